Source: an optimization exercise on an open RTL-to-GDS flow (aim: small area). Production flows keep margins and buffers that such runs may drop.
Only simulation tests tie the RTL to the original design; equivalence was not proved.
The runs stand in the order in which they began. Some may have run side by side, so a run need not build on the results above it, and the first need not be the original design.
Not every run is shown, and edits may drop behaviour that the tests do not exercise.
The clock port is modelled as an ideal driver; clocking choices that lean on that would not hold on a real chip.
Power figures rest on the tool's default switching activity, not on a simulated workload.

==> flow/design.v <==
module SPI (
			input wire   MOSI ,
			input clk , 
			input rst , 
			input wire SCK ,
			input wire CS ,
			output  MISO  ,
			output reg DATR , 
			input datr_clr ,  
			input wire [7:0] tx_load_data , 
			input tx_load_ctrl ,
			output wire [7:0] rx_read_data
			);
reg r1_mosi , r2_mosi ;
reg r1_sck , r2_sck , r3_sck ; 
reg r1_cs , r2_cs , r3_cs ; 
reg r_miso ; 
reg [7:0] rx_REG     ;
reg [7:0] tx_REG     ;		
reg [2:0] tx_COUNTER ;
reg [7:0] rx_DATA    ;
reg [7:0] tx_DATA    ; 
reg sck_posedge ; 
always@( posedge clk ) begin 
	if ( rst == 1'b1 ) begin 
		r1_mosi <= 1'b0 ; r2_mosi <= 1'b0 ; 
		r1_sck <= 1'b0 ; r2_sck <= 1'b0 ; r3_sck <= 1'b0 ; 
		r1_cs <= 1'b0 ; r2_cs <= 1'b0 ; r3_cs <= 1'b0 ; 
		r_miso <= 1'b0 ; DATR <= 1'b0 ; sck_posedge <= 1'b0 ; 
		rx_REG <= 8'd0 ; tx_REG <= 8'd0 ; tx_COUNTER <= 3'd0 ; rx_DATA <= 8'd0 ; 
	end 
	else begin 
	r1_mosi <= MOSI ; 
	r2_mosi <= r1_mosi ;
	r1_sck <= SCK ; 
	r2_sck <= r1_sck ;
	r3_sck <= r2_sck ; 
	r1_cs <= CS ; 
	r2_cs <= r1_cs ; 
	r3_cs <= r2_cs ;
	if ( (r3_cs == 1'b1) && (r2_cs == 1'b0) ) begin 
		tx_COUNTER <= 3'b110 ; 
		tx_REG <= 8'B11111111 ; 
		r_miso <=  1'b1 ; 
		DATR <= 1'B0 ; 
		sck_posedge <= 1'b0 ; 
	end 
	else if( (r3_sck == 1'b0) && (r2_sck == 1'b1) && ( r3_cs == 1'b0 )) begin 
		if ( tx_COUNTER == 3'B111  ) begin 
			rx_DATA[7:0] <= { rx_REG[6:0] , r2_mosi }; 
			DATR <= 1'b1 ; 
		end 
		else begin 
			rx_REG[7:0] <= { rx_REG[6:0] , r2_mosi } ;
		end
	sck_posedge <= 1'b1 ; 
	end 
	else if( (r3_sck == 1'b1) && (r2_sck == 1'b0) && (r3_cs == 1'b0 ) ) begin 
	if( sck_posedge == 1'b1 ) begin 
		tx_COUNTER <= tx_COUNTER - 1'b1 ;
		r_miso <= tx_REG[ tx_COUNTER ] ; 
		sck_posedge <= 1'b0 ; 
	end 
	end 
	if ( datr_clr == 1'b1 ) begin 
		DATR <= 1'b0 ; 
	end 
	if ( tx_load_ctrl == 1'b1  ) begin 
		tx_REG <= tx_load_data ;
	end 
	end 
end 
assign MISO = r_miso  ; 
assign rx_read_data = rx_DATA ; 
endmodule 
module main (	
				 input wire mclk ,
				 input wire rst ,
				 input wire MOSI ,
				 input wire SCK  ,
				 input wire CS   ,
				 output wire MISO ,
				 output wire [7:0] SEG , 
				 output wire [7:0] DEG 
 ) ;
 localparam STATE_IDLE   = 3'B00 ; 
 localparam STATE_READ   = 3'B01 ; 
 localparam STATE_WAIT   = 3'B10 ; 
 localparam STATE_FINISH = 3'B11 ;
 localparam TMUX_OVF = 18'd25000 ; 
 localparam INTERVAL_OVF = 7'd10 ;
localparam SEG_A  = 0 ; 
localparam SEG_B  = 1 ; 
localparam SEG_C  = 2 ; 
localparam SEG_D  = 3 ;
localparam SEG_E  = 4 ; 
localparam SEG_F  = 5 ; 
localparam SEG_G  = 6 ; 
localparam SEG_DP = 7 ;
localparam S117_CNTR_ADDR  = 4'b0001 ;
localparam S117_DIGEN_ADDR = 4'b0010 ;
localparam S117_BADJ_ADDR  = 4'b0011 ;
localparam S117_SEG0_ADDR  = 4'b0100 ;
localparam S117_SEG1_ADDR  = 4'b0101 ;
localparam S117_SEG2_ADDR  = 4'b0110 ;
localparam S117_SEG3_ADDR  = 4'b0111 ;
localparam S117_BLNK0_ADDR = 4'B1000 ; 
localparam S117_BLNK1_ADDR = 4'B1001 ;
localparam S117_DP_ADDR    = 4'B1010 ; 
localparam S117_CNTR_PWRDN = 7 ;
localparam S117_CNTR_TEST  = 6 ; 
localparam S117_CNTR_CLKMD = 5 ;
localparam S117_CNTR_POL   = 4 ; 
localparam S117_CNTR_NC3   = 3 ; 
localparam S117_CNTR_NC2   = 2 ; 
localparam S117_CNTR_NC1   = 1 ; 
localparam S117_CNTR_NC0   = 0 ; 
localparam S117_BADJ_PWDMD7 = 7 ; 
localparam S117_BADJ_PWDMD6 = 6 ; 
localparam S117_BADJ_PWDMD5 = 5 ; 
localparam S117_BADJ_PWDMD4 = 4 ; 
localparam S117_BADJ_PWDMD3 = 3 ; 
localparam S117_BADJ_PWDMD2 = 2 ; 
localparam S117_BADJ_PWDMD1 = 1 ; 
localparam S117_BADJ_PWDMD0 = 0 ; 
localparam S117_SEG0_DIG2_3 = 7 ;
localparam S117_SEG0_DIG2_2 = 6 ;
localparam S117_SEG0_DIG2_1 = 5 ;
localparam S117_SEG0_DIG2_0 = 4 ;
localparam S117_SEG0_DIG1_3 = 3 ;
localparam S117_SEG0_DIG1_2 = 2 ;
localparam S117_SEG0_DIG1_1 = 1 ;
localparam S117_SEG0_DIG1_0 = 0 ;
localparam S117_SEG1_DIG4_3 = 7 ;
localparam S117_SEG1_DIG4_2 = 6 ;
localparam S117_SEG1_DIG4_1 = 5 ;
localparam S117_SEG1_DIG4_0 = 4 ;
localparam S117_SEG1_DIG3_3 = 3 ;
localparam S117_SEG1_DIG3_2 = 2 ;
localparam S117_SEG1_DIG3_1 = 1 ;
localparam S117_SEG1_DIG3_0 = 0 ;
localparam S117_SEG2_DIG6_3 = 7 ;
localparam S117_SEG2_DIG6_2 = 6 ;
localparam S117_SEG2_DIG6_1 = 5 ;
localparam S117_SEG2_DIG6_0 = 4 ;
localparam S117_SEG2_DIG5_3 = 3 ;
localparam S117_SEG2_DIG5_2 = 2 ;
localparam S117_SEG2_DIG5_1 = 1 ;
localparam S117_SEG2_DIG5_0 = 0 ;
localparam S117_SEG3_DIG8_3 = 7 ;
localparam S117_SEG3_DIG8_2 = 6 ;
localparam S117_SEG3_DIG8_1 = 5 ;
localparam S117_SEG3_DIG8_0 = 4 ;
localparam S117_SEG3_DIG7_3 = 3 ;
localparam S117_SEG3_DIG7_2 = 2 ;
localparam S117_SEG3_DIG7_1 = 1 ;
localparam S117_SEG3_DIG7_0 = 0 ;
localparam S117_DIGEN_DIG8EN = 7 ;
localparam S117_DIGEN_DIG7EN = 6 ;
localparam S117_DIGEN_DIG6EN = 5 ;
localparam S117_DIGEN_DIG5EN = 4 ;
localparam S117_DIGEN_DIG4EN = 3 ;
localparam S117_DIGEN_DIG3EN = 2 ;
localparam S117_DIGEN_DIG2EN = 1 ;
localparam S117_DIGEN_DIG1EN = 0 ;
localparam S117_BLNK0_BP7 = 7 ; 
localparam S117_BLNK0_BP6 = 6 ;
localparam S117_BLNK0_BP5 = 5 ;
localparam S117_BLNK0_BP4 = 4 ;
localparam S117_BLNK0_BP3 = 3 ;
localparam S117_BLNK0_BP2 = 2 ;
localparam S117_BLNK0_BP1 = 1 ;
localparam S117_BLNK0_BP0 = 0 ;
localparam S117_BLNK1_BP7 = 7 ; 
localparam S117_BLNK1_BP6 = 6 ;
localparam S117_BLNK1_BP5 = 5 ;
localparam S117_BLNK1_BP4 = 4 ;
localparam S117_BLNK1_BP3 = 3 ;
localparam S117_BLNK1_BP2 = 2 ;
localparam S117_BLNK1_BP1 = 1 ;
localparam S117_BLNK1_BP0 = 0 ;
localparam S117_DP_DP7 = 7 ; 
localparam S117_DP_DP6 = 6 ;
localparam S117_DP_DP5 = 5 ;
localparam S117_DP_DP4 = 4 ;
localparam S117_DP_DP3 = 3 ;
localparam S117_DP_DP2 = 2 ;
localparam S117_DP_DP1 = 1 ;
localparam S117_DP_DP0 = 0 ;
reg [7:0] S117_CNTR ;
reg [7:0] S117_BADJ ;
reg [7:0] S117_SEG0 ;
reg [7:0] S117_SEG1 ;
reg [7:0] S117_SEG2 ;
reg [7:0] S117_SEG3 ;
reg [7:0] S117_DIGEN;
reg [7:0] S117_DUMMY;
reg [7:0] S117_BLNK0;
reg [7:0] S117_BLNK1; 
reg [7:0] S117_DP ; 
 wire tx_load_w ; 
 wire [7:0] tx_data_w ; 
 wire datr_clr_w ; 
 wire datr_w ; 
 wire [7:0] rx_data_w ; 
 wire [7:0] reg_file_in_w ;
 wire [7:0] reg_file_out_w ; 
 wire wrd_w ; 
 wire [3:0] reg_addr_w ;
reg [7:0] decoder_r ;
reg [7:0] seg_driver_r ; 
reg [7:0] dig_driver_r ;  
reg datr_clr_r ; 
reg tx_load_r ; 
reg wrd_r ; 
reg cs_r1 ; 
reg cs_r2 ; 
reg cs_r3 ; 
reg [1:0] state ; 
reg [7:0] ctrl_word ; 
reg [3:0] seg_r ; 
SPI s117_spi(
 .clk( mclk) ,
 .rst( rst ) ,
 .MOSI(MOSI) ,
 .SCK(SCK) ,
 .CS(CS) ,
 .MISO(MISO),
 .datr_clr(datr_clr_w ) ,
 .tx_load_ctrl( tx_load_w ) ,
 .tx_load_data(tx_data_w) ,
 .DATR(datr_w ),
 .rx_read_data( rx_data_w )
 ) ;
always@( posedge mclk ) begin 
	if ( rst == 1'b1 ) begin 
		cs_r1 <= 1'b0 ; cs_r2 <= 1'b0 ; cs_r3 <= 1'b0 ; 
		state <= STATE_IDLE ; ctrl_word <= 8'd0 ; 
		datr_clr_r <= 1'b0 ; wrd_r <= 1'b0 ; tx_load_r <= 1'b0 ; 
	end 
	else begin 
	cs_r1 <= CS ; 
	cs_r2 <= cs_r1 ; 
	cs_r3 <= cs_r2 ; 
	if ( cs_r2 == 1'b0 && cs_r3 == 1'b1 ) begin 
		state <= STATE_IDLE ; 
	end 
	else begin 
		case( state )
			STATE_IDLE : begin 	  
								if ( datr_w == 1'b1 ) begin 
									datr_clr_r <= 1'b1 ; 
									ctrl_word <= rx_data_w ;
									state <= STATE_READ ; 
								end 
								else begin 
									state <= STATE_IDLE ; 
									datr_clr_r <= 1'b0 ; 
									wrd_r <= 1'b0 ; 
									tx_load_r <= 1'b0 ; 
								end 
							end 
			STATE_READ : begin			
									wrd_r <= 1'b0 ; 
									datr_clr_r <= 1'b0 ; 
									tx_load_r <= 1'b1 ; 
									state <= STATE_WAIT ;				
								end 
			STATE_WAIT : begin 
									tx_load_r <= 1'b0 ;
									if ( datr_w == 1'b0 ) begin 
										state <= STATE_WAIT ; 
									end 
									else begin 
										datr_clr_r <= 1'b1 ; 
										if ( ctrl_word[7:4] == 4'b1000 ) begin 
											wrd_r <= 1'b1 ; 
										end 
										state <= STATE_FINISH ;
									end 
								end 
			STATE_FINISH : begin 
									wrd_r <= 1'b0 ; 
									datr_clr_r <= 1'b0 ;
									tx_load_r <= 1'b0 ; 
									state <= STATE_IDLE ; 
								end
			default : state <= STATE_IDLE ; 					
		endcase 							
	end 
	end 
end
always@(posedge mclk ) begin
	if ( rst == 1'b1 ) begin 
		S117_CNTR <= 8'd0 ; S117_DIGEN <= 8'd0 ; S117_BADJ <= 8'd0 ; 
		S117_SEG0 <= 8'd0 ; S117_SEG1 <= 8'd0 ; S117_SEG2 <= 8'd0 ; S117_SEG3 <= 8'd0 ; 
		S117_BLNK0 <= 8'd0 ; S117_BLNK1 <= 8'd0 ; S117_DP <= 8'd0 ; S117_DUMMY <= 8'd0 ; 
	end 
	else if ( wrd_w == 1'b1 ) begin 
		case ( reg_addr_w ) 
			S117_CNTR_ADDR :  S117_CNTR <= rx_data_w ;  
			S117_DIGEN_ADDR : S117_DIGEN <= rx_data_w ;  
			S117_BADJ_ADDR : S117_BADJ <= rx_data_w ; 
			S117_SEG0_ADDR : S117_SEG0 <= rx_data_w ;  
			S117_SEG1_ADDR : S117_SEG1 <= rx_data_w ; 
			S117_SEG2_ADDR : S117_SEG2 <= rx_data_w ;  
			S117_SEG3_ADDR : S117_SEG3 <= rx_data_w ;  
			S117_BLNK0_ADDR : S117_BLNK0 <= rx_data_w ;
			S117_BLNK1_ADDR : S117_BLNK1 <= rx_data_w ;
			S117_DP_ADDR : S117_DP <= rx_data_w ; 
			default : S117_DUMMY <= rx_data_w ; 
		endcase
	end
end
reg [17:0] tmux_counter ; 
reg tmux_count_out ;
reg tmux_r ;  
reg tmux_posedge  ; 
always@( posedge mclk ) begin 
	if ( rst == 1'b1 ) begin 
		tmux_counter <= 0 ; tmux_count_out <= 0 ; tmux_r <= 0 ; tmux_posedge <= 0 ; 
	end 
	else begin 
	tmux_r <= tmux_count_out ; 
	if( tmux_r == 1'b0 && tmux_count_out == 1'b1 ) begin 
		tmux_posedge <= 1'b1 ; 
	end 
	else begin 
		tmux_posedge <= 1'b0 ; 
	end 
	if ( S117_CNTR[S117_CNTR_PWRDN] == 1'b1 ) begin 
		tmux_counter <= 0 ; 
		tmux_count_out <= 0 ; 
		tmux_r <= 0 ; 
		tmux_posedge <= 0 ;
	end 
	else if ( tmux_counter == TMUX_OVF ) begin 
		tmux_count_out <= ~tmux_count_out ; 
		tmux_counter <= 0 ; 
	end 
	else begin 
		tmux_counter <= tmux_counter + 1'b1 ; 
	end 
	end 
end 
always@( seg_r , S117_CNTR[S117_CNTR_POL] ) begin 
	if( S117_CNTR[S117_CNTR_POL] == 1'b1  ) begin
		decoder_r = (( seg_r == 4'b0000 ) ? ( 8'b11000000 ) :
						( seg_r == 4'b0001 ) ? ( 8'b11111001 ) :
						( seg_r == 4'b0010 ) ? ( 8'b10100100 ) :
						( seg_r == 4'b0011 ) ? ( 8'b10110000 ) :
						( seg_r == 4'b0100 ) ? ( 8'b10011001 ) :
						( seg_r == 4'b0101 ) ? ( 8'b10010010 ) :
						( seg_r == 4'b0110 ) ? ( 8'b10000010 ) :
						( seg_r == 4'b0111 ) ? ( 8'b11111000 ) :
						( seg_r == 4'b1000 ) ? ( 8'b10000000 ) :
						( seg_r == 4'b1001 ) ? ( 8'b10010000 ) : ( 8'b11111111 ) ) ;
	end 
	else begin 
		decoder_r = (( seg_r == 4'b0000 ) ? ( 8'b00111111 ) :
						( seg_r == 4'b0001 ) ? ( 8'b00000110 ) :
						( seg_r == 4'b0010 ) ? ( 8'b01011011 ) :
						( seg_r == 4'b0011 ) ? ( 8'b01001111 ) :
						( seg_r == 4'b0100 ) ? ( 8'b01100110 ) :
						( seg_r == 4'b0101 ) ? ( 8'b01101101 ) :
						( seg_r == 4'b0110 ) ? ( 8'b01111101 ) :
						( seg_r == 4'b0111 ) ? ( 8'b00000111 ) :
						( seg_r == 4'b1000 ) ? ( 8'b01111111 ) :
						( seg_r == 4'b1001 ) ? ( 8'b01101111 ) : ( 8'b00000000 ) ) ;
	end  
end 
reg [7:0] pwm_counter ;
reg [7:0]pwm_out ; 
always@( posedge mclk ) begin 
	if ( rst == 1'b1 ) begin 
		pwm_counter <= 0 ; pwm_out <= 0 ; 
	end 
	else begin 
	if ( pwm_counter == 8'b11111111 && S117_BADJ != 8'B00000000 ) begin 
		pwm_out <= 8'b11111111 ; 
	end 
	else if ( pwm_counter == 8'b11111111 && S117_BADJ == 8'B00000000 ) begin 
		pwm_out <= 8'b00000000 ; 
	end 
	else if ( pwm_counter < S117_BADJ ) begin 
		pwm_out <= 8'b11111111  ; 
	end 
	else if ( pwm_counter >= S117_BADJ ) begin 
		pwm_out <= 8'b00000000 ; 
	end 
	if ( S117_CNTR[S117_CNTR_PWRDN] == 1'b1 ) begin 
		pwm_counter <= 0 ; 
		pwm_out <= 0 ; 
	end 
	else begin 
		pwm_counter <= pwm_counter + 1'b1 ; 
	end 
	end 
end 
reg [2:0] digit_counter ; 
always@( posedge mclk ) begin 
	if ( rst == 1'b1 ) begin 
		dig_driver_r <= 0 ; digit_counter <= 0 ; seg_r <= 0 ; 
	end 
	else if (  S117_CNTR[S117_CNTR_PWRDN] == 1'b1 ) begin 
		dig_driver_r <= 0 ; 
	end 
	else begin 	
		if ( tmux_posedge == 1'b1 ) begin 
			digit_counter <= digit_counter + 1'b1 ; 
			if ( S117_DIGEN[digit_counter] == 1'b1  ) begin 
				dig_driver_r <= ( S117_CNTR[S117_CNTR_POL] == 1'b0 ?  ( 1'b1 << digit_counter ) : ~( 1'b1 << digit_counter ) ) ;
				if ( digit_counter == 3'b000 )
					seg_r <= S117_SEG0[3:0] ; 
				else if ( digit_counter == 3'b001 )
					seg_r <= S117_SEG0[7:4] ; 
				else if ( digit_counter == 3'b010 )
					seg_r <= S117_SEG1[3:0] ; 
				else if ( digit_counter == 3'b011 ) 
					seg_r <= S117_SEG1[7:4] ; 
				else if ( digit_counter == 3'b100 )
					seg_r <= S117_SEG2[3:0] ; 
				else if ( digit_counter == 3'b101 )
					seg_r <= S117_SEG2[7:4] ; 
				else if ( digit_counter == 3'b110 )
					seg_r <= S117_SEG3[3:0] ; 
				else if ( digit_counter == 3'b111 )
					seg_r <= S117_SEG3[7:4] ; 
			end 
			else begin 
				seg_r <= 0 ; 
				dig_driver_r <= 0 ; 
			end 
		end
	end 
end
reg [7:0] blink_compl;
reg [7:0] blink_comph;
always@( S117_BLNK0 , S117_BLNK1 ) begin 
	if ( S117_BLNK0 > S117_BLNK1 ) begin 
		blink_compl = S117_BLNK1 ; 
		blink_comph = S117_BLNK0 ; 
	end 
	else if ( S117_BLNK1 > S117_BLNK0 ) begin 
		blink_comph = S117_BLNK1 ; 
		blink_compl = S117_BLNK0 ;
	end 
	else begin 
		blink_comph = S117_BLNK1 ; 
		blink_compl = S117_BLNK0 ;
	end  
end 
reg [3:0] interval_counter ; 
reg [7:0] blink_counter ; 
reg [7:0] blink_out ;
always@( posedge mclk ) begin 
	if ( rst == 1'b1 ) begin 
		interval_counter <= 0 ; 
		blink_counter <= 0 ;  
		blink_out <= 0 ; 
	end 
	else if ( S117_CNTR[S117_CNTR_PWRDN] == 1'b1 ) begin 
		interval_counter <= 0 ; 
		blink_counter <= 0 ;  
	end 
	else if ( tmux_posedge == 1'b1 && S117_CNTR[S117_CNTR_PWRDN] == 1'b0  ) begin 
		if ( interval_counter ==  INTERVAL_OVF )begin 
			interval_counter <= 4'b0 ; 
			blink_counter <= blink_counter + 1'b1 ; 
			if ( blink_compl == 0 ) begin 
				blink_out <= 8'b11111111  ; 
			end 
			else if ( blink_counter < blink_compl && blink_counter < blink_comph ) begin 
				blink_out <= 8'b00000000 ; 
			end 
			else if ( blink_counter >=  blink_compl  && blink_counter < blink_comph ) begin 
				blink_out <= 8'b11111111 ; 
			end 
			else if ( blink_counter >= blink_comph ) begin 
				blink_counter <= 0 ; 
			end 
		end
		else 
			interval_counter <= interval_counter + 1'b1 ; 	
	end 
end 
always@( posedge mclk ) begin 
	if ( rst == 1'b1 ) begin 
		seg_driver_r <= 0 ; 
	end 
	else if ( S117_CNTR[S117_CNTR_PWRDN] == 1'b0  ) begin 
		if ( S117_CNTR[S117_CNTR_TEST] == 1'B1 ) 
			seg_driver_r <= S117_CNTR[S117_CNTR_POL] == 1'b0 ? 8'b11111111 : 8'b00000000 ; 
		else 
			seg_driver_r <= ( S117_CNTR[S117_CNTR_CLKMD] ? ( blink_out ) : 8'B11111111 ) & pwm_out & ( decoder_r    | (  S117_DP[digit_counter - 1'b1 ] << 7 ) );
	end 
	else begin  
		seg_driver_r <= 0 ;
	end 
end 
assign reg_addr_w = ctrl_word[3:0] ; 
assign wrd_w = wrd_r ; 
assign datr_clr_w = datr_clr_r ; 
assign tx_load_w = tx_load_r ; 
 assign tx_data_w  = (( reg_addr_w == S117_CNTR_ADDR  ) ? (S117_CNTR)   :
						   ( reg_addr_w == S117_DIGEN_ADDR ) ? (S117_DIGEN)  :
						   ( reg_addr_w == S117_BADJ_ADDR  ) ? (S117_BADJ)   :
						   ( reg_addr_w == S117_SEG0_ADDR  ) ? (S117_SEG0)   :
						   ( reg_addr_w == S117_SEG1_ADDR  ) ? (S117_SEG1)   :
						   ( reg_addr_w == S117_SEG2_ADDR  ) ? (S117_SEG2)   :
						   ( reg_addr_w == S117_SEG3_ADDR  ) ? (S117_SEG3)   :
						   ( reg_addr_w == S117_BLNK0_ADDR ) ? (S117_BLNK0)  :
						   ( reg_addr_w == S117_BLNK1_ADDR ) ? (S117_BLNK1)  :
						   ( reg_addr_w == S117_DP_ADDR )    ? (S117_DP)	  : S117_DUMMY ) ; 
assign  SEG = seg_driver_r ;
assign  DEG = dig_driver_r ; 
 endmodule 
==> flow/run.sh <==
#!/bin/bash
# synth_recipe.tcl (not shown) runs the flow's synth.tcl, then flattens the netlist and writes it again
# the make line also repeats each setting of config.mk as NAME=value (left out here)
make -C /OpenROAD-flow-scripts/flow DESIGN_CONFIG=/design/flow/config.mk WORK_HOME=/design/flow/orfs CLKGATE_MAP_FILE= SYNTH_SCRIPT=/design/flow/synth_recipe.tcl finish
==> flow/config.mk <==
export PLATFORM = sky130hd
export DESIGN_NAME = main
export DESIGN_NICKNAME = main
export VERILOG_FILES = /design/flow/design.v
export SDC_FILE = /design/flow/constraint.sdc
export NUM_CORES = 4
export LEC_CHECK = 0
export CAP_MARGIN = 20
export CORE_MARGIN = 2
export CORE_UTILIZATION = 40
export SLEW_MARGIN = 20
==> flow/constraint.sdc <==
create_clock -name core_clock -period 10.0 [get_ports {mclk}]
set_input_delay 2.0000 -clock core_clock [delete_from_list [all_inputs] [get_ports {mclk}]]
set_output_delay 2.0000 -clock core_clock [all_outputs]
set_load 0.01 [all_outputs]
==> flow_summary.toml, run 1 <==
[worst_hold_path]
worstHoldPathCells = 1
hold_class = "flop to flop"
hp-start = "tmux_r$_SDFF_PP0_"

[yosys]
synth_top_family_by_area = "simple AND/OR/NAND/NOR gates"
synth_commonest_cells = "dfxtp_1, nor2_1, nand2_1"
synth_largest_area_cell = "dfxtp_1"
synth_most_common_cell = "dfxtp_1"
synth_compound_area_share_pct = 16.8
syn_inst = 1263
ys_top_cells_by_area = "dfxtp_1, mux2i_1, ha_1"
synth_edf_count = 0
ys_seq_elements = 204
synth.top_cell.area_share_pct = 38.5
syn_nets = 1316
yosys.area_share.adder_pct = 5.66
yosysSeqAreaShare_pct = 38.5
yosys.area_share.simple_pct = 21.2
synthArstFlopShare_pct = 0
muxShareOfSynthArea_pct = 10.5
synth_xor_area_share_pct = 2.97
syn_avg_cell_area_sq_um = 8.40
synth.distinct_cells = 69
synthFlopType = "dfxtp_1"
ys_warn_count = 2
syn-cell-area_sq_um = 10600

[setup_path]
critPathBufInv = 1
cpPeakStageDelay_ns = 0.57
reg2reg_slack_ns = 6.15
cpMaxStageDelayCell = "a221oi_2"
worstSetupStartpointType = "flop"
rr_startpoint = "S117_BLNK1[7]$_SDFFE_PP0P_"
worstSetupEndpointType = "flop"
crit_arrival_ns = 4.26
critPathMostFrequentCell = "ha_1"
crit_start = "S117_BLNK1[7]$_SDFFE_PP0P_"
critical_path_class = "flop to flop"
crit_cells = 13
crit_fanout = 18
critical_path_required_ns = 10.42
reg2reg_depth = 13
crit_chain = "inv_1 -> ha_1 -> nand4_1 -> nand2b_1 -> o22ai_4 -> mux2i_1 -> ha_1 -> nor2b_1 -> nor3_1 -> o21ai_0 -> a221oi_2 -> o211ai_2 -> o311ai_2"
critical_path.top_delay_family = "compound AO/OA/AOI/OAI gates"

[placement]
post-place-ws_ns = 5.90
dpl_cell_area_sq_um = 11000
hpwl_mm = 18.4
io_buffers = 21
gp_congestion = 0.865

[timing]
period_share_pct = 38.5
skew_ns = 0.0161
final_hold_viol_count = 0
worst_slew_pin_slew_ns = 1.08
hold_ws_ns = 0.387
finalSetupViolations = 0
fin_ws_ns = 6.15
slew_violations = 0
relSlewSlack_pct = 28.0
period_needed_ns = 3.85
max_freq_mhz = 260
rsz0062_at_grt = "no"
setup_tns_ns = 0

[detailed_routing]
antenna_left = 0
vias_per_cell = 5.53
firstDrtPassIters = 5
routed_wl_mm = 27.2
detail_route.wl_per_cell_um = 17.1
via_count = 8795
drt_iter0_drc = 517
drc = 0

[final_layout]
largest_register_ffs = 18
seq_area_sq_um = 4090
fillers = 2558
final_area_sq_um = 11800
utilization_pct = 45.4
largest-register = "tmux_counter"
area_growth_pct = 11.4
drive_gt1_share_pct = 6.61
fin_nets = 1292
multi_input_comb_area_sq_um = 6070
n_antenna_cell = 0

[floorplanning]
io_pins = 22
die_h_um = 167
num_rows = 59
die_w_um = 167
start_util_pct = 40.7
die_area_sq_um = 27900
core-area_sq_um = 26100

[cts]
worst_skew_pair.late_latency_ns = 0.52
cts_tree = "done"
clkTransAtPathRegs_ns = 0.06
root_buffer = "clkbuf_16"
post_cts_buffers = 0
cts_max_level = 1
postCtsResizedCells = 0
cts_buffer_depth = 3
cts_made_buffers = 24
cts_hold_buf = 0
cts.sinks = 204

[global_routing]
grt_pass1_wl_mm = 44.4
use_met1_pct = 27.7
grt_pass1_vias = 8213
antenna_found_initial = 0
grt_overflow_total = 0
grt_busiest_layer = "met2"
use_met2_pct = 30.2
grt_usage_pct = 19.3
met3_usage_pct = 2.47
grt_max_degree = 81

[status]
status = "timing/DRC/antenna clean"

[power]
p_comb_share_pct = 2.3
power.internal_mw = 1.41
p_seq_share_pct = 46.3
switching_share_pct = 21.1
power_density_nw_per_um2 = 151
p_leak_nw = 4.35
peakVddDrop_uv = 162
p_switching_mw = 0.376
pwr-share-clk_pct = 51.4

[job]
cap_violations = 0
[cell families (layout without fill, tap and decap cells)]
logic type,Yosys count,count (layout)
AO/OA/AOI/OAI,278,278
XOR/XNOR,36,36
adder cells (fa/ha/maj),48,48
buffers and inverters,117,110
flip-flops,204,204
multiplexers,103,103
AND/OR/NAND/NOR,477,477
[worst paths after layout]
| kind | endpoint |
|---|---|
| max | blink_counter[4]$_SDFFE_PP0P_ |
| min | tmux_posedge$_SDFF_PP0_ |
| max reg2reg | blink_counter[4]$_SDFFE_PP0P_ |
| min reg2reg | tmux_posedge$_SDFF_PP0_ |
[layout make-up]
cell class	count	share of cell area (%)
multi-input combinational	942	51.3
clock buffer	34	6.00
clock inverter	9	1.07
timing repair buffer	30	2.33
tap	335	3.55
inverter	37	1.17
sequential	204	34.6
[power groups by stage]
stage	Combinational [mW]	Clock [mW]	Sequential, mW
CTS	0.0419	0.937	0.824
global placement	0.0412	0	0.842
global route	0.0465	0.969	0.825
floorplan	0.0288	0	0.842
finish	0.0414	0.916	0.824
detailed placement	0.0416	0	0.842
[stage by stage]
step	power (mW)	std cells
2_1_floorplan	0.871	1263
3_5_place_dp	0.884	1548
6_report	1.78	1591
4_1_cts	1.80	1591
5_1_grt	1.84	1591
3_3_place_gp	0.883	1548
[layout by cell type (no fill, tap or decap), types with 23 or more instances in the layout]
master / instances
nor2b_1: 31
clkbuf_16: 25
a21oi_1: 115
ha_1: 48
mux2i_1: 93
nand2_1: 137
nand3_1: 42
nor2_1: 156
nand2b_1: 34
xor2_1: 23
dfxtp_1: 203
inv_1: 36
o21ai_0: 57
[metal layers]
metal | vias to the layer above | part of all wire (%) | routed length [um]
li1 | 4382 | - | -
met1 | 4195 | 48 | 13200
met2 | 175 | 45 | 12100
met3 | 43 | 4.3 | 1180
met4 | 0 | 2.7 | 732
met5 | - | 0 | 0
==> run 2: changes to the inputs <==
==> flow/design.v (replaced) <==
module SPI (
    input  wire       clk,
    input  wire       rst,
    input  wire       MOSI,
    input  wire       SCK,
    input  wire       CS,
    output reg        MISO,
    output reg        DATR,
    input  wire       datr_clr,
    input  wire [7:0] tx_load_data,
    input  wire       tx_load_ctrl,
    output reg  [7:0] rx_read_data,
    output wire       cs_fall
);
reg r1_mosi, r2_mosi;
reg r1_sck, r2_sck, r3_sck;
reg r1_cs, r2_cs, r3_cs;
reg sck_posedge;
reg [6:0] rx_REG;
reg [7:0] tx_REG;
reg [2:0] tx_COUNTER;
assign cs_fall = r3_cs & ~r2_cs;
wire sck_rise = ~r3_sck & r2_sck & ~r3_cs;
wire sck_fall = r3_sck & ~r2_sck & ~r3_cs;
always @(posedge clk) begin
    r1_mosi <= MOSI;
    r2_mosi <= r1_mosi;
end
always @(posedge clk) begin
    if (rst) begin
        r1_sck <= 1'b0; r2_sck <= 1'b0; r3_sck <= 1'b0;
        r1_cs  <= 1'b0; r2_cs  <= 1'b0; r3_cs  <= 1'b0;
    end else begin
        r1_sck <= SCK; r2_sck <= r1_sck; r3_sck <= r2_sck;
        r1_cs  <= CS;  r2_cs  <= r1_cs;  r3_cs  <= r2_cs;
    end
end
always @(posedge clk) begin
    if (rst)
        rx_REG <= 7'd0;
    else if (sck_rise)
        rx_REG <= {rx_REG[5:0], r2_mosi};
end
always @(posedge clk) begin
    if (sck_rise && tx_COUNTER == 3'b111)
        rx_read_data <= {rx_REG, r2_mosi};
end
always @(posedge clk) begin
    if (rst)
        tx_REG <= 8'd0;
    else if (tx_load_ctrl)
        tx_REG <= tx_load_data;
    else if (cs_fall)
        tx_REG <= 8'hFF;
end
always @(posedge clk) begin
    if (rst) begin
        tx_COUNTER <= 3'd0;
        MISO       <= 1'b0;
        DATR       <= 1'b0;
    end else begin
        if (cs_fall) begin
            tx_COUNTER <= 3'b110;
            MISO       <= 1'b1;
            DATR       <= 1'b0;
        end else if (sck_rise) begin
            if (tx_COUNTER == 3'b111)
                DATR <= 1'b1;
        end else if (sck_fall && sck_posedge) begin
            tx_COUNTER <= tx_COUNTER - 1'b1;
            MISO       <= tx_REG[tx_COUNTER];
        end
        if (datr_clr)
            DATR <= 1'b0;
    end
end
always @(posedge clk) begin
    if (cs_fall)
        sck_posedge <= 1'b0;
    else if (sck_rise)
        sck_posedge <= 1'b1;
    else if (sck_fall)
        sck_posedge <= 1'b0;
end
endmodule
module main (
    input  wire       mclk,
    input  wire       rst,
    input  wire       MOSI,
    input  wire       SCK,
    input  wire       CS,
    output wire       MISO,
    output wire [7:0] SEG,
    output wire [7:0] DEG
);
localparam STATE_IDLE   = 2'b00;
localparam STATE_READ   = 2'b01;
localparam STATE_WAIT   = 2'b10;
localparam STATE_FINISH = 2'b11;
reg [7:0] S117_CNTR;
reg [7:0] S117_DIGEN;
reg [7:0] S117_BADJ;
reg [7:0] S117_SEG0;
reg [7:0] S117_SEG1;
reg [7:0] S117_SEG2;
reg [7:0] S117_SEG3;
reg [7:0] S117_BLNK0;
reg [7:0] S117_BLNK1;
reg [7:0] S117_DP;
reg [7:0] S117_DUMMY;
wire pwrdn = S117_CNTR[7];
wire test  = S117_CNTR[6];
wire clkmd = S117_CNTR[5];
wire pol   = S117_CNTR[4];
wire       datr_w;
wire [7:0] rx_data_w;
wire       cs_fall;
reg  [7:0] tx_data_w;
reg       datr_clr_r;
reg       tx_load_r;
reg       wrd_r;
reg [1:0] state;
reg [3:0] reg_addr;
reg       cmd_write;
SPI s117_spi (
    .clk(mclk),
    .rst(rst),
    .MOSI(MOSI),
    .SCK(SCK),
    .CS(CS),
    .MISO(MISO),
    .DATR(datr_w),
    .datr_clr(datr_clr_r),
    .tx_load_data(tx_data_w),
    .tx_load_ctrl(tx_load_r),
    .rx_read_data(rx_data_w),
    .cs_fall(cs_fall)
);
always @(posedge mclk) begin
    if (rst) begin
        state      <= STATE_IDLE;
        datr_clr_r <= 1'b0;
        wrd_r      <= 1'b0;
        tx_load_r  <= 1'b0;
    end else if (cs_fall) begin
        state <= STATE_IDLE;
    end else begin
        case (state)
        STATE_IDLE: begin
            if (datr_w) begin
                datr_clr_r <= 1'b1;
                state      <= STATE_READ;
            end else begin
                datr_clr_r <= 1'b0;
                wrd_r      <= 1'b0;
                tx_load_r  <= 1'b0;
            end
        end
        STATE_READ: begin
            wrd_r      <= 1'b0;
            datr_clr_r <= 1'b0;
            tx_load_r  <= 1'b1;
            state      <= STATE_WAIT;
        end
        STATE_WAIT: begin
            tx_load_r <= 1'b0;
            if (datr_w) begin
                datr_clr_r <= 1'b1;
                if (cmd_write)
                    wrd_r <= 1'b1;
                state <= STATE_FINISH;
            end
        end
        STATE_FINISH: begin
            wrd_r      <= 1'b0;
            datr_clr_r <= 1'b0;
            tx_load_r  <= 1'b0;
            state      <= STATE_IDLE;
        end
        endcase
    end
end
always @(posedge mclk) begin
    if (!cs_fall && state == STATE_IDLE && datr_w) begin
        reg_addr  <= rx_data_w[3:0];
        cmd_write <= rx_data_w[7:4] == 4'b1000;
    end
end
wire [7:0] wdata = rx_data_w & {8{~rst}};
wire       we    = wrd_r | rst;
wire       is_dummy = reg_addr == 4'd0 || reg_addr > 4'd10;
always @(posedge mclk) begin
    if (we && (rst || reg_addr == 4'd1))  S117_CNTR  <= wdata;
    if (we && (rst || reg_addr == 4'd2))  S117_DIGEN <= wdata;
    if (we && (rst || reg_addr == 4'd3))  S117_BADJ  <= wdata;
    if (we && (rst || reg_addr == 4'd4))  S117_SEG0  <= wdata;
    if (we && (rst || reg_addr == 4'd5))  S117_SEG1  <= wdata;
    if (we && (rst || reg_addr == 4'd6))  S117_SEG2  <= wdata;
    if (we && (rst || reg_addr == 4'd7))  S117_SEG3  <= wdata;
    if (we && (rst || reg_addr == 4'd8))  S117_BLNK0 <= wdata;
    if (we && (rst || reg_addr == 4'd9))  S117_BLNK1 <= wdata;
    if (we && (rst || reg_addr == 4'd10)) S117_DP    <= wdata;
    if (we && (rst || is_dummy))          S117_DUMMY <= wdata;
end
always @(*) begin
    case (reg_addr)
    4'd1:    tx_data_w = S117_CNTR;
    4'd2:    tx_data_w = S117_DIGEN;
    4'd3:    tx_data_w = S117_BADJ;
    4'd4:    tx_data_w = S117_SEG0;
    4'd5:    tx_data_w = S117_SEG1;
    4'd6:    tx_data_w = S117_SEG2;
    4'd7:    tx_data_w = S117_SEG3;
    4'd8:    tx_data_w = S117_BLNK0;
    4'd9:    tx_data_w = S117_BLNK1;
    4'd10:   tx_data_w = S117_DP;
    default: tx_data_w = S117_DUMMY;
    endcase
end
localparam [14:0] TMUX_START = 15'b010011011010111;   
reg [14:0] tmux_lfsr;
reg        tmux_half;
wire tmux_hit    = tmux_lfsr[14:1] == 14'b10011011010111;
wire tmux_end    = tmux_hit & ~tmux_lfsr[0];
wire tmux_posedge = tmux_hit & tmux_lfsr[0] & tmux_half;
wire tmux_load   = rst | pwrdn | tmux_end;
always @(posedge mclk) begin
    if (tmux_load)
        tmux_lfsr <= TMUX_START;
    else
        tmux_lfsr <= {tmux_lfsr[13:0], tmux_lfsr[14] ^ tmux_lfsr[13]};
    if (rst | pwrdn)
        tmux_half <= 1'b0;
    else if (tmux_end)
        tmux_half <= ~tmux_half;
end
wire step = tmux_posedge & ~pwrdn;
function lt8;
    input [7:0] a;
    input [7:0] b;
    integer i;
    begin
        lt8 = 1'b0;
        for (i = 0; i < 8; i = i + 1)
            lt8 = (~a[i] & b[i]) | (~(a[i] ^ b[i]) & lt8);
    end
endfunction
reg [7:0] pwm_counter;
reg       pwm_out;
always @(posedge mclk) begin
    if (rst | pwrdn) begin
        pwm_counter <= 8'd0;
        pwm_out     <= 1'b0;
    end else begin
        pwm_counter <= pwm_counter + 1'b1;
        if (pwm_counter == 8'hFF)
            pwm_out <= S117_BADJ != 8'd0;
        else
            pwm_out <= lt8(pwm_counter, S117_BADJ);
    end
end
reg [2:0] digit_counter;
reg [3:0] seg_r;
reg [7:0] dig_driver_r;
wire [31:0] seg_all = {S117_SEG3, S117_SEG2, S117_SEG1, S117_SEG0};
always @(posedge mclk) begin
    if (rst) begin
        dig_driver_r  <= 8'd0;
        digit_counter <= 3'd0;
        seg_r         <= 4'd0;
    end else if (pwrdn) begin
        dig_driver_r <= 8'd0;
    end else if (step) begin
        digit_counter <= digit_counter + 1'b1;
        if (S117_DIGEN[digit_counter]) begin
            dig_driver_r <= pol ? ~(8'd1 << digit_counter) : (8'd1 << digit_counter);
            seg_r        <= seg_all[digit_counter*4 +: 4];
        end else begin
            seg_r        <= 4'd0;
            dig_driver_r <= 8'd0;
        end
    end
end
reg [3:0] interval_counter;
reg [7:0] blink_counter;
reg       blink_out;
wire interval_end = interval_counter[3] & interval_counter[1];   
wire lt0 = lt8(blink_counter, S117_BLNK0);
wire lt1 = lt8(blink_counter, S117_BLNK1);
wire lo_zero = S117_BLNK0 == 8'd0 || S117_BLNK1 == 8'd0;
always @(posedge mclk) begin
    if (rst) begin
        interval_counter <= 4'd0;
        blink_counter    <= 8'd0;
        blink_out        <= 1'b0;
    end else if (pwrdn) begin
        interval_counter <= 4'd0;
        blink_counter    <= 8'd0;
    end else if (tmux_posedge) begin
        if (interval_end) begin
            interval_counter <= 4'd0;
            if (!lo_zero && !lt0 && !lt1)
                blink_counter <= 8'd0;
            else
                blink_counter <= blink_counter + 1'b1;
            if (lo_zero)
                blink_out <= 1'b1;
            else if (lt0 && lt1)
                blink_out <= 1'b0;
            else if (lt0 || lt1)
                blink_out <= 1'b1;
        end else begin
            interval_counter <= interval_counter + 1'b1;
        end
    end
end
wire [6:0] pattern =
    seg_r == 4'd0 ? 7'b0111111 :
    seg_r == 4'd1 ? 7'b0000110 :
    seg_r == 4'd2 ? 7'b1011011 :
    seg_r == 4'd3 ? 7'b1001111 :
    seg_r == 4'd4 ? 7'b1100110 :
    seg_r == 4'd5 ? 7'b1101101 :
    seg_r == 4'd6 ? 7'b1111101 :
    seg_r == 4'd7 ? 7'b0000111 :
    seg_r == 4'd8 ? 7'b1111111 :
    seg_r == 4'd9 ? 7'b1101111 : 7'b0000000;
wire dp_bit = S117_DP[digit_counter - 1'b1];
wire gate   = (clkmd ? blink_out : 1'b1) & pwm_out;
reg [7:0] seg_driver_r;
always @(posedge mclk) begin
    if (rst | pwrdn)
        seg_driver_r <= 8'd0;
    else if (test)
        seg_driver_r <= {8{~pol}};
    else
        seg_driver_r <= {8{gate}} & {pol | dp_bit, pattern ^ {7{pol}}};
end
assign SEG = seg_driver_r;
assign DEG = dig_driver_r;
endmodule
==> run 2 against run 1 <==
  * Final cell count shrank 30%
  * Utilization decreased by 0.24 points
  * Die area shrank 14%
  * Clock power decreased by 23%
  * Highest routed layer unchanged
  * Combinational power is 110% higher
  * Clock-buffer cell count decreased by 16
  * Sequential share of layout area is 14 points higher
  * Worst setup slack better by 0.29 ns
  * Area after synthesis is 15% lower
  * Flip-flop and latch count decreased by 8
  * Non-clock buffer count decreased by 1
==> flow_summary.toml, run 2 <==
[status]
status = "timing/DRC/antenna clean"

[timing]
period_share_pct = 35.5
finalSetupViolations = 0
setup_tns_ns = 0
worst_slew_pin_slew_ns = 1.19
slew_violations = 0
period_needed_ns = 3.55
rsz0062_at_grt = "no"
fin_ws_ns = 6.45
skew_ns = 0.0152
final_hold_viol_count = 0
hold_ws_ns = 0.331
relSlewSlack_pct = 20.5
max_freq_mhz = 281

[setup_path]
critPathBufInv = 3
critical_path_class = "primary input to flop"
rr_startpoint = "digit_counter[0]$_SDFFE_PP0P_"
critical_path.top_delay_family = "buffers and inverters"
worstSetupStartpointType = "primary input"
r2r_end = "seg_driver_r[7]$_SDFF_PP0_"
reg2reg_depth = 6
reg2reg_slack_ns = 7.29
crit_fanout = 47
crit_arrival_ns = 3.60
cpMaxStageDelayCell = "o21ai_0"
worstSetupEndpointType = "flop"
crit_start = "rst"
crit_chain = "buf_2 -> buf_4 -> inv_1 -> o21ai_0"
cpPeakStageDelay_ns = 0.56
critical_path_required_ns = 10.04

[yosys]
ys_warn_count = 2
synth.top_cell.area_share_pct = 33.4
syn-cell-area_sq_um = 9070
synth_largest_area_cell = "edfxtp_1"
synth_commonest_cells = "edfxtp_1, dfxtp_1, nand2_1"
yosysSeqAreaShare_pct = 54.4
ys_seq_elements = 196
synthFlopType = "edfxtp_1"
synth_most_common_cell = "edfxtp_1"
syn_avg_cell_area_sq_um = 11.2
ys_top_cells_by_area = "edfxtp_1, dfxtp_1, ha_1"
syn_nets = 855
synth_edf_count = 101
synthArstFlopShare_pct = 0
syn_inst = 812
synth.distinct_cells = 72

[power]
p_leak_nw = 3.48
finalPower_mw = 1.69
peakVddDrop_uv = 110
power_density_nw_per_um2 = 167

[placement]
gp_congestion = 0.982
dp_cells = 1080
io_buffers = 21
dpl_cell_area_sq_um = 9490
post-place-ws_ns = 5.99
hpwl_mm = 14.9

[cts]
cts_max_level = 4
cts_tree = "done"
postCtsResizedCells = 0
worst_skew_pair.late_latency_ns = 0.44
cts_buffer_depth = 2
clkTransAtPathRegs_ns = 0.08
cts_hold_buf = 0
cts_made_buffers = 17
cts.sinks = 196
post_cts_buffers = 0
root_buffer = "clkbuf_16"

[floorplanning]
core-area_sq_um = 22400
die_h_um = 155
start_util_pct = 40.4
io_pins = 22
num_rows = 55
die_area_sq_um = 23900
die_w_um = 155

[final_layout]
drive_gt1_share_pct = 8.83
utilization_pct = 45.1
largest_register_ffs = 15
fillers = 2067
n_antenna_cell = 0
final_cell_mix = "edfxtp_1, dfxtp_1, nand2_1"
area_growth_pct = 11.6
final_cells = 1112
fin_nets = 857
largest-register = "tmux_lfsr"
final_common_cell = "edfxtp_1"
final_area_sq_um = 10100

[global_routing]
grt_pass1_vias = 6001
antenna_found_initial = 0
grt_max_degree = 48
grt_usage_pct = 18.5
grt_overflow_total = 0
grt_pass1_wl_mm = 34.1

[worst_hold_path]
worstHoldPathCells = 0
hold_class = "flop to flop"
hp-start = "s117_spi.r1_mosi$_DFF_P_"
min_to = "s117_spi.r2_mosi$_DFF_P_"

[detailed_routing]
antenna_left = 0
drt_iter0_drc = 634
drc = 0
routed_wl_mm = 21.5
vias_per_cell = 5.71
detail_route.wl_per_cell_um = 19.3
via_count = 6345
firstDrtPassIters = 5

[job]
cap_violations = 0
[run 2: final cells by class]
type	instances	area (sq um)	share of cell area (%)
Tap cell	285	357	3.52
Clock inverter	14	186	1.84
Timing Repair Buffer	29	265	2.62
Clock buffer	18	439	4.34
Inverter	37	139	1.37
Multi-Input combinational cell	533	3800	37.6
Sequential cell	196	4930	48.7
[run 2: worst max path at each step]
stage                         endpoint  slack (ns)  depth (start not counted)
6_report       S117_BLNK1[7]$_DFFE_PP_        6.45                          4
5_1_grt        tmux_lfsr[3]$_SDFF_PP0_        6.31                          5
4_1_cts        tmux_lfsr[3]$_SDFF_PP0_        6.46                          5
3_5_place_dp   tmux_lfsr[8]$_SDFF_PP0_        5.99                          5
3_3_place_gp   tmux_lfsr[3]$_SDFF_PP0_        6.03                          5
2_1_floorplan  S117_BLNK1[0]$_DFFE_PP_        6.72                          4
[run 2: cell families after synthesis]
group / Yosys count / synth area share [%]
DFF: 196 / 54.4
xor gates and xnor gates: 25 / 2.41
AOI/OAI and AO/OA: 167 / 13.0
and+or+nand+nor: 268 / 14.9
muxes: 34 / 6.14
buffers and inverters: 83 / 3.78
adders and majority gates: 39 / 5.35
[run 2: power by group]
part | total, mW | internal (mW) | leakage [nW] | switching [mW]
logic | 0.0862 | 0.0365 | 1.39 | 0.0497
registers | 0.900 | 0.875 | 1.79 | 0.0253
clock network | 0.705 | 0.369 | 0.306 | 0.336
[run 2: per-layer routing]
metal  GRT usage, %  part of all wire [%]
met5              0                     0
met4           6.97                   3.5
met1           25.5                    45
met2           28.7                    45
met3           4.01                   6.5
==> run 3: changes to the inputs <==
--- a/flow/design.v
+++ b/flow/design.v
@@ -9,14 +9,14 @@
     input  wire       datr_clr,
     input  wire [7:0] tx_load_data,
     input  wire       tx_load_ctrl,
-    output reg  [7:0] rx_read_data,
+    output wire [7:0] rx_read_data,
     output wire       cs_fall
 );
 reg r1_mosi, r2_mosi;
 reg r1_sck, r2_sck, r3_sck;
 reg r1_cs, r2_cs, r3_cs;
 reg sck_posedge;
-reg [6:0] rx_REG;
+reg [7:0] rx_REG;
 reg [7:0] tx_REG;
 reg [2:0] tx_COUNTER;
 assign cs_fall = r3_cs & ~r2_cs;
@@ -37,14 +37,11 @@
 end
 always @(posedge clk) begin
     if (rst)
-        rx_REG <= 7'd0;
+        rx_REG <= 8'd0;
     else if (sck_rise)
-        rx_REG <= {rx_REG[5:0], r2_mosi};
-end
-always @(posedge clk) begin
-    if (sck_rise && tx_COUNTER == 3'b111)
-        rx_read_data <= {rx_REG, r2_mosi};
+        rx_REG <= {rx_REG[6:0], r2_mosi};
 end
+assign rx_read_data = rx_REG;
 always @(posedge clk) begin
     if (rst)
         tx_REG <= 8'd0;
@@ -261,26 +258,31 @@
 end
 reg [2:0] digit_counter;
 reg [3:0] seg_r;
-reg [7:0] dig_driver_r;
+reg       deg_on_hi;
+reg       deg_on_lo;
 wire [31:0] seg_all = {S117_SEG3, S117_SEG2, S117_SEG1, S117_SEG0};
 always @(posedge mclk) begin
     if (rst) begin
-        dig_driver_r  <= 8'd0;
+        deg_on_hi     <= 1'b0;
+        deg_on_lo     <= 1'b0;
         digit_counter <= 3'd0;
         seg_r         <= 4'd0;
     end else if (pwrdn) begin
-        dig_driver_r <= 8'd0;
+        deg_on_hi <= 1'b0;
+        deg_on_lo <= 1'b0;
     end else if (step) begin
         digit_counter <= digit_counter + 1'b1;
-        if (S117_DIGEN[digit_counter]) begin
-            dig_driver_r <= pol ? ~(8'd1 << digit_counter) : (8'd1 << digit_counter);
-            seg_r        <= seg_all[digit_counter*4 +: 4];
-        end else begin
-            seg_r        <= 4'd0;
-            dig_driver_r <= 8'd0;
-        end
+        deg_on_hi     <= S117_DIGEN[digit_counter] & ~pol;
+        deg_on_lo     <= S117_DIGEN[digit_counter] & pol;
+        if (S117_DIGEN[digit_counter])
+            seg_r <= seg_all[digit_counter*4 +: 4];
+        else
+            seg_r <= 4'd0;
     end
 end
+wire [2:0] shown_digit = digit_counter - 1'b1;
+wire [7:0] dig_sel = 8'd1 << shown_digit;
+wire [7:0] dig_driver_w = (dig_sel & {8{deg_on_hi}}) | (~dig_sel & {8{deg_on_lo}});
 reg [3:0] interval_counter;
 reg [7:0] blink_counter;
 reg       blink_out;
@@ -337,5 +339,5 @@
         seg_driver_r <= {8{gate}} & {pol | dp_bit, pattern ^ {7{pol}}};
 end
 assign SEG = seg_driver_r;
-assign DEG = dig_driver_r;
+assign DEG = dig_driver_w;
 endmodule
--- a/flow/config.mk
+++ b/flow/config.mk
@@ -5,7 +5,10 @@
 export SDC_FILE = /design/flow/constraint.sdc
 export NUM_CORES = 4
 export LEC_CHECK = 0
+export ABC_AREA = 1
 export CAP_MARGIN = 20
 export CORE_MARGIN = 2
 export CORE_UTILIZATION = 40
+export CTS_BUF_LIST = sky130_fd_sc_hd__clkbuf_4 sky130_fd_sc_hd__clkbuf_8
+export CTS_CLUSTER_SIZE = 30
 export SLEW_MARGIN = 20
==> run 3 against run 2 <==
  * Area after synthesis fell by 6.5%
  * Utilization is essentially flat
  * Worst hold slack improved by 0.0029 ns
  * Flip-flop and latch count down 13
  * Routed wire length is 4.5% lower
  * Sequential power down 5.3%
==> flow_summary.toml, run 3 <==
[setup_path]
r2r_end = "seg_driver_r[7]$_SDFF_PP0_"
cpPeakStageDelay_ns = 0.95
cpMaxStageDelayCell = "dfxtp_1"
crit_start = "digit_counter[0]$_SDFFE_PP0P_"
reg2reg_slack_ns = 7.03
crit_fanout = 31
crit_end = "DEG[7]"
reg2reg_depth = 9
critPathBufInv = 3
critPathMostFrequentCell = "nand2_1"
critical_path_class = "flop to output port"
crit_chain = "inv_1 -> ha_1 -> or2_2 -> nand2_1 -> inv_1 -> nand2_1 -> nand2_1 -> o21ai_0 -> clkdlybuf4s50_1"
crit_arrival_ns = 3.77
critical_path.top_delay_family = "buffers and inverters"
rr_startpoint = "digit_counter[0]$_SDFFE_PP0P_"
crit_cells = 9
worstSetupStartpointType = "flop"
worstSetupEndpointType = "output port"
critical_path_required_ns = 8.00

[timing]
rsz0062_at_grt = "no"
hold_ws_ns = 0.334
finalSetupViolations = 0
worst_slew_pin_slew_ns = 1.12
skew_ns = 0.0158
period_share_pct = 57.7
final_hold_viol_count = 0
setup_tns_ns = 0
slew_violations = 0
relSlewSlack_pct = 25.0
max_freq_mhz = 173
fin_ws_ns = 4.23
period_needed_ns = 5.77

[final_layout]
area_growth_pct = 11.2
largest_register_ffs = 15
final_common_cell = "inv_1"
largest-register = "tmux_lfsr"
drive_gt1_share_pct = 6.02
n_antenna_cell = 0
final_area_sq_um = 9430
final_cell_mix = "inv_1, nand2_1, o21ai_0"
fillers = 2052
fin_nets = 1009
utilization_pct = 45.2

[floorplanning]
core-area_sq_um = 20900
num_rows = 53
die_h_um = 150
start_util_pct = 40.6
die_w_um = 150
die_area_sq_um = 22400
io_pins = 22

[global_routing]
use_met2_pct = 30.4
use_met1_pct = 25.5
grt_pass1_wl_mm = 32.8
met3_usage_pct = 4.39
grt_busiest_layer = "met2"
grt_pass1_vias = 6101
grt_overflow_total = 0
antenna_found_initial = 0
grt_max_degree = 33
grt_usage_pct = 19.1

[detailed_routing]
vias_per_cell = 5.17
drc = 0
detail_route.wl_per_cell_um = 16.3
firstDrtPassIters = 5
antenna_left = 0
via_count = 6486
routed_wl_mm = 20.5
drt_iter0_drc = 544

[yosys]
syn_inst = 948
synth_xor_area_share_pct = 0.310
synthFlopType = "edfxtp_1"
syn_avg_cell_area_sq_um = 8.95
ys_top_cells_by_area = "edfxtp_1, dfxtp_1, inv_1"
synth.distinct_cells = 48
synth_top_family_by_area = "simple AND/OR/NAND/NOR gates"
muxShareOfSynthArea_pct = 0.118
syn_nets = 990
synth_edf_count = 93
synth_compound_area_share_pct = 15.0
synthArstFlopShare_pct = 0
ys_warn_count = 2
synth_largest_area_cell = "edfxtp_1"
ys_seq_elements = 183
synth.top_cell.area_share_pct = 32.9
synth_most_common_cell = "inv_1"
yosysSeqAreaShare_pct = 54.2
syn-cell-area_sq_um = 8480
yosys.area_share.adder_pct = 5.46
yosys.area_share.simple_pct = 16.8
synth_commonest_cells = "inv_1, nand2_1, o21ai_0"

[cts]
root_buffer = "clkbuf_8"
worst_skew_pair.late_latency_ns = 0.46
cts_hold_buf = 0
clkTransAtPathRegs_ns = 0.09
postCtsResizedCells = 0
cts_buffer_depth = 2
cts_max_level = 4
cts.sinks = 183
post_cts_buffers = 0
cts_tree = "done"
cts_made_buffers = 17

[placement]
gp_congestion = 0.925
dpl_cell_area_sq_um = 8970
post-place-ws_ns = 4.78
io_buffers = 21
hpwl_mm = 14.7

[power]
p_leak_nw = 3.64
peakVddDrop_uv = 81.0
power_density_nw_per_um2 = 162

[status]
status = "timing/DRC/antenna clean"

[job]
cap_violations = 0

[worst_hold_path]
hold_class = "flop to flop"
==> run 3: cell type report <==
| cell class | count | area, sq um | area share, % |
|---|---|---|---|
| Inverter | 152 | 571 | 6.05 |
| Clock buffer | 22 | 284 | 3.01 |
| Timing Repair Buffer | 29 | 270 | 2.86 |
| Multi-Input combinational cell | 584 | 3200 | 34.0 |
| Sequential cell | 183 | 4590 | 48.7 |
| Tap cell | 275 | 344 | 3.65 |
| Clock inverter | 10 | 166 | 1.76 |
==> run 3: worst reg2reg max path, cell delays in order, from the launching register on <==
cell and delay (ns):
dfxtp_1 0.95, inv_1 0.62, ha_1 0.39, or2_2 0.27, nand2_1 0.16, inv_1 0.13
nand3_1 0.10, nand3_1 0.08, nand2_1 0.08, a21oi_1 0.06
==> run 3: kinds of logic (layout without fill, tap and decap cells) <==
kind of cell | after synthesis | after routing
AOI/OAI and AO/OA | 230 | 230
xor gates and xnor gates | 3 | 3
adders and majority gates | 37 | 37
buffers and inverters | 181 | 213
DFF | 183 | 183
muxes | 1 | 1
and+or+nand+nor | 313 | 313
==> run 3: report_power, final <==
group / switching (mW) / leakage, nW / internal, mW
sequential: 0.0244 / 1.69 / 0.828
clock: 0.263 / 0.233 / 0.296
combinational: 0.0749 / 1.72 / 0.0392
total: 0.362 / 3.64 / 1.16
==> run 3: how the worst min path moves through the flow <==
stage / start / to / slack (ns) / depth (start not counted)
after detailed placement: s117_spi.r1_mosi$_DFF_P_ / s117_spi.r2_mosi$_DFF_P_ / 0.31 / 0
final: s117_spi.r1_mosi$_DFF_P_ / s117_spi.r2_mosi$_DFF_P_ / 0.33 / 0
after global placement: s117_spi.r1_mosi$_DFF_P_ / s117_spi.r2_mosi$_DFF_P_ / 0.31 / 0
after floorplan: s117_spi.r1_mosi$_DFF_P_ / s117_spi.r2_mosi$_DFF_P_ / 0.31 / 0
after global routing: s117_spi.r1_mosi$_DFF_P_ / s117_spi.r2_mosi$_DFF_P_ / 0.35 / 0
after CTS: s117_spi.r1_mosi$_DFF_P_ / s117_spi.r2_mosi$_DFF_P_ / 0.34 / 0
==> run 3: per-stage QoR <==
stage / instances / total power, mW
after CTS: 1254 / 1.54
final: 1255 / 1.53
after global placement: 1222 / 0.982
after global routing: 1255 / 1.59
after floorplan: 948 / 0.943
after detailed placement: 1222 / 0.984
==> run 3: layer usage <==
layer  routed length [um]  up-vias
met4                  521        0
met2                 9450      166
li1                     -     3260
met1                 9370     3024
met3                 1170       36
met5                    0        -
==> run 4: changes to the inputs <==
==> flow/flow/run.sh (new file) <==
#!/bin/bash
set -euo pipefail
W=$(pwd)
F="$W/flow"

make -C "$FLOW_HOME" DESIGN_CONFIG="$W/config.mk" WORK_HOME="$W/orfs" \
    CLKGATE_MAP_FILE= SYNTH_SCRIPT="$F/own_synth.tcl" synth > "$W/own_synth.log" 2>&1

export CTS_ARGS="-sink_clustering_enable -repair_clock_nets -dont_use_dummy_load -buf_list {sky130_fd_sc_hd__clkbuf_4 sky130_fd_sc_hd__clkbuf_8} -sink_clustering_size 25"
export BUFFER_PORTS_ARGS="-buffer_cell sky130_fd_sc_hd__buf_1"
bash "$W/standard.sh" finish > "$W/own_layout.log" 2>&1
==> flow/flow/area.abc (new file) <==
&get -n
&st
&dc2
&dc2
&dch -f
&nf -a -R 100 -E 1000
&put
topo
==> flow/flow/own_synth.tcl (new file) <==
# Standard synthesis (synth_recipe.tcl) with one change: the combinational
# logic is mapped by ABC with an area-oriented script, and full/half adders
# are left to ABC instead of being extracted first. Registers are mapped by
# the same steps as in the standard synthesis, so they keep its names and cells.
proc synth {args} { yosys synth -nofsm -noshare {*}$args }
set ::env(ADDER_MAP_FILE) ""
set own_abc_script [file join [file dirname [file normalize [info script]]] area.abc]
proc abc {args} {
    global own_abc_script
    set out {}
    set skip 0
    foreach a $args {
        if {$skip} { set skip 0; continue }
        if {$a eq "-script"} { set skip 1; continue }
        lappend out $a
    }
    yosys abc -script $own_abc_script {*}$out
}
source $::env(SCRIPTS_DIR)/synth.tcl
# left out here: clear keep_hierarchy, flatten, clean up, hide names made inside functions, write 1_2_yosys.v
==> flow/standard.sh (new file) <==
#!/bin/bash
# synth_recipe.tcl (not shown) runs the flow's synth.tcl, then flattens the netlist and writes it again
# the make line also repeats each setting of config.mk as NAME=value (left out here)
make -C /OpenROAD-flow-scripts/flow DESIGN_CONFIG=/design/flow/config.mk WORK_HOME=/design/flow/orfs CLKGATE_MAP_FILE= SYNTH_SCRIPT=/design/flow/synth_recipe.tcl "${@:-finish}"
==> flow/config.mk (replaced) <==
export PLATFORM = sky130hd
export DESIGN_NAME = main
export DESIGN_NICKNAME = main
export VERILOG_FILES = /design/flow/design.v
export SDC_FILE = /design/flow/constraint.sdc
export NUM_CORES = 4
export LEC_CHECK = 0
export CAP_MARGIN = 20
export CORE_MARGIN = 2
export CORE_UTILIZATION = 40
export SLEW_MARGIN = 20
removed: flow/run.sh
==> run 4 against run 3 <==
  * Register-to-register slack better by 0.05 ns
  * Utilization down 0.74 points
  * Highest routed layer unchanged
  * Final cell count is 28% lower
  * Still clean
  * Synthesized cell count fell by 33%
  * Sequential share of layout area grew 8.9 points
  * Area after synthesis shrank 14%
  * Clock power decreased by 34%
  * Sequential power shrank 1%
  * Combinational power shrank 53%
  * Non-clock buffer count did not move
==> flow_summary.toml, run 4 <==
[timing]
final_hold_viol_count = 0
relSlewSlack_pct = 23.6
worst_slew_pin_slew_ns = 1.14
setup_tns_ns = 0
slew_violations = 0
finalSetupViolations = 0
fin_ws_ns = 5.77
rsz0062_at_grt = "no"
max_freq_mhz = 236
hold_ws_ns = 0.340
period_share_pct = 42.3
period_needed_ns = 4.23
skew_ns = 0.0429

[yosys]
synth_top_family_by_area = "compound AO/OA/AOI/OAI gates"
synth_xor_area_share_pct = 0.360
syn_avg_cell_area_sq_um = 11.5
ys_seq_elements = 183
yosys.area_share.simple_pct = 14.7
synth.distinct_cells = 50
muxShareOfSynthArea_pct = 0.891
syn-cell-area_sq_um = 7300
synth_most_common_cell = "edfxtp_1"
synthFlopType = "edfxtp_1"
yosys.area_share.adder_pct = 0.137
yosysSeqAreaShare_pct = 62.9
synth.top_cell.area_share_pct = 38.3
ys_warn_count = 2
syn_nets = 639
syn_inst = 634
synth_edf_count = 93
synth_commonest_cells = "edfxtp_1, dfxtp_1, nand2_1, nor2_1, a21oi_1"
synth_largest_area_cell = "edfxtp_1"
synthArstFlopShare_pct = 0
ys_top_cells_by_area = "edfxtp_1, dfxtp_1, a222oi_1"
synth_compound_area_share_pct = 19.6

[detailed_routing]
antenna_left = 0
via_count = 5632
vias_per_cell = 6.20
routed_wl_mm = 18.7
detail_route.wl_per_cell_um = 20.6
drt_iter0_drc = 628
firstDrtPassIters = 6
drc = 0

[setup_path]
critical_path_required_ns = 8.00
crit_arrival_ns = 2.23
critical_path_class = "flop to output port"
crit_fanout = 17
worstSetupEndpointType = "output port"
worstSetupStartpointType = "flop"

[global_routing]
grt_overflow_total = 0
grt_pass1_wl_mm = 28.9
antenna_found_initial = 0
grt_pass1_vias = 5256
grt_max_degree = 53
grt_usage_pct = 19.4

[final_layout]
area_growth_pct = 9.32
final_cell_mix = "edfxtp_1, dfxtp_1, nor2_1, nand2_1, a21oi_1"
fin_nets = 687
drive_gt1_share_pct = 5.00
final_common_cell = "edfxtp_1"
largest-register = "tmux_lfsr"
largest_register_ffs = 15
n_antenna_cell = 0

[cts]
cts_buffer_depth = 2
postCtsResizedCells = 0
cts_tree = "done"
cts.sinks = 183
clkTransAtPathRegs_ns = 0.11
cts_made_buffers = 17
root_buffer = "clkbuf_8"
cts_hold_buf = 0
cts_max_level = 4
worst_skew_pair.late_latency_ns = 0.48
post_cts_buffers = 0

[placement]
io_buffers = 21
post-place-ws_ns = 5.96
gp_congestion = 0.943
hpwl_mm = 12.9

[power]
p_switching_mw = 0.278
power_density_nw_per_um2 = 159
peakVddDrop_uv = 82.6
switching_share_pct = 22.0
p_seq_share_pct = 66.5
p_leak_nw = 2.69
pwr-share-clk_pct = 29.3
p_comb_share_pct = 4.2
power.internal_mw = 0.989

[floorplanning]
die_area_sq_um = 19300
die_h_um = 139
io_pins = 22
start_util_pct = 40.6
core-area_sq_um = 18000
num_rows = 49
die_w_um = 139

[status]
status = "timing/DRC/antenna clean"

[worst_hold_path]
hold_class = "flop to flop"

[job]
cap_violations = 0
[run 4: layer usage]
metal	global-route usage, %	routed length [um]
met1	25.5	7960
met2	30.8	8660
met3	4.87	1530
met4	7.97	556
met5	0	0
[run 4: area by class of cell]
type                    instances  area (sq um)
multi-input cells             425          2630
inverters                      26          97.6
repair buffers                 29           140
fillers                      1630          9980
well taps                     229           287
clock buffers                  17           234
flip-flops and latches        183          4590
[run 4: cell families after synthesis]
family | after synthesis
flip-flops | 183
multiplexers | 4
AO/OA/AOI/OAI | 201
adder cells (fa/ha/maj) | 1
XOR/XNOR | 3
buffers and inverters | 26
AND/OR/NAND/NOR | 216
[run 4: worst paths after layout]
| path | slack (ns) | from | to | cells past startpoint |
|---|---|---|---|---|
| max | 5.77 | digit_counter[2]$_SDFFE_PP0P_ | DEG[2] | 4 |
| min | 0.34 | s117_spi.r1_mosi$_DFF_P_ | s117_spi.r2_mosi$_DFF_P_ | 0 |
| max reg2reg | 7.08 | digit_counter[0]$_SDFFE_PP0P_ | deg_on_lo$_SDFFE_PP0P_ | 6 |
| min reg2reg | 0.34 | s117_spi.r1_mosi$_DFF_P_ | s117_spi.r2_mosi$_DFF_P_ | 0 |
[run 4: worst max-delay path, stage by stage (launching register included)]
cell      delay, ns
dfxtp_1        0.78
clkinv_1       0.54
a21oi_1        0.26
a31oi_1        0.06
buf_1          0.16
[run 4: power groups by stage]
stage          clock, mW  combinational, mW  sequential (mW)
6_report           0.371             0.0535            0.842
5_1_grt            0.406             0.0587            0.845
4_1_cts            0.380             0.0534            0.841
3_5_place_dp           0             0.0532            0.858
3_3_place_gp           0             0.0516            0.857
2_1_floorplan          0             0.0348            0.849
[run 4: per-stage QoR]
| step | util, % | instance area (sq um) | total power, mW | std cells |
|---|---|---|---|---|
| 2_1_floorplan | - | 7300 | 0.884 | 634 |
| 3_3_place_gp | 43.0 | 7730 | 0.909 | 892 |
| 3_5_place_dp | 43.1 | 7740 | 0.911 | 892 |
| 4_1_cts | 44.4 | 7970 | 1.27 | 909 |
| 5_1_grt | 44.4 | 7980 | 1.31 | 909 |
| 6_report | 44.4 | 7980 | 1.27 | 909 |
==> run 5: changes to the inputs <==
==> flow/flow/run.sh (replaced) <==
#!/bin/bash
set -euo pipefail
W=$(pwd)
F="$W/flow"

make -C "$FLOW_HOME" DESIGN_CONFIG="$W/config.mk" WORK_HOME="$W/orfs" \
    CLKGATE_MAP_FILE= SYNTH_SCRIPT="$F/own_synth.tcl" synth > "$W/own_synth.log" 2>&1

export CTS_ARGS="-sink_clustering_enable -repair_clock_nets -dont_use_dummy_load -root_buf sky130_fd_sc_hd__clkbuf_16 -buf_list {sky130_fd_sc_hd__clkbuf_4}"
export POST_CTS_TCL="$F/post_cts.tcl"
export BUFFER_PORTS_ARGS="-buffer_cell sky130_fd_sc_hd__buf_1"
bash "$W/standard.sh" finish > "$W/own_layout.log" 2>&1
==> flow/flow/post_cts.tcl (new file) <==
# After clock tree synthesis (small leaf buffers, large root): upsize any
# leaf clock buffer whose flip-flop clock pins see more than 110 ps of slew,
# then legalize the placement again.
set clk_target 0.110
set clk_next [dict create sky130_fd_sc_hd__clkbuf_1 sky130_fd_sc_hd__clkbuf_2 \
  sky130_fd_sc_hd__clkbuf_2 sky130_fd_sc_hd__clkbuf_4 \
  sky130_fd_sc_hd__clkbuf_4 sky130_fd_sc_hd__clkbuf_8 \
  sky130_fd_sc_hd__clkbuf_8 sky130_fd_sc_hd__clkbuf_16]
estimate_parasitics -placement
set clk_changed 0
foreach b [get_cells clkbuf_*] {
  while 1 {
    set net [get_nets -of_objects [get_pins -of_objects $b -filter "direction == output"]]
    set mx 0
    foreach p [get_pins -of_objects $net -filter "direction == input"] {
      set s [get_property $p slew_max]
      if {$s > $mx} { set mx $s }
    }
    set m [get_property $b ref_name]
    if {$mx <= $clk_target || ![dict exists $clk_next $m]} { break }
    replace_cell $b [dict get $clk_next $m]
    estimate_parasitics -placement
    incr clk_changed
    puts "post_cts: [get_full_name $b] $m -> [get_property $b ref_name] (slew $mx)"
  }
}
if {$clk_changed > 0} {
  detailed_placement
  check_placement -verbose
  estimate_parasitics -placement
}
--- a/flow/config.mk
+++ b/flow/config.mk
@@ -7,5 +7,5 @@
 export LEC_CHECK = 0
 export CAP_MARGIN = 20
 export CORE_MARGIN = 2
-export CORE_UTILIZATION = 40
+export CORE_UTILIZATION = 80
 export SLEW_MARGIN = 20
==> run 5 against run 4 <==
  * Non-clock buffer count shrank 3
  * Area after synthesis is the same
  * Utilization grew 44 points
  * Clock skew shrank 0.013 ns
==> flow_summary.toml, run 5 <==
[floorplanning]
die_w_um = 99.5
core-area_sq_um = 8810
start_util_pct = 82.9
io_pins = 22
num_rows = 34
die_area_sq_um = 9900
die_h_um = 99.5

[yosys]
ys_warn_count = 2
synth.top_cell.area_share_pct = 38.3
syn_avg_cell_area_sq_um = 11.5
syn_nets = 639
synth_commonest_cells = "edfxtp_1, dfxtp_1, nand2_1, nor2_1, a21oi_1"
synthFlopType = "edfxtp_1"
ys_seq_elements = 183
syn_inst = 634
synth_most_common_cell = "edfxtp_1"
ys_top_cells_by_area = "edfxtp_1, dfxtp_1, a222oi_1"
syn-cell-area_sq_um = 7300
synth.distinct_cells = 50
synth_largest_area_cell = "edfxtp_1"
yosysSeqAreaShare_pct = 62.9
synth_edf_count = 93
synthArstFlopShare_pct = 0

[global_routing]
grt_usage_pct = 40.8
grt_pass1_vias = 5664
antenna_found_initial = 0
grt_max_degree = 53
grt_pass1_wl_mm = 30.2
grt_overflow_total = 0

[final_layout]
n_antenna_cell = 0
fin_nets = 684
largest-register = "tmux_lfsr"
utilization_pct = 88.4
final_common_cell = "edfxtp_1"
area_growth_pct = 6.67
final_cell_mix = "edfxtp_1, dfxtp_1, nor2_1, nand2_1, a21oi_1"
largest_register_ffs = 15
drive_gt1_share_pct = 4.87

[timing]
finalSetupViolations = 0
relSlewSlack_pct = 29.3
period_share_pct = 40.1
period_needed_ns = 4.01
setup_tns_ns = 0
rsz0062_at_grt = "no"
skew_ns = 0.0303
hold_ws_ns = 0.346
final_hold_viol_count = 0
max_freq_mhz = 249
worst_slew_pin_slew_ns = 1.06
slew_violations = 0

[cts]
cts_tree = "done"
worst_skew_pair.late_latency_ns = 0.39
cts.sinks = 183
clkTransAtPathRegs_ns = 0.09

[setup_path]
critical_path_required_ns = 8.00
worstSetupEndpointType = "output port"
critical_path_class = "flop to output port"
crit_fanout = 16
worstSetupStartpointType = "flop"
crit_arrival_ns = 2.01
reg2reg_slack_ns = 6.94

[placement]
io_buffers = 21
gp_congestion = 1.08
hpwl_mm = 12.9

[power]
peakVddDrop_uv = 145
power.internal_mw = 0.974
p_switching_mw = 0.287
p_leak_nw = 2.67
power_density_nw_per_um2 = 162
switching_share_pct = 22.7
p_comb_share_pct = 4.5
pwr-share-clk_pct = 28.5
p_seq_share_pct = 67.0

[detailed_routing]
antenna_left = 0
vias_per_cell = 7.64
firstDrtPassIters = 10
drt_iter0_drc = 1343
routed_wl_mm = 19.7
via_count = 6001
drc = 0
detail_route.wl_per_cell_um = 25.1

[job]
cap_violations = 0

[status]
status = "timing/DRC/antenna clean"

[worst_hold_path]
hold_class = "flop to flop"
[run 5: cell counts after synthesis]
Identical to the previous run, type by type.
[run 5: layout make-up]
type,instances,area (sq um)
Clock buffer,17,206
Fill cell,414,1020
Inverter,26,97.6
Multi-Input combinational cell,425,2640
Sequential cell,183,4590
Tap cell,108,135
Timing Repair Buffer,26,115
[run 5: power groups by stage]
stage               logic (mW)  registers [mW]  clock network (mW)
finish                  0.0569           0.845               0.360
global route            0.0609           0.846               0.375
detailed placement      0.0533           0.859                   0
global placement        0.0498           0.857                   0
floorplan               0.0348           0.849                   0
[run 5: critical path, cell delays in order (launching register included)]
cell     delay [ns]
dfxtp_1        0.49
and2_0         0.65
a21oi_1        0.15
a31oi_1        0.17
buf_1          0.17
[run 5: cell families (layout without fill, tap and decap cells)]
| kind of cell | count (synthesis) | in the layout | synth area share, % |
|---|---|---|---|
| and+or+nand+nor | 216 | 216 | 14.7 |
| xor gates and xnor gates | 3 | 3 | 0.360 |
| muxes | 4 | 4 | 0.891 |
| adders and majority gates | 1 | 1 | 0.137 |
| DFF | 183 | 183 | 62.9 |
| AOI/OAI and AO/OA | 201 | 201 | 19.6 |
| buffers and inverters | 26 | 69 | 1.34 |
[run 5: worst paths after layout]
kind / cells after the start / startpoint / end
worst max-delay path: 4 / digit_counter[0]$_SDFFE_PP0P_ / DEG[2]
worst min-delay path: 0 / s117_spi.r1_mosi$_DFF_P_ / s117_spi.r2_mosi$_DFF_P_
worst max register to register: 9 / tmux_lfsr[6]$_SDFF_PP1_ / blink_counter[7]$_SDFFE_PP0P_
worst min register to register: 0 / s117_spi.r1_mosi$_DFF_P_ / s117_spi.r2_mosi$_DFF_P_
[run 5: through the flow]
stage,cells,total power [mW],setup slack [ns],area [sq um]
finish,785,1.26,5.99,7790
global route,785,1.28,5.82,7790
detailed placement,768,0.912,5.91,7560
floorplan,634,0.884,6.59,7300
global placement,767,0.907,6.11,7540
[run 5: per-layer routing]
metal / part of all wire, % / global-route usage [%] / wire (um)
met1: 35 / 52.1 / 6830
met2: 47 / 67.1 / 9280
met3: 14 / 11.1 / 2670
met4: 4.9 / 16.0 / 958
met5: 0 / 0 / 0

[afterwards: timing with drivers on the ports]
No port has a modelled driver above. Below, the same layouts with a new extraction and two added sets of constraints.
Step 1: set_driving_cell puts a clkbuf_16 on mclk and a buf_2 on each other input, an assumption about the parent block.
Step 2 moves the port delays by t, midway between the first and last clock arrival at a register: inputs arrive t later, outputs are due t later. That takes back most of the time a late clock gives input paths.
Slacks: ideal / step 1 / step 2; pairs: ideal / step 1.
run | shift t [ns] | setup WS [ns] | cell pins on the clock port's net
run 1 | 0.563 | 6.154 / 6.154 / 6.070 | 1
run 2 | 0.475 | 6.447 / 6.469 / 5.994 | 1
run 3 | 0.495 | 4.235 / 4.193 / 4.689 | 1
run 4 | 0.495 | 5.767 / 5.726 / 5.920 | 1
run 5 | 0.420 | 5.988 / 5.946 / 5.667 | 1
After both steps every run listed still meets setup and hold. The setup slack of run 2, which loses most, moves by +0.022 ns with the drivers and by -0.453 ns with both steps.
